This design comes from an exercise in tuning for small area, a short achievable clock period and few clock cycles on the open sky130 flow, not from production work. At most, simulation tests tie the RTL to the original design; equivalence was not proved. The runs stand in the order in which they began. Some may have run side by side, so a run need not build on the results above it, and the first need not be the original design. Not every run is shown, and edits may drop behaviour that the tests do not exercise. The RTL of runs 2 to 4 was laid out without a check of its function. Power figures rest on the tool's default switching activity, not on a simulated workload.

==> flow/design.v <==
`timescale 1ns / 1ps
module ALU(
    input [31:0] A,
    input [31:0] B,
    input [2:0] ALU_control,
    output reg [31:0] ALU_result,
    output reg Zero
    );
always@(*)
begin
		case(ALU_control)
		4'b000:
			ALU_result = A+B;
		4'b001:
			ALU_result = A-B;
		4'b010:
			ALU_result = A&B;
		4'b011:
			ALU_result = A|B;
		4'b100:
			ALU_result = A<<B;
		4'b101:
			ALU_result = A>>B;
		default:
			ALU_result = 32'b0;
		endcase
if(ALU_result==0)
begin
	Zero = 1'b1;
end
else
begin
	Zero = 1'b0;
end
end
endmodule
`timescale 1ns / 1ps
module ALU_control(
    input [5:0] Funct,
	 input ALU_op,
    output reg[2:0] ALU_control
    );
wire [6:0] ALU_control_in;
assign ALU_control_in = {ALU_op,Funct};
always@(ALU_control_in)
casex(ALU_control_in)
7'b0100000: ALU_control = 3'b000;
7'b0100010: ALU_control = 3'b001;
7'b0100100: ALU_control = 3'b010;
7'b0100101: ALU_control = 3'b011;
7'b0000000: ALU_control = 3'b100;
7'b0000010: ALU_control = 3'b101;
default: ALU_control = 3'b000;
endcase
endmodule
`timescale 1ns / 1ps
module ControlUnit(
    input [5:0] Opcode,
	 input [5:0] Funct,
    output reg ALU_op,
	 output reg ALU_src,
    output reg Reg_write,
    output reg Writeback_src
    );
wire Funct_MSB;
assign Funct_MSB = Funct[5];
always@(*)
begin 
	case(Opcode)
		6'b000000:
		begin
			ALU_op = 1'b0;
			Reg_write = 1'b1;
			if(Funct_MSB == 1'b1)
			begin
			ALU_src = 1'b0;
			end
			else
			begin
			ALU_src = 1'b1;
			end
			Writeback_src = 1'b0;
		end
		6'b111111:
		begin
			ALU_op = 1'b1;
			Reg_write = 1'b1;
			ALU_src= 1'b0;
			Writeback_src = 1'b1;
		end
		default: begin
			ALU_op = 1'b1;
			Reg_write = 1'b0;
			ALU_src= 1'b0;
			Writeback_src = 1'b0;
		end
	endcase
end
endmodule
`timescale 1ns / 1ps
module RegisterFile(
    input [4:0] ReadRegNum1,
    input [4:0] ReadRegNum2,
    input [4:0] WriteRegNum,
    input [31:0] WriteData,
    output [31:0] ReadData1,
    output [31:0] ReadData2,
    input RegWrite,
    input clk,
    input Reset
    );
reg [31:0] reg_mem [31:0];
assign ReadData1 = reg_mem[ReadRegNum1];
assign ReadData2 = reg_mem[ReadRegNum2];
always@(posedge clk, negedge Reset)
begin
	if(Reset == 0)begin
		reg_mem[0]= 0;
		reg_mem[1]= 20;
		reg_mem[2]= 40;
		reg_mem[3]= 10;
		reg_mem[4]= 10;
		reg_mem[5]= 15;
		reg_mem[6]= 50;
		reg_mem[7]= 5;
		reg_mem[8]= 20;
		reg_mem[9]= 30;
		reg_mem[10]= 0;
		reg_mem[11]= 30;
		reg_mem[12]= 10;
		reg_mem[13]= 15;
	end
	else if(RegWrite == 1)begin
		reg_mem[WriteRegNum] = WriteData;
	end
end
endmodule
`timescale 1ns / 1ps
module InstructionFetch(
		input clk,
		input Reset,
		output reg [31:0] PC
		);
always@(posedge clk, negedge Reset)
begin
if(Reset==0)
PC<=0;
else
PC<=PC+4;
end
endmodule
`timescale 1ns / 1ps
module Datapath(
	input clk,
	input Reg_write,ALU_op,ALU_src,Writeback_src,Reset,
	output [5:0] Opcode,
	output [5:0] Funct,
	output [31:0] PC,
	input [31:0] InstructionCode,
	output [4:0] RegWriteNum,
	output [31:0] RegWriteData
	);
wire [31:0] Instr;
wire [4:0] WriteRegNum;
wire [31:0] WriteData;
wire [4:0] ReadRegNum1;
wire [31:0] ReadData1;
wire [4:0] ReadRegNum2;
wire [31:0] RegReadData2;
wire [31:0] Imm, ReadData2;
wire [31:0] Shamt;
wire [2:0] ALU_control;
wire [31:0] ALU_result;
wire Zero;
InstructionFetch IF(.clk(clk),.Reset(Reset), .PC(PC));
assign Instr = InstructionCode;
assign WriteRegNum = Instr[25:21];
assign ReadRegNum1 = Instr[20:16];
assign ReadRegNum2 = Instr[15:11];
RegisterFile Rfile(
	.ReadRegNum1(ReadRegNum1),
	.ReadRegNum2(ReadRegNum2),
	.WriteRegNum(WriteRegNum),
	.WriteData(WriteData),
	.ReadData1(ReadData1),
	.ReadData2(ReadData2),
	.RegWrite(Reg_write),
	.clk(clk),
	.Reset(Reset)
	);
assign Imm = {{11{Instr[21]}}, Instr[21:0]};
assign Shamt = {{27{Instr[10]}}, Instr[10:6]};
ALU_control ALU_control_unit(.Funct(Instr[5:0]), .ALU_op(ALU_op), .ALU_control(ALU_control));
assign RegReadData2 = (ALU_src == 1'b0)? ReadData2 : Shamt;
ALU ALU_unit(.A(ReadData1), .B(RegReadData2), .ALU_control(ALU_control), .ALU_result(ALU_result), .Zero(Zero));
assign WriteData = (Writeback_src==1'b0)? ALU_result : Imm;
assign Opcode = Instr[31:26];
assign Funct = Instr[5:0];
assign RegWriteNum = WriteRegNum;
assign RegWriteData = WriteData;
endmodule
`timescale 1ns / 1ps
module RISC_processor(
    input clk,
    input Reset,
    output [31:0] PC,
    input [31:0] InstructionCode,
    output RegWriteEn,
    output [4:0] RegWriteNum,
    output [31:0] RegWriteData
    );
	 wire Reg_write,ALU_op,ALU_src,Writeback_src;
	 wire [5:0] Opcode;
	 wire [5:0] Funct;
	 Datapath DU
	 (
		.clk(clk),
		.Reg_write(Reg_write),
		.ALU_op(ALU_op),
		.ALU_src(ALU_src),
		.Writeback_src(Writeback_src),
		.Reset(Reset),
		.Opcode(Opcode),
		.Funct(Funct),
		.PC(PC),
		.InstructionCode(InstructionCode),
		.RegWriteNum(RegWriteNum),
		.RegWriteData(RegWriteData)
		);
	 assign RegWriteEn = Reg_write;
	 ControlUnit CU
	 (
		.Opcode(Opcode),
		.Funct(Funct),
		.ALU_op(ALU_op),
		.ALU_src(ALU_src),
		.Reg_write(Reg_write),
		.Writeback_src(Writeback_src)
	 );
endmodule
==> flow/run.sh <==
#!/bin/bash
# synth_recipe.tcl (not shown) runs the flow's synth.tcl, then flattens the netlist and writes it again
# the make line also repeats each setting of config.mk as NAME=value (left out here)
make -C /OpenROAD-flow-scripts/flow DESIGN_CONFIG=/design/flow/config.mk WORK_HOME=/design/flow/orfs CLKGATE_MAP_FILE= SYNTH_SCRIPT=/design/flow/synth_recipe.tcl finish
==> flow/config.mk <==
export PLATFORM = sky130hd
export DESIGN_NAME = RISC_processor
export DESIGN_NICKNAME = RISC_processor
export VERILOG_FILES = /design/flow/design.v
export SDC_FILE = /design/flow/constraint.sdc
export NUM_CORES = 4
export LEC_CHECK = 0
export ABC_CLOCK_PERIOD_IN_PS = 10000
export CAP_MARGIN = 20
export CORE_MARGIN = 2
export CORE_UTILIZATION = 40
export SLEW_MARGIN = 20
==> flow/constraint.sdc <==
create_clock -name core_clock -period 14.0 [get_ports {clk}]
set_input_delay 2.8000 -clock core_clock [delete_from_list [all_inputs] [get_ports {clk}]]
set_output_delay 2.8000 -clock core_clock [all_outputs]
set_load 0.01 [all_outputs]
==> results by group, run 1 <==
STA
  • Worst Skew: 54.8 ps
  • Clock period minus worst slack: 13,840 ps
  • Fmax: just over 70 MHz
  • RSZ-0062 raised after global routing: no
  • Tightest Pin Transition: 1320 ps
  • Slew headroom: 0.122
  • Final period utilization: 0.988
  • Fin. max-slew vios: 0
  • Final Hold Vio Count: 0
  • Final setup fails: 0
  • Final worst slack: 161 ps

Drt
  • Starting DRC count in detailed routing: 11.4k
  • Drt wl/cell: between 40 and 50 microns
  • 1st-pass router iterations: 18
  • Final WL: about 350 mm
  • Vias post-DR: 59.9k
  • DRC: 0
  • Post-route ant nets: 0
  • Drt via density: 7.42

Floorplan
  • Initial core utilization: 0.403
  • Die area: 148,000 sq um
  • Horiz. Die Dim: 385 microns
  • Core area: roughly 140,000 sq um
  • Die Y: 385 microns
  • Core Rows: 139
  • # IOs: 104

Yosys
  • Post-Syn Area: 57,900 sq um
  • Synth Register Bits: approximately 1.1k
  • Avg Inst Size Synth: 9.76 sq um
  • Synthesis warning total: 6
  • Fraction of registers with async set/reset: 0.454
  • Library cells used by synthesis: 106
  • Cell count after synthesis: a little under 6k
  • EDFF count, synth: 576
  • Seq/Total Area, Yosys: 0.506
  • Ys flop type: edfxtp_1

CTS
  • H-tree Lvls: 3
  • Clk slew on worst S/H paths: 60 ps
  • CTS Root Cell: clkbuf_16
  • CTS buffer count: between 100 and 150
  • Clk sinks: 1,054
  • Max clock buf depth: 3
  • Hold buffers post-CTS: 0
  • CTS tree: yes
  • Clk Latency, worst-skew pair: between 700 and 800 ps

Pwr
  • Max VDD drop: 0.0998 mV
  • Pwr per Cell Area: approximately 130 nW/um^2
  • P_leak: 26.4 nW

Critical path
  • Crit Path Category: in2out
  • Cell mode on critical path: buf_4
  • Crit path max-delay cell type: or4_1
  • Worst setup startpoint: InstructionCode[11]
  • CP Max Fanout: 32
  • Worst endpoint required time: 11,200 ps
  • Arr. time, crit path: 11,040 ps
  • Slowest Stage Delay on Critical Path: 710 ps
  • Crit end category: primary output
  • Crit path launch type: input port
  • Worst reg2reg path startpoint: DU.Rfile.reg_mem[13][6]$_DFFE_PN0P_

Final layout
  • Post-route insts no fill: 8,072
  • Util after Layout: 0.465
  • Most frequent cells in the layout: nand3_1, edfxtp_1, nand2_1
  • Area grow syn2layout: 15.4%
  • Net count, final: 6,112
  • Most common cell after layout, fill and taps aside: nand3_1
  • Fill cell count: roughly 14k
  • Share of cells above drive strength 1: 0.142

Global routing
  • First-pass GRT wire length: 475 mm
  • Vias in the first global route: 55.6k
  • Total grt overflow: 0
  • Largest net degree at the start of global routing: 149
  • Initial antenna violation count: 40
  • Tot GR Track Use: 0.467

Flow run
  • Max_cap viols: 0

Place
  • GP Congestion: ~1.1
  • Placed cells: 7,829
  • Pre-CTS WS: -42.3 ps
  • Dpl hpwl: between 200 and 250 mm
  • Number of port buffers: 101

Worst hold path
  • Worst Hold Class: reg2reg
  • Worst hold start: DU.IF.PC[31]$_DFF_PN0_

Outcome
  • Outcome: no timing/DRC/antenna violations
worst max-delay path: cells and delay by family:
kind            cells  cell delay (ps)
simple gates       11             2750
xor+xnor            2              350
compound gates      9             2200
buf+inv             8             2480
fa+ha+maj           1              360
cells by family after synthesis:
family	Yosys count	synth area share
buffers and inverters	596	0.0458
and+or+nand+nor	2667	0.238
DFF	1054	0.506
adders and majority gates	48	0.00998
xor gates and xnor gates	80	0.0124
AOI/OAI and AO/OA	1300	0.154
muxes	192	0.0340
other	1	0.0000647
state kept, by name, indices dropped and copies added, names as in the netlist:
register,count
DU.IF.PC,30
DU.Rfile.reg_mem,1024
layout make-up:
cell class	instances	area [sq um]	share of cell area
sequential	1054	29300	0.438
multi-input combinational	4289	26500	0.397
timing repair buffer	541	4620	0.0692
clock buffer	156	3180	0.0476
tap	1903	2380	0.0356
clock inverter	58	617	0.00923
inverter	43	163	0.00243
antenna	28	70.1	0.00105
timing repair:
item / CTS / global route
setup endpoints to repair: 1 / 7
setup buffers: 0 / 0
resized for setup: 1 / 5
where the power goes:
group	switching, mW	internal (mW)	total (mW)
Combinational	1.54	0.591	2.14
Clock	1.38	1.78	3.15
Sequential	0.0710	3.57	3.64
cells in the mapped netlist (all sizes together), types with 22 or more instances:
cell,count,area (sq um)
inv,42,158
mux2,37,417
a22oi,235,1770
dfrtp,445,11100
nand3b,23,176
buf,178,1080
a21oi,120,608
a221oi,38,339
o32a,28,280
nand4,285,1780
nand3,910,4570
nand2,520,1950
clkbuf,375,1410
nand2b,22,138
a2111oi,86,785
xor2,27,236
mux2i,155,1550
or3,24,155
o21ai,454,2270
nor3,57,295
nor2,270,1020
nor4,57,363
ha,35,438
a22o,37,324
or4,37,282
o31ai,37,288
xnor2,53,483
and3,350,2190
a31oi,38,244
dfstp,33,867
edfxtp,576,17300
metrics by stage:
stage / hold WS [ps] / total power [mW] / area [sq um] / TNS [ps]
2_1_floorplan: 448 / 4.64 / 57900 / 0
3_3_place_gp: 463 / 5.72 / 62800 / -191
3_5_place_dp: 470 / 5.71 / 62900 / -42.3
4_1_cts: 486 / 8.80 / 66700 / 0
5_1_grt: 510 / 9.09 / 66800 / 0
6_report: 482 / 8.94 / 66800 / 0
path summary, 6_finish.rpt:
kind | to | slack [ps] | cells past startpoint
worst max-delay path | RegWriteData[31] | 160 | 31
worst max register to register | DU.Rfile.reg_mem[30][28]$_DFFE_PP_ | 6480 | 28
min in group asynchronous | DU.Rfile.reg_mem[6][31]$_DFFE_PN0P_ | 2050 | 1
worst min-delay path | DU.IF.PC[31]$_DFF_PN0_ | 480 | 1
worst min register to register | DU.IF.PC[31]$_DFF_PN0_ | 480 | 1
max in group asynchronous | DU.Rfile.reg_mem[10][5]$_DFFE_PN0P_ | 8760 | 4
routing by layer:
layer  up-vias  track usage  share of wire
met3      1760        0.199           0.16
met1     29100        0.565           0.34
li1      23000            -              -
met2      5929        0.656           0.40
met5         -      0.00812         0.0012
met4        24        0.354          0.094
Testbench counts, summed over its fixed seeds: cycles 64,000.
==> run 2: changes to the inputs <==
==> flow/design.v (replaced) <==
module RISC_processor(
    input clk,
    input Reset,
    output [31:0] PC,
    input [31:0] InstructionCode,
    output RegWriteEn,
    output [4:0] RegWriteNum,
    output [31:0] RegWriteData
    );
reg [29:0] pc_q;
always @(posedge clk or negedge Reset)
    if (!Reset) pc_q <= 30'd0;
    else        pc_q <= pc_q + 30'd1;
assign PC = {pc_q, 2'b00};
reg        d_v;
reg [31:0] ir;
always @(posedge clk or negedge Reset)
    if (!Reset) d_v <= 1'b0;
    else        d_v <= 1'b1;
always @(posedge clk)
    ir <= InstructionCode;
reg        w_we;
reg [4:0]  w_rd;
reg [31:0] w_data;
wire [1023:0] rf_flat;
genvar gi;
generate
for (gi = 0; gi < 32; gi = gi + 1) begin : R
    reg [31:0] q;
    wire wen = w_we && (w_rd == gi);
    if (gi < 14) begin : RST
        localparam [31:0] INIT =
            gi == 1  ? 32'd20 : gi == 2  ? 32'd40 : gi == 3  ? 32'd10 :
            gi == 4  ? 32'd10 : gi == 5  ? 32'd15 : gi == 6  ? 32'd50 :
            gi == 7  ? 32'd5  : gi == 8  ? 32'd20 : gi == 9  ? 32'd30 :
            gi == 11 ? 32'd30 : gi == 12 ? 32'd10 : gi == 13 ? 32'd15 : 32'd0;
        always @(posedge clk or negedge Reset)
            if (!Reset)   q <= INIT;
            else if (wen) q <= w_data;
    end else begin : NORST
        always @(posedge clk)
            if (wen) q <= w_data;
    end
    assign rf_flat[gi*32 +: 32] = q;
end
endgenerate
wire [5:0] op  = ir[31:26];
wire [4:0] rd  = ir[25:21];
wire [4:0] rs1 = ir[20:16];
wire [4:0] rs2 = ir[15:11];
wire [4:0] sh  = ir[10:6];
wire [5:0] fn  = ir[5:0];
wire is_r  = (op == 6'b000000);
wire is_li = (op == 6'b111111);
wire d_we  = d_v && (is_r || is_li);
wire f_sub = (fn == 6'b100010);
wire f_and = (fn == 6'b100100);
wire f_or  = (fn == 6'b100101);
wire f_sll = (fn == 6'b000000);
wire f_srl = (fn == 6'b000010);
wire [31:0] rf_a = rf_flat[rs1*32 +: 32];
wire [31:0] rf_b = rf_flat[rs2*32 +: 32];
wire [31:0] rd_a = (w_we && w_rd == rs1) ? w_data : rf_a;
wire [31:0] rd_b = (w_we && w_rd == rs2) ? w_data : rf_b;
wire [31:0] imm   = {{10{ir[21]}}, ir[21:0]};
wire [31:0] shamt = {{27{sh[4]}}, sh};
reg        e_we;
reg [4:0]  e_rd;
reg [31:0] e_a, e_b;
reg        e_fa, e_fb;      
reg        e_sub, e_and, e_or, e_sll, e_srl, e_add;
reg [4:0]  e_sh;
always @(posedge clk or negedge Reset)
    if (!Reset) e_we <= 1'b0;
    else        e_we <= d_we;
always @(posedge clk) begin
    e_rd  <= rd;
    e_sh  <= sh;
    e_sub <= is_r && f_sub;
    e_and <= is_r && f_and;
    e_or  <= is_r && f_or;
    e_sll <= is_r && f_sll;
    e_srl <= is_r && f_srl;
    e_add <= !(is_r && (f_and || f_or || f_sll || f_srl));
    e_fa  <= e_we && is_r && (e_rd == rs1);
    e_fb  <= e_we && is_r && fn[5] && (e_rd == rs2);
    e_a   <= is_li ? 32'd0 : rd_a;
    e_b   <= is_li ? imm : !fn[5] ? shamt : (f_sub ? ~rd_b : rd_b);
end
wire [31:0] a = e_fa ? w_data : e_a;
wire [31:0] b = e_fb ? (e_sub ? ~w_data : w_data) : e_b;
wire [31:0] sum = a + b + {31'd0, e_sub};
wire [31:0] shl = e_sh[4] ? 32'd0 : a << e_sh[3:0];
wire [31:0] shr = e_sh[4] ? 32'd0 : a >> e_sh[3:0];
wire [31:0] res = ({32{e_add}} & sum)
                | ({32{e_and}} & (a & b))
                | ({32{e_or }} & (a | b))
                | ({32{e_sll}} & shl)
                | ({32{e_srl}} & shr);
always @(posedge clk or negedge Reset)
    if (!Reset) w_we <= 1'b0;
    else        w_we <= e_we;
always @(posedge clk) begin
    w_rd   <= e_rd;
    w_data <= res;
end
assign RegWriteEn   = w_we;
assign RegWriteNum  = w_rd;
assign RegWriteData = w_data;
endmodule
==> run 2 against run 1 <==
Still clean. Worst hold slack worse by 150 ps. Clock skew down 20 ps. Clock-buffer cell count up 35. Setup slack better by 8900 ps. Final area up 5.8%. Wire length down 45%. Die area up 8.7%. Critical endpoint is now RegWriteData[29].
==> results by group, run 2 <==
Yosys
  • Ys flop type: edfxtp_1
  • Cell count after synthesis: between 4k and 5k
  • Area share of the leading cell type in the synthesized netlist: 0.274
  • Seq/Total Area, Yosys: 0.514
  • Library cells used by synthesis: 65
  • Avg Inst Size Synth: 15.5 sq um
  • Area contributors post-synth: edfxtp_1, mux4_2, dfrtp_1
  • List of most frequent post-synthesis cells: mux4_2, edfxtp_1, mux2_2
  • Area leader, netlist: edfxtp_1
  • Most numerous cell in the Yosys netlist: mux4_2
  • Synthesis warning total: 1
  • Synth Register Bits: between 1k and 1.5k
  • Post-Syn Area: between 60,000 and 70,000 sq um
  • Fraction of registers with async set/reset: 0.398
  • EDFF count, synth: between 500 and 600

STA
  • Sum of negative setup slack: 0 ps
  • Clock period minus worst slack: 4970 ps
  • RSZ-0062 raised after global routing: no
  • Tightest Pin Transition: between 1000 and 1500 ps
  • Final setup fails: 0
  • Fin. max-slew vios: 0
  • Final period utilization: 0.355
  • Worst Skew: 34.6 ps
  • Fin Hold WS: 331 ps
  • Final Hold Vio Count: 0
  • Fmax: roughly 200 MHz
  • Slew headroom: 0.233

Critical path
  • Crit path max-delay cell type: clkdlybuf4s50_1
  • WP depth: 2
  • Crit end category: primary output
  • Slowest Stage Delay on Critical Path: 650 ps
  • Crit path max-delay family: buffers and inverters
  • CP Max Fanout: 37
  • Critical path cell sequence: buf_4 -> clkdlybuf4s50_1
  • Arr. time, crit path: 2170 ps
  • CP Buf/Inv Count: 2
  • Worst r2r path cells: 12
  • Crit path launch type: flip-flop
  • Crit Path Category: reg2out
  • Worst endpoint required time: around 11,000 ps

Drt
  • DRC: 0
  • Vias post-DR: around 39k
  • Final WL: 194 mm
  • Drt wl/cell: roughly 31 microns
  • 1st-pass router iterations: 7
  • Drt via density: 6.26
  • Post-route ant nets: 0
  • Starting DRC count in detailed routing: 4,602

Floorplan
  • Die area: 161,000 sq um
  • Horiz. Die Dim: 401 microns
  • Initial core utilization: 0.403
  • Die Y: 401 microns
  • Core area: 156,000 sq um
  • Core Rows: ~150
  • # IOs: 104

Place
  • Dpl hpwl: 113 mm
  • Number of port buffers: just over 100
  • Placed cell area: around 66,000 sq um
  • GP Congestion: just under 1

Worst hold path
  • Hold depth: 0
  • Worst Hold Class: reg2reg

Outcome
  • Outcome: no timing/DRC/antenna violations

Global routing
  • Total grt overflow: 0
  • Tot GR Track Use: 0.242
  • Initial antenna violation count: 7
  • Vias in the first global route: 39.0k
  • Largest net degree at the start of global routing: between 100 and 150
  • First-pass GRT wire length: 283 mm

CTS
  • CTS tree: yes
  • Clk Latency, worst-skew pair: 780 ps
  • CTS buffer count: 135
  • Post_cts resized: 0
  • Hold buffers post-CTS: 0
  • Max clock buf depth: 3
  • Clk sinks: 1,208
  • H-tree Lvls: 4
  • Postcts setup bufs: 0
  • Clk slew on worst S/H paths: 60 ps
  • CTS Root Cell: clkbuf_16

Final layout
  • Share of cells above drive strength 1: 0.372
  • Most common cell after layout, fill and taps aside: mux4_2
  • Net count, final: 4,156
  • Area grow syn2layout: 12.2%
  • Fill cell count: 13.7k
  • Max reg flops: 1,024
  • Post-route cell area: 70,700 sq um
  • Most frequent cells in the layout: mux4_2, edfxtp_1, mux2_2

Pwr
  • Pwr per Cell Area: roughly 130 nW/um^2
  • Power, Total: 8.92 mW
  • P_leak: 27.3 nW
  • Max VDD drop: approximately 0.12 mV

Flow run
  • Max_cap viols: 0
-- run 2: per-layer routing --
layer | share of wire | wire [microns] | vias up | GRT usage
li1 | - | - | 16100 | -
met1 | 0.44 | 84900 | 20900 | 0.356
met2 | 0.45 | 87700 | 1776 | 0.364
met3 | 0.085 | 16600 | 285 | 0.0484
met4 | 0.026 | 5100 | 0 | 0.0677
met5 | 0 | 0 | - | 0
-- run 2: area by class of cell --
class	instances	area [sq um]	share of cell area
clock buffers	191	3810	0.0539
repair buffers	216	1950	0.0276
well taps	2058	2570	0.0364
diodes	1	2.50	0.0000354
multi-input cells	2383	29000	0.409
flip-flops and latches	1208	32400	0.459
clock inverters	58	581	0.00821
inverters	111	417	0.00589
-- run 2: logic make-up (layout without fill, tap and decap cells) --
logic type | after synthesis | after routing | share of synthesized area
multiplexers | 1323 | 1323 | 0.354
flip-flops | 1208 | 1208 | 0.514
other | 2 | 4 | 0.000119
adder cells (fa/ha/maj) | 67 | 67 | 0.0135
AND/OR/NAND/NOR | 488 | 488 | 0.0331
XOR/XNOR | 103 | 103 | 0.0143
buffers and inverters | 484 | 576 | 0.0310
AO/OA/AOI/OAI | 399 | 399 | 0.0404
-- run 2: stage by stage --
stage | utilization | std cells | setup WS, ps
after floorplan | - | 4075 | 10170
after detailed placement | 0.424 | 5976 | 8730
after global placement | 0.424 | 5976 | 8720
after CTS | 0.452 | 6225 | 8980
final | 0.452 | 6226 | 9030
after global routing | 0.452 | 6225 | 8780
-- run 2: worst paths after layout --
check / start / endpoint / slack [ps]
setup / recovery: w_data[29]$_DFF_P_ / RegWriteData[29] / 9030
hold / removal: ir[24]$_DFF_P_ / e_rd[3]$_DFF_P_ / 330
setup reg to reg: e_fa$_DFF_P_ / w_data[30]$_DFF_P_ / 9040
hold reg to reg: ir[24]$_DFF_P_ / e_rd[3]$_DFF_P_ / 330
max in group asynchronous: Reset / R[13].q[19]$_DFFE_PN0P_ / 9670
min in group asynchronous: Reset / R[6].q[6]$_DFFE_PN0P_ / 2030
-- run 2: report_power, final --
part           switching (mW)  internal (mW)
Combinational           0.822          0.473
Clock                    1.50           2.08
Sequential             0.0915           3.96
==> run 3: changes to the inputs <==
==> flow/design.v (replaced) <==
module RISC_processor(
    input clk,
    input Reset,
    output [31:0] PC,
    input [31:0] InstructionCode,
    output RegWriteEn,
    output [4:0] RegWriteNum,
    output [31:0] RegWriteData
    );
reg [29:0] pc_q;
always @(posedge clk or negedge Reset)
    if (!Reset) pc_q <= 30'd0;
    else        pc_q <= pc_q + 30'd1;
assign PC = {pc_q, 2'b00};
reg [25:0] ir;
reg        p_we;                         
reg        p_li, p_rs2, p_sh, p_sub, p_and, p_or, p_sll, p_srl, p_add;
wire [5:0] i_op = InstructionCode[31:26];
wire [5:0] i_fn = InstructionCode[5:0];
wire       i_r  = (i_op == 6'b000000);
wire       i_sl = i_r && (i_fn == 6'b000000);
wire       i_sr = i_r && (i_fn == 6'b000010);
wire       i_an = i_r && (i_fn == 6'b100100);
wire       i_or = i_r && (i_fn == 6'b100101);
always @(posedge clk or negedge Reset)
    if (!Reset) p_we <= 1'b0;
    else        p_we <= i_r || (i_op == 6'b111111);
reg [3:0] r1h, r2h;
reg [7:0] r1l, r2l;
wire [4:0] i_rs1 = InstructionCode[20:16];
wire [4:0] i_rs2 = InstructionCode[15:11];
integer m;
always @(posedge clk) begin
    for (m = 0; m < 4; m = m + 1) begin
        r1h[m] <= (i_op != 6'b111111) && (i_rs1[4:3] == m);
        r2h[m] <= i_r && i_fn[5] && (i_rs2[4:3] == m);
    end
    for (m = 0; m < 8; m = m + 1) begin
        r1l[m] <= (i_rs1[2:0] == m);
        r2l[m] <= (i_rs2[2:0] == m);
    end
end
always @(posedge clk) begin
    ir    <= InstructionCode[25:0];
    p_li  <= (i_op == 6'b111111);
    p_rs2 <= i_r && i_fn[5];
    p_sh  <= i_r && !i_fn[5];
    p_sub <= i_r && (i_fn == 6'b100010);
    p_and <= i_an;
    p_or  <= i_or;
    p_sll <= i_sl && !InstructionCode[10];
    p_srl <= i_sr && !InstructionCode[10];
    p_add <= !(i_sl || i_sr || i_an || i_or);
end
wire [4:0] rd  = ir[25:21];
wire [4:0] rs1 = ir[20:16];
wire [4:0] rs2 = ir[15:11];
wire [4:0] sh  = ir[10:6];
wire       we  = p_we;
wire [31:0] imm   = {{10{ir[21]}}, ir[21:0]};
wire [31:0] shamt = {{27{sh[4]}}, sh};
localparam [14*32-1:0] INITS = {
    32'd15, 32'd10, 32'd30, 32'd0, 32'd30, 32'd20, 32'd5,
    32'd50, 32'd15, 32'd10, 32'd10, 32'd40, 32'd20, 32'd0};
wire [31:0]   res;
wire [1023:0] rf_q;
wire [31:0]   wsel;
reg  [13:0]   dflt;
genvar gi, gb;
generate
for (gi = 0; gi < 32; gi = gi + 1) begin : R
    reg  [31:0] q;
    wire [31:0] d;
    assign wsel[gi] = we && (rd == gi);
    wire nsel = !wsel[gi];
    for (gb = 0; gb < 32; gb = gb + 1) begin : B
        rf_hold u(.q(q[gb]), .w(res[gb]), .en(wsel[gi]), .nen(nsel), .d(d[gb]));
    end
    always @(posedge clk)
        q <= d;
    assign rf_q[gi*32 +: 32] = q;
end
endgenerate
always @(posedge clk or negedge Reset)
    if (!Reset) dflt <= 14'h3fff;
    else        dflt <= dflt & ~wsel[13:0];
wire [31:0] s1, s2;       
wire [13:0] c1, c2;       
generate
for (gi = 0; gi < 32; gi = gi + 1) begin : S
    wire h1 = r1h[gi >> 3] && r1l[gi & 7];
    wire h2 = r2h[gi >> 3] && r2l[gi & 7];
    if (gi < 14) begin : D
        assign s1[gi] = h1 && !dflt[gi];
        assign s2[gi] = h2 && !dflt[gi];
        assign c1[gi] = h1 && dflt[gi];
        assign c2[gi] = h2 && dflt[gi];
    end else begin : N
        assign s1[gi] = h1;
        assign s2[gi] = h2;
    end
end
endgenerate
wire [31:0] rf_a, rf_b;
generate
for (gb = 0; gb < 32; gb = gb + 1) begin : P
    wire [31:0] col;
    wire [13:0] cm;
    for (gi = 0; gi < 32; gi = gi + 1) begin : C
        assign col[gi] = rf_q[gi*32 + gb];
        if (gi < 14) begin : I
            assign cm[gi] = INITS[gi*32 + gb];
        end
    end
    rf_rdbit ua(.s(s1), .d(col), .c(|(c1 & cm)), .y(rf_a[gb]));
    rf_rdbit ub(.s(s2), .d(col), .c(|(c2 & cm)), .y(rf_b[gb]));
end
endgenerate
wire [31:0] a = rf_a;
wire [31:0] b = rf_b | (p_li ? imm : 32'd0) | (p_sh ? shamt : 32'd0);
wire [31:0] sum;
alu_add32 add(.a(p_sub ? ~a : a), .b(b), .s(sum));
wire [31:0] shl = a << sh[3:0];
wire [31:0] shr = a >> sh[3:0];
assign res = ({32{p_add && !p_sub}} & sum)
           | ({32{p_sub}} & ~sum)
           | ({32{p_and}} & (a & b))
           | ({32{p_or }} & (a | b))
           | ({32{p_sll}} & shl)
           | ({32{p_srl}} & shr);
reg        w_we;
reg [4:0]  w_rd;
reg [31:0] w_data;
always @(posedge clk or negedge Reset)
    if (!Reset) w_we <= 1'b0;
    else        w_we <= we;
always @(posedge clk) begin
    w_rd   <= rd;
    w_data <= res;
end
assign RegWriteEn   = w_we;
assign RegWriteNum  = w_rd;
assign RegWriteData = w_data;
endmodule
module rf_hold(input q, input w, input en, input nen, output d);
assign d = (q & nen) | (w & en);
endmodule
module rf_aoi222(input a1, input b1, input a2, input b2, input a3, input b3, output y);
assign y = ~((a1 & b1) | (a2 & b2) | (a3 & b3));
endmodule
module rf_aoi221(input a1, input b1, input a2, input b2, input c, output y);
assign y = ~((a1 & b1) | (a2 & b2) | c);
endmodule
module rf_rdbit(input [31:0] s, input [31:0] d, input c, output y);
wire [10:0] g;
genvar j;
generate
for (j = 0; j < 10; j = j + 1) begin : G
    rf_aoi222 u(.a1(s[3*j]), .b1(d[3*j]), .a2(s[3*j+1]), .b2(d[3*j+1]),
                .a3(s[3*j+2]), .b3(d[3*j+2]), .y(g[j]));
end
endgenerate
rf_aoi221 u10(.a1(s[30]), .b1(d[30]), .a2(s[31]), .b2(d[31]), .c(c), .y(g[10]));
assign y = ~&g;
endmodule
module alu_pg(input a, input b, output p, output g);
assign p = a ^ b;
assign g = a & b;
endmodule
module alu_ao(input g1, input t1, input g0, output g);
assign g = g1 | (t1 & g0);
endmodule
module alu_aa(input t1, input t0, output t);
assign t = t1 & t0;
endmodule
module alu_xor(input a, input b, output y);
assign y = a ^ b;
endmodule
module alu_add32(input [31:0] a, input [31:0] b, output [31:0] s);
wire [31:0] p, g0;
wire [31:0] gl [0:5];
wire [31:0] tl [0:5];
genvar l, i;
generate
for (i = 0; i < 32; i = i + 1) begin : PG
    alu_pg u(.a(a[i]), .b(b[i]), .p(p[i]), .g(g0[i]));
end
assign gl[0] = g0;
assign tl[0] = p;
for (l = 0; l < 5; l = l + 1) begin : L
    for (i = 0; i < 32; i = i + 1) begin : B
        if (i & (1 << l)) begin : C
            alu_ao ug(.g1(gl[l][i]), .t1(tl[l][i]), .g0(gl[l][((i >> l) << l) - 1]), .g(gl[l+1][i]));
            if ((i >> (l + 1)) != 0) begin : T
                alu_aa ut(.t1(tl[l][i]), .t0(tl[l][((i >> l) << l) - 1]), .t(tl[l+1][i]));
            end else begin : NT
                assign tl[l+1][i] = 1'b0;
            end
        end else begin : P
            assign gl[l+1][i] = gl[l][i];
            assign tl[l+1][i] = tl[l][i];
        end
    end
end
assign s[0] = p[0];
for (i = 1; i < 32; i = i + 1) begin : S
    alu_xor x(.a(p[i]), .b(gl[5][i-1]), .y(s[i]));
end
endgenerate
endmodule
==> flow/flow/run.sh (new file) <==
#!/bin/bash
# Layout: the standard flow (standard.sh) with its unchanged synthesis and
# the design's SDC. The setup repair steps are asked to keep a larger slack
# margin, so that they work on paths well below the design's clock period,
# and to repair only the worst paths (not every endpoint's negative slack).
set -euo pipefail
bash standard.sh SETUP_SLACK_MARGIN=10 TNS_END_PERCENT=0 finish > flow_make.log 2>&1
==> flow/standard.sh (new file) <==
#!/bin/bash
# synth_recipe.tcl (not shown) runs the flow's synth.tcl, then flattens the netlist and writes it again
# the make line also repeats each setting of config.mk as NAME=value (left out here)
make -C /OpenROAD-flow-scripts/flow DESIGN_CONFIG=/design/flow/config.mk WORK_HOME=/design/flow/orfs CLKGATE_MAP_FILE= SYNTH_SCRIPT=/design/flow/synth_recipe.tcl "${@:-finish}"
--- a/flow/config.mk
+++ b/flow/config.mk
@@ -5,8 +5,9 @@
 export SDC_FILE = /design/flow/constraint.sdc
 export NUM_CORES = 4
 export LEC_CHECK = 0
-export ABC_CLOCK_PERIOD_IN_PS = 10000
+export ABC_CLOCK_PERIOD_IN_PS = 4000
 export CAP_MARGIN = 20
 export CORE_MARGIN = 2
 export CORE_UTILIZATION = 40
 export SLEW_MARGIN = 20
+export SYNTH_HIERARCHICAL = 1
removed: flow/run.sh
==> run 3 against run 2 <==
Clock skew is 11 ps higher. Register-to-register slack worse by 950 ps. Final cell count is 4.9% higher. Sequential cell count is 43 lower. Critical path depth is 20 higher. Core utilization is 3.2 points higher. Via count is 27% higher. Sequential share of layout area is 6.4 points lower. First-iteration DRC count is 140% higher. Wire length is 26% higher. Clock power is 4% lower. Largest cell class is now multi-input gates. Largest power group unchanged.
==> results by group, run 3 <==
Pwr
  • Pwr per Cell Area: 131 nW/um^2
  • P_leak: ~23 nW
  • Max VDD drop: 0.0976 mV

Drt
  • Drt wl/cell: 37.5 microns
  • Vias post-DR: 49.6k
  • 1st-pass router iterations: 14
  • Drt via density: roughly 7.6
  • Post-route ant nets: 0
  • DRC: 0
  • Final WL: 245 mm
  • Starting DRC count in detailed routing: 11.1k

Critical path
  • CP Max Fanout: 35
  • Slowest Stage Delay on Critical Path: 620 ps
  • Crit end category: flip-flop
  • Critical path cell sequence: nor2_4 -> buf_6 -> a222oi_1 -> nand4_1 -> or3_4 -> a21oi_4 -> nand2_1 -> ha_1 -> and2_4 -> and2_1 -> a21o_4 -> buf_4 -> a21o_1 -> a21o_1 -> xor2_1 -> nor2_1 -> a21oi_1 -> a31oi_1 -> o311ai_0 -> a211o_1 -> buf_12 -> a22o_1
  • Worst r2r path cells: 22
  • Crit path max-delay cell type: dfstp_2
  • Arr. time, crit path: 6530 ps
  • Crit path launch type: flip-flop
  • Worst endpoint required time: 14,620 ps
  • Cell mode on critical path: a21o_1
  • Crit Path Category: reg2reg

Floorplan
  • Initial core utilization: 0.402
  • Core area: between 100,000 and 150,000 sq um
  • Die area: around 130,000 sq um
  • # IOs: 104
  • Core Rows: 129
  • Horiz. Die Dim: 357 microns
  • Die Y: about 360 microns

Global routing
  • Largest net degree at the start of global routing: 61
  • Total grt overflow: 0
  • First-pass GRT wire length: 342 mm
  • Vias in the first global route: between 40k and 50k
  • Initial antenna violation count: 20
  • Tot GR Track Use: 0.367

Yosys
  • Synth Register Bits: ~1.2k
  • Area share of the leading cell type in the synthesized netlist: 0.450
  • Most numerous cell in the Yosys netlist: dfxtp_1
  • Avg Inst Size Synth: approximately 11 sq um
  • Area contributors post-synth: dfxtp_1, a22o_1, a222oi_1
  • Synthesis warning total: 8
  • List of most frequent post-synthesis cells: dfxtp_1, a22o_1, a222oi_1
  • Ys flop type: dfxtp_1
  • EDFF count, synth: 0
  • Seq/Total Area, Yosys: 0.474
  • Post-Syn Area: 49,800 sq um
  • Fraction of registers with async set/reset: 0.0395
  • Cell count after synthesis: 4,395
  • Area leader, netlist: dfxtp_1
  • Library cells used by synthesis: 77

Final layout
  • Share of cells above drive strength 1: 0.154
  • Post-route insts no fill: 6,528
  • Area grow syn2layout: 20.3%
  • Max reg flops: roughly 1.0k
  • Most frequent cells in the layout: dfxtp_1, a22o_1, a222oi_1
  • Most common cell after layout, fill and taps aside: dfxtp_1
  • Net count, final: 4,850

Place
  • Number of port buffers: 101
  • Dpl hpwl: 142 mm
  • Placed cells: 6,241
  • GP Congestion: 1.02

CTS
  • Hold buffers post-CTS: 0
  • H-tree Lvls: 3
  • CTS tree: yes
  • Clk sinks: ~1.2k
  • CTS Root Cell: clkbuf_16
  • Max clock buf depth: 3
  • Clk slew on worst S/H paths: roughly 60 ps
  • Clk Latency, worst-skew pair: 770 ps
  • CTS buffer count: 118

STA
  • Final setup fails: 0
  • Tightest Pin Transition: 1230 ps
  • Final period utilization: 0.422
  • Fmax: about 170 MHz
  • Worst Skew: 45.2 ps
  • Slew headroom: 0.174
  • Fin. max-slew vios: 0
  • Fin Hold WS: 388 ps
  • Clock period minus worst slack: between 5000 and 6000 ps
  • Final Hold Vio Count: 0
  • RSZ-0062 raised after global routing: yes
  • Sum of negative setup slack: 0 ps

Worst hold path
  • Worst Hold Class: reg2reg
  • Hold depth: 0

Outcome
  • Outcome: no timing/DRC/antenna violations

Flow run
  • Max_cap viols: 0
## run 3: changes by cell type in the layout (fill, tap and decap cells not counted), sizes merged, moves of 90 or more
cell,before,now
a22o,0,1034
dfxtp,151,1119
mux4,677,19
a222oi,18,644
edfxtp,576,0
mux2,466,31
dfrtp,448,32
nand4,13,135
mux2i,180,72
and2,4,102
buf,116,206
## run 3: report_power, final
part	leakage (nW)	total, mW	switching, mW	internal, mW
sequential	9.65	3.54	0.101	3.44
clock	2.07	3.43	1.42	2.02
combinational	11.3	0.891	0.587	0.305
total	23.0	7.86	2.11	5.76
## run 3: cell type report
class	instances	area [sq um]
Clock buffer	169	3520
Sequential cell	1165	23600
Tap cell	1637	2050
Inverter	45	169
Clock inverter	45	657
Antenna cell	14	35.0
Timing Repair Buffer	307	2970
Fill cell	11300	63800
Multi-Input combinational cell	3146	26900
## run 3: routing by layer
| metal | global-route usage | share of wire | vias to the layer above | wire length (microns) |
|---|---|---|---|---|
| met4 | 0.249 | 0.078 | 10 | 19200 |
| met3 | 0.151 | 0.16 | 891 | 38400 |
| met2 | 0.500 | 0.39 | 4246 | 96100 |
| met1 | 0.469 | 0.37 | 24300 | 91100 |
| li1 | - | - | 20100 | - |
| met5 | 0 | 0.00027 | - | 65 |
## run 3: worst paths after layout
| check | from | end | slack, ps |
|---|---|---|---|
| worst min-delay path | ir[25]$_DFF_P_ | w_rd[4]$_DFF_P_ | 390 |
| worst max register to register | dflt[5]$_DFF_PN1_ | R[31].q[29]$_DFF_P_ | 8090 |
| worst min register to register | ir[25]$_DFF_P_ | w_rd[4]$_DFF_P_ | 390 |
| worst max-delay path | dflt[5]$_DFF_PN1_ | R[31].q[29]$_DFF_P_ | 8090 |
| max in group asynchronous | Reset | pc_q[5]$_DFF_PN0_ | 11330 |
| min in group asynchronous | Reset | pc_q[26]$_DFF_PN0_ | 2190 |
## run 3: worst max-delay path, delay by kind of cell, from the launching register on
family	cells	cell delay (ps)
buf+inv	3	600
fa+ha+maj	1	440
compound gates	10	2100
flops	1	620
simple gates	7	1750
xor+xnor	1	170
## run 3: logic make-up after synthesis
kind of cell,after synthesis,synth area share
DFF,1165,0.474
other,1,0.0000754
AOI/OAI and AO/OA,2059,0.375
buffers and inverters,150,0.0142
muxes,122,0.0301
xor gates and xnor gates,90,0.0158
and+or+nand+nor,775,0.0826
adders and majority gates,33,0.00830
## run 3: Yosys stat by module, one instance, submodules excluded
module,copies in the design,cells inside,cell area [sq um],flip-flops and latches
RISC_processor,1,2227,30400,1165
alu_aa,45,1,6.26,0
alu_add32,1,1,7.51,0
alu_ao,75,1,7.51,0
alu_pg,32,1,12.5,0
alu_xor,31,1,8.76,0
rf_aoi221,64,1,15.0,0
rf_aoi222,640,1,10.0,0
rf_hold,1024,1,8.76,0
rf_rdbit,64,4,23.8,0
## run 3: through the flow
step	power [mW]	util	worst slack [ps]	cell area, sq um
floorplan	4.00	-	8960	50200
global placement	4.37	0.438	7610	54200
detailed placement	4.38	0.439	7700	54300
CTS	7.79	0.482	8460	59600
global route	8.03	0.484	8120	59900
finish	7.86	0.484	8090	59900
## run 3: what timing repair did
item,in CTS,in global routing
pin swaps,75,33
cloned,13,1
setup endpoints to repair,1130,1130
endpoints found under the hold margin,0,0
resized for setup,155,43
buffers inserted,39,6
==> run 4: changes to the inputs <==
==> flow/design.v (replaced) <==
module RISC_processor(
    input clk,
    input Reset,
    output [31:0] PC,
    input [31:0] InstructionCode,
    output RegWriteEn,
    output [4:0] RegWriteNum,
    output [31:0] RegWriteData
    );
reg [29:0] pc_q;
always @(posedge clk or negedge Reset)
    if (!Reset) pc_q <= 30'd0;
    else        pc_q <= pc_q + 30'd1;
assign PC = {pc_q, 2'b00};
wire [31:0] ins = InstructionCode;
wire [5:0] op  = ins[31:26];
wire [4:0] rd  = ins[25:21];
wire [4:0] rs1 = ins[20:16];
wire [4:0] rs2 = ins[15:11];
wire [4:0] sh  = ins[10:6];
wire [5:0] fn  = ins[5:0];
wire is_r  = (op == 6'b000000);
wire is_li = (op == 6'b111111);
wire f_sll = is_r && (fn == 6'b000000);
wire f_srl = is_r && (fn == 6'b000010);
wire f_and = is_r && (fn == 6'b100100);
wire f_or  = is_r && (fn == 6'b100101);
wire f_sub = is_r && (fn == 6'b100010);
wire use_rs2 = is_r && fn[5];
wire [31:0] imm   = {{10{ins[21]}}, ins[21:0]};
wire [31:0] shamt = {{27{sh[4]}}, sh};
reg        e_we;                         
reg [4:0]  e_rd;
reg [31:0] e_a, e_b;
reg        e_fa, e_fb;                   
reg        e_add, e_sub, e_and, e_or, e_sll, e_srl;
reg [3:0]  e_sh;
reg        w_we;
reg [4:0]  w_rd;
reg [31:0] w_data;
localparam [14*32-1:0] INITS = {
    32'd15, 32'd10, 32'd30, 32'd0, 32'd30, 32'd20, 32'd5,
    32'd50, 32'd15, 32'd10, 32'd10, 32'd40, 32'd20, 32'd0};
wire [31:0]   res;
wire [1023:0] rf_q;
wire [31:0]   wsel;
reg  [13:0]   dflt;
genvar gi, gb;
generate
for (gi = 0; gi < 32; gi = gi + 1) begin : R
    reg  [31:0] q;
    wire [31:0] d;
    assign wsel[gi] = e_we && (e_rd == gi);
    wire nsel = !wsel[gi];
    for (gb = 0; gb < 32; gb = gb + 1) begin : B
        rf_hold u(.q(q[gb]), .w(res[gb]), .en(wsel[gi]), .nen(nsel), .d(d[gb]));
    end
    always @(posedge clk)
        q <= d;
    assign rf_q[gi*32 +: 32] = q;
end
endgenerate
always @(posedge clk or negedge Reset)
    if (!Reset) dflt <= 14'h3fff;
    else        dflt <= dflt & ~wsel[13:0];
wire [31:0] s1, s2;       
wire [13:0] c1, c2;       
generate
for (gi = 0; gi < 32; gi = gi + 1) begin : S
    wire h1 = !is_li   && (rs1 == gi);
    wire h2 = use_rs2  && (rs2 == gi);
    if (gi < 14) begin : D
        assign s1[gi] = h1 && !dflt[gi];
        assign s2[gi] = h2 && !dflt[gi];
        assign c1[gi] = h1 && dflt[gi];
        assign c2[gi] = h2 && dflt[gi];
    end else begin : N
        assign s1[gi] = h1;
        assign s2[gi] = h2;
    end
end
endgenerate
wire [31:0] rf_a, rf_b;
generate
for (gb = 0; gb < 32; gb = gb + 1) begin : P
    wire [31:0] col;
    wire [13:0] cm;
    for (gi = 0; gi < 32; gi = gi + 1) begin : C
        assign col[gi] = rf_q[gi*32 + gb];
        if (gi < 14) begin : I
            assign cm[gi] = INITS[gi*32 + gb];
        end
    end
    rf_rdbit ua(.s(s1), .d(col), .c(|(c1 & cm)), .y(rf_a[gb]));
    rf_rdbit ub(.s(s2), .d(col), .c(|(c2 & cm)), .y(rf_b[gb]));
end
endgenerate
always @(posedge clk or negedge Reset)
    if (!Reset) e_we <= 1'b0;
    else        e_we <= is_r || is_li;
always @(posedge clk) begin
    e_rd  <= rd;
    e_sh  <= sh[3:0];
    e_a   <= rf_a;
    e_b   <= rf_b | (is_li ? imm : 32'd0) | ((is_r && !fn[5]) ? shamt : 32'd0);
    e_fa  <= e_we && !is_li && (e_rd == rs1);
    e_fb  <= e_we && use_rs2 && (e_rd == rs2);
    e_sub <= f_sub;
    e_and <= f_and;
    e_or  <= f_or;
    e_sll <= f_sll && !sh[4];
    e_srl <= f_srl && !sh[4];
    e_add <= !(f_sll || f_srl || f_and || f_or);
end
wire [31:0] a = e_fa ? w_data : e_a;
wire [31:0] b = e_fb ? w_data : e_b;
wire [31:0] sum;
alu_add32 add(.a(a), .b(e_sub ? ~b : b), .ci(e_sub), .s(sum));
wire [31:0] shl = a << e_sh;
wire [31:0] shr = a >> e_sh;
assign res = ({32{e_add}} & sum)
           | ({32{e_and}} & (a & b))
           | ({32{e_or }} & (a | b))
           | ({32{e_sll}} & shl)
           | ({32{e_srl}} & shr);
always @(posedge clk or negedge Reset)
    if (!Reset) w_we <= 1'b0;
    else        w_we <= e_we;
always @(posedge clk) begin
    w_rd   <= e_rd;
    w_data <= res;
end
assign RegWriteEn   = w_we;
assign RegWriteNum  = w_rd;
assign RegWriteData = w_data;
endmodule
module rf_hold(input q, input w, input en, input nen, output d);
assign d = (q & nen) | (w & en);
endmodule
module rf_aoi222(input a1, input b1, input a2, input b2, input a3, input b3, output y);
assign y = ~((a1 & b1) | (a2 & b2) | (a3 & b3));
endmodule
module rf_aoi221(input a1, input b1, input a2, input b2, input c, output y);
assign y = ~((a1 & b1) | (a2 & b2) | c);
endmodule
module rf_rdbit(input [31:0] s, input [31:0] d, input c, output y);
wire [10:0] g;
genvar j;
generate
for (j = 0; j < 10; j = j + 1) begin : G
    rf_aoi222 u(.a1(s[3*j]), .b1(d[3*j]), .a2(s[3*j+1]), .b2(d[3*j+1]),
                .a3(s[3*j+2]), .b3(d[3*j+2]), .y(g[j]));
end
endgenerate
rf_aoi221 u10(.a1(s[30]), .b1(d[30]), .a2(s[31]), .b2(d[31]), .c(c), .y(g[10]));
assign y = ~&g;
endmodule
module alu_add32(input [31:0] a, input [31:0] b, input ci, output [31:0] s);
wire [31:0] p = a ^ b;
reg  [31:0] g, t;
reg  [31:0] gn, tn;
integer l, i;
always @* begin
    g = a & b;
    t = p;
    g[0] = g[0] | (p[0] & ci);
    for (l = 0; l < 5; l = l + 1) begin
        gn = g;
        tn = t;
        for (i = 0; i < 32; i = i + 1)
            if (i[l]) begin
                gn[i] = g[i] | (t[i] & g[((i >> l) << l) - 1]);
                tn[i] = t[i] & t[((i >> l) << l) - 1];
            end
        g = gn;
        t = tn;
    end
end
assign s = p ^ {g[30:0], ci};
endmodule
==> run 4 against run 3 <==
Sequential power rose by 4%. Critical path type is now in2reg. Critical endpoint is now e_a[25]$_DFF_P_. Register-to-register slack improved by 1000 ps. Via count rose by 8.4%. Wire length up 12%. Highest routed layer unchanged. Sequential cell count grew 23.
==> results by group, run 4 <==
Outcome
  • Outcome: no timing/DRC/antenna violations

Critical path
  • Slowest Stage Delay on Critical Path: ~550 ps
  • Critical path cell sequence: clkdlybuf4s50_1 -> buf_12 -> nand2b_4 -> buf_4 -> nor2_4 -> buf_12 -> a222oi_1 -> nand4_1 -> or3_1
  • WP depth: 9
  • Arr. time, crit path: 5630 ps
  • CP Max Fanout: 17
  • Worst endpoint required time: ~15,000 ps
  • CP Buf/Inv Count: 4
  • Crit path max-delay family: simple AND/OR/NAND/NOR gates
  • Crit path max-delay cell type: nand4_1
  • Worst r2r path cells: 12
  • Cell mode on critical path: buf_12
  • Crit Path Category: in2reg
  • Crit end category: flip-flop
  • Crit path launch type: input port

CTS
  • Max clock buf depth: 3
  • Clk sinks: 1,188
  • Hold buffers post-CTS: 0
  • CTS tree: yes
  • CTS buffer count: 130
  • Clk Latency, worst-skew pair: 790 ps
  • Clk slew on worst S/H paths: roughly 60 ps
  • CTS Root Cell: clkbuf_16
  • H-tree Lvls: 4

Pwr
  • Max VDD drop: between 0.1 and 0.15 mV
  • Pwr per Cell Area: 126 nW/um^2
  • P_leak: 24.5 nW

Yosys
  • Fraction of registers with async set/reset: 0.0387
  • Area contributors post-synth: dfxtp_1, a22o_1, a222oi_1
  • EDFF count, synth: 0
  • Seq/Total Area, Yosys: 0.462
  • List of most frequent post-synthesis cells: dfxtp_1, a22o_1, a222oi_1
  • Area share of the leading cell type in the synthesized netlist: 0.439
  • Post-Syn Area: 52,000 sq um
  • Most numerous cell in the Yosys netlist: dfxtp_1
  • Cell count after synthesis: roughly 4.6k
  • Synth Register Bits: about 1.2k
  • Ys flop type: dfxtp_1
  • Library cells used by synthesis: 82
  • Area leader, netlist: dfxtp_1
  • Synthesis warning total: 8
  • Avg Inst Size Synth: 11.3 sq um

Global routing
  • Initial antenna violation count: 25
  • Tot GR Track Use: 0.395
  • Vias in the first global route: ~49k
  • First-pass GRT wire length: 380 mm
  • Largest net degree at the start of global routing: 70
  • Total grt overflow: 0

STA
  • Fin Hold WS: 455 ps
  • Tightest Pin Transition: roughly 1200 ps
  • Final period utilization: 0.355
  • Clock period minus worst slack: 4970 ps
  • Final setup fails: 0
  • Final worst slack: 9030 ps
  • Final Hold Vio Count: 0
  • Sum of negative setup slack: 0 ps
  • Fin. max-slew vios: 0
  • Slew headroom: 0.217
  • Worst Skew: 44.4 ps
  • RSZ-0062 raised after global routing: yes
  • Fmax: 201 MHz

Place
  • GP Congestion: 0.999
  • Pre-CTS WS: 6890 ps
  • Number of port buffers: approximately 100
  • Dpl hpwl: 157 mm

Drt
  • Post-route ant nets: 0
  • 1st-pass router iterations: 13
  • Vias post-DR: 53.7k
  • DRC: 0
  • Final WL: 275 mm
  • Starting DRC count in detailed routing: 11.6k
  • Drt via density: 7.71
  • Drt wl/cell: between 30 and 40 microns

Final layout
  • Share of cells above drive strength 1: 0.186
  • Max reg flops: approximately 1.0k
  • Most common cell after layout, fill and taps aside: dfxtp_1
  • Most frequent cells in the layout: dfxtp_1, a22o_1, a222oi_1
  • Area grow syn2layout: 24.0%
  • Net count, final: 5,188

Floorplan
  • Core area: 129,000 sq um
  • Horiz. Die Dim: 365 microns
  • # IOs: roughly 100
  • Initial core utilization: 0.402
  • Die area: 133,000 sq um
  • Core Rows: around 130
  • Die Y: 365 microns

Worst hold path
  • Hold depth: 0
  • Worst Hold Class: reg2reg

Flow run
  • Max_cap viols: 0
==> run 4: cell count changes in the layout (fill, tap and decap cells not counted), sizes merged, moves of 21 or more <==
cell    delta
a221oi    +22
nand2     +52
inv       +22
xor2      -27
xnor2     +30
mux2      +56
dfxtp     +23
a21o      -44
and2      -73
buf      +129
nor3      +32
clkbuf    +28
mux4      +21
==> run 4: cell type report <==
type	count	area (sq um)
Inverter	64	240
Fill cell	11500	64800
Clock inverter	33	375
Timing Repair Buffer	441	4950
Multi-Input combinational cell	3293	28800
Tap cell	1742	2180
Clock buffer	195	3910
Sequential cell	1188	24100
Antenna cell	16	40.0
==> run 4: timing repair <==
action | in CTS | in global routing
gates resized for setup | 311 | 29
gates cloned | 22 | 3
buffers inserted | 88 | 29
pin swaps | 101 | 46
endpoints found under the setup margin | 1139 | 1141
==> run 4: routing by layer <==
metal | global-route usage | wire length [microns] | share of wire
met5 | 0.0145 | 178 | 0.00065
met3 | 0.146 | 44600 | 0.16
met2 | 0.536 | 107000 | 0.39
met4 | 0.286 | 23900 | 0.087
met1 | 0.508 | 99300 | 0.36
==> run 4: worst reg2reg max path: cells and delay by family (launching register included) <==
family / cells / cell delay, ps
AO/OA/AOI/OAI: 5 / 1890
adder cells (fa/ha/maj): 2 / 930
AND/OR/NAND/NOR: 1 / 690
flip-flops: 1 / 430
multiplexers: 1 / 360
buffers and inverters: 2 / 270
XOR/XNOR: 1 / 160
==> run 4: kinds of logic after synthesis <==
group | count (synthesis) | synth area share
AOI/OAI and AO/OA | 2085 | 0.365
and+or+nand+nor | 814 | 0.0803
DFF | 1188 | 0.462
buffers and inverters | 180 | 0.0153
xor gates and xnor gates | 93 | 0.0157
muxes | 208 | 0.0517
other | 1 | 0.0000721
adders and majority gates | 36 | 0.00952
==> run 4: final timing paths <==
check	startpoint	to	slack, ps
min reg2reg	e_rd[4]$_DFF_P_	w_rd[4]$_DFF_P_	460
min	e_rd[4]$_DFF_P_	w_rd[4]$_DFF_P_	460
min in group asynchronous	Reset	pc_q[4]$_DFF_PN0_	2200
max in group asynchronous	Reset	w_we$_DFF_PN0_	11240
max	InstructionCode[16]	e_a[25]$_DFF_P_	9030
max reg2reg	e_fb$_DFF_P_	R[17].q[4]$_DFF_P_	9120
==> run 4: Yosys stat by module (local to each module, per instance) <==
| module | cells inside | copies in the design |
|---|---|---|
| alu_add32 | 182 | 1 |
| rf_rdbit | 4 | 64 |
| rf_aoi222 | 1 | 640 |
| RISC_processor | 2439 | 1 |
| rf_aoi221 | 1 | 64 |
| rf_hold | 1 | 1024 |
==> run 4: per-stage QoR <==
stage               utilization  instances  power (mW)  instance area, sq um
detailed placement        0.443       6585        4.57                 57300
finish                    0.499       6972        8.11                 64500
CTS                       0.495       6923        8.05                 64000
global placement          0.443       6585        4.56                 57300
floorplan                     -       4658        4.13                 52700
global route              0.499       6962        8.28                 64500
==> run 4: report_power, final <==
| part | leakage (nW) | switching, mW | internal, mW |
|---|---|---|---|
| sequential | 9.84 | 0.177 | 3.51 |
| combinational | 12.5 | 0.606 | 0.327 |
| clock | 2.12 | 1.48 | 2.01 |
| total | 24.5 | 2.26 | 5.85 |
==> run 5: changes to the inputs <==
--- a/flow/design.v
+++ b/flow/design.v
@@ -31,9 +31,9 @@
 wire [31:0] shamt = {{27{sh[4]}}, sh};
 reg        e_we;                         
 reg [4:0]  e_rd;
-reg [31:0] e_a, e_b;
+reg [31:0] e_an, e_bn;                   
 reg        e_fa, e_fb;                   
-reg        e_add, e_sub, e_and, e_or, e_sll, e_srl;
+reg        e_add, e_sub, e_and, e_or, e_sll, e_srl, e_li;
 reg [3:0]  e_sh;
 reg        w_we;
 reg [4:0]  w_rd;
@@ -67,7 +67,7 @@
 wire [13:0] c1, c2;       
 generate
 for (gi = 0; gi < 32; gi = gi + 1) begin : S
-    wire h1 = !is_li   && (rs1 == gi);
+    wire h1 = (rs1 == gi);
     wire h2 = use_rs2  && (rs2 == gi);
     if (gi < 14) begin : D
         assign s1[gi] = h1 && !dflt[gi];
@@ -80,7 +80,8 @@
     end
 end
 endgenerate
-wire [31:0] rf_a, rf_b;
+wire [31:0] bconst = (is_li ? imm : 32'd0) | ((is_r && !fn[5]) ? shamt : 32'd0);
+wire [31:0] rf_an, rf_bn;
 generate
 for (gb = 0; gb < 32; gb = gb + 1) begin : P
     wire [31:0] col;
@@ -91,8 +92,8 @@
             assign cm[gi] = INITS[gi*32 + gb];
         end
     end
-    rf_rdbit ua(.s(s1), .d(col), .c(|(c1 & cm)), .y(rf_a[gb]));
-    rf_rdbit ub(.s(s2), .d(col), .c(|(c2 & cm)), .y(rf_b[gb]));
+    rf_rdbit ua(.s(s1), .d(col), .cn(!(|(c1 & cm))), .yn(rf_an[gb]));
+    rf_rdbit ub(.s(s2), .d(col), .cn(!((|(c2 & cm)) | bconst[gb])), .yn(rf_bn[gb]));
 end
 endgenerate
 always @(posedge clk or negedge Reset)
@@ -101,8 +102,8 @@
 always @(posedge clk) begin
     e_rd  <= rd;
     e_sh  <= sh[3:0];
-    e_a   <= rf_a;
-    e_b   <= rf_b | (is_li ? imm : 32'd0) | ((is_r && !fn[5]) ? shamt : 32'd0);
+    e_an  <= rf_an;
+    e_bn  <= rf_bn;
     e_fa  <= e_we && !is_li && (e_rd == rs1);
     e_fb  <= e_we && use_rs2 && (e_rd == rs2);
     e_sub <= f_sub;
@@ -110,19 +111,32 @@
     e_or  <= f_or;
     e_sll <= f_sll && !sh[4];
     e_srl <= f_srl && !sh[4];
-    e_add <= !(f_sll || f_srl || f_and || f_or);
-end
-wire [31:0] a = e_fa ? w_data : e_a;
-wire [31:0] b = e_fb ? w_data : e_b;
+    e_li  <= is_li;
+    e_add <= !(f_sll || f_srl || f_and || f_or || is_li);
+end
+wire [31:0] a = e_fa ? w_data : ~e_an;
+wire [31:0] b = e_fb ? w_data : ~e_bn;
 wire [31:0] sum;
-alu_add32 add(.a(a), .b(e_sub ? ~b : b), .ci(e_sub), .s(sum));
-wire [31:0] shl = a << e_sh;
-wire [31:0] shr = a >> e_sh;
-assign res = ({32{e_add}} & sum)
-           | ({32{e_and}} & (a & b))
-           | ({32{e_or }} & (a | b))
-           | ({32{e_sll}} & shl)
-           | ({32{e_srl}} & shr);
+alu_add32 add(.a(e_sub ? ~a : a), .b(b), .s(sum));
+function [31:0] rev32(input [31:0] x);
+    integer r;
+    for (r = 0; r < 32; r = r + 1) rev32[r] = x[31 - r];
+endfunction
+wire [31:0] shx = (e_sll ? rev32(a) : a) >> e_sh;
+wire [31:0] shl = rev32(shx);
+wire [31:0] shr = shx;
+wire [31:0] rest = ({32{e_and}} & (a & b))
+                 | ({32{e_or }} & (a | b))
+                 | ({32{e_sll}} & shl)
+                 | ({32{e_srl}} & shr)
+                 | ({32{e_li }} & b);
+wire e_pos = e_add && !e_sub;
+genvar gr;
+generate
+for (gr = 0; gr < 32; gr = gr + 1) begin : RS
+    alu_res u(.sum(sum[gr]), .pos(e_pos), .neg(e_sub), .rest(rest[gr]), .y(res[gr]));
+end
+endgenerate
 always @(posedge clk or negedge Reset)
     if (!Reset) w_we <= 1'b0;
     else        w_we <= e_we;
@@ -140,10 +154,10 @@
 module rf_aoi222(input a1, input b1, input a2, input b2, input a3, input b3, output y);
 assign y = ~((a1 & b1) | (a2 & b2) | (a3 & b3));
 endmodule
-module rf_aoi221(input a1, input b1, input a2, input b2, input c, output y);
-assign y = ~((a1 & b1) | (a2 & b2) | c);
-endmodule
-module rf_rdbit(input [31:0] s, input [31:0] d, input c, output y);
+module rf_aoi22(input a1, input b1, input a2, input b2, output y);
+assign y = ~((a1 & b1) | (a2 & b2));
+endmodule
+module rf_rdbit(input [31:0] s, input [31:0] d, input cn, output yn);
 wire [10:0] g;
 genvar j;
 generate
@@ -152,29 +166,54 @@
                 .a3(s[3*j+2]), .b3(d[3*j+2]), .y(g[j]));
 end
 endgenerate
-rf_aoi221 u10(.a1(s[30]), .b1(d[30]), .a2(s[31]), .b2(d[31]), .c(c), .y(g[10]));
-assign y = ~&g;
-endmodule
-module alu_add32(input [31:0] a, input [31:0] b, input ci, output [31:0] s);
-wire [31:0] p = a ^ b;
-reg  [31:0] g, t;
-reg  [31:0] gn, tn;
-integer l, i;
-always @* begin
-    g = a & b;
-    t = p;
-    g[0] = g[0] | (p[0] & ci);
-    for (l = 0; l < 5; l = l + 1) begin
-        gn = g;
-        tn = t;
-        for (i = 0; i < 32; i = i + 1)
-            if (i[l]) begin
-                gn[i] = g[i] | (t[i] & g[((i >> l) << l) - 1]);
-                tn[i] = t[i] & t[((i >> l) << l) - 1];
+rf_aoi22 u10(.a1(s[30]), .b1(d[30]), .a2(s[31]), .b2(d[31]), .y(g[10]));
+assign yn = (&g) & cn;
+endmodule
+module alu_res(input sum, input pos, input neg, input rest, output y);
+assign y = (sum & pos) | (!sum & neg) | rest;
+endmodule
+module alu_pg(input a, input b, output p, output g);
+assign p = a ^ b;
+assign g = a & b;
+endmodule
+module alu_ao(input g1, input t1, input g0, output g);
+assign g = g1 | (t1 & g0);
+endmodule
+module alu_aa(input t1, input t0, output t);
+assign t = t1 & t0;
+endmodule
+module alu_xor(input a, input b, output y);
+assign y = a ^ b;
+endmodule
+module alu_add32(input [31:0] a, input [31:0] b, output [31:0] s);
+wire [31:0] p, g0;
+wire [31:0] gl [0:5];
+wire [31:0] tl [0:5];
+genvar l, i;
+generate
+for (i = 0; i < 32; i = i + 1) begin : PG
+    alu_pg u(.a(a[i]), .b(b[i]), .p(p[i]), .g(g0[i]));
+end
+assign gl[0] = g0;
+assign tl[0] = p;
+for (l = 0; l < 5; l = l + 1) begin : L
+    for (i = 0; i < 32; i = i + 1) begin : B
+        if (i & (1 << l)) begin : C
+            alu_ao ug(.g1(gl[l][i]), .t1(tl[l][i]), .g0(gl[l][((i >> l) << l) - 1]), .g(gl[l+1][i]));
+            if ((i >> (l + 1)) != 0) begin : T
+                alu_aa ut(.t1(tl[l][i]), .t0(tl[l][((i >> l) << l) - 1]), .t(tl[l+1][i]));
+            end else begin : NT
+                assign tl[l+1][i] = 1'b0;
             end
-        g = gn;
-        t = tn;
-    end
-end
-assign s = p ^ {g[30:0], ci};
-endmodule
+        end else begin : P
+            assign gl[l+1][i] = gl[l][i];
+            assign tl[l+1][i] = tl[l][i];
+        end
+    end
+end
+assign s[0] = p[0];
+for (i = 1; i < 32; i = i + 1) begin : S
+    alu_xor x(.a(p[i]), .b(gl[5][i-1]), .y(s[i]));
+end
+endgenerate
+endmodule
==> flow/flow/run.sh (replaced) <==
#!/bin/bash
# Layout: the standard flow (standard.sh) with its unchanged synthesis and
# the design's SDC. The setup repair steps are asked to keep a larger slack
# margin, so that they work on paths well below the design's clock period.
# Ports are buffered (as the standard flow does) with buf_4 cells.
set -euo pipefail
bash standard.sh SETUP_SLACK_MARGIN=10 TNS_END_PERCENT=0 \
  "BUFFER_PORTS_ARGS=-buffer_cell sky130_fd_sc_hd__buf_4" finish > flow_make.log 2>&1
==> run 5 against run 4 <==
Sequential share of layout area grew 0.58 points. Non-clock buffer count shrank 52. Area after synthesis shrank 0.42%. Sequential cell count grew 1. Clock power grew 5%. Still clean on timing, DRC and antenna. Largest cell class unchanged. Critical path type unchanged.
==> results by group, run 5 <==
Pwr
  • Comb pwr share: 0.064
  • Power, Total: 7.73 mW
  • Pwr per Cell Area: 122 nW/um^2
  • Clock group share of total power: 0.473
  • Max VDD drop: 0.137 mV
  • Switch share: 0.249
  • Cell internal pwr: 5.80 mW
  • Sequential Power Share: 0.463
  • P_leak: 24.3 nW
  • NetSw: 1.93 mW

Final layout
  • Max reg flops: approximately 1.0k
  • Fill cell count: 11.6k
  • Post-route cell area: 63,600 sq um
  • Net count, final: 5,101
  • Most common cell after layout, fill and taps aside: dfxtp_1
  • Area grow syn2layout: 22.7%
  • Most frequent cells in the layout: dfxtp_1, a22o_1, a222oi_1
  • Post-route insts no fill: between 6k and 7k
  • Share of cells above drive strength 1: 0.202
  • Util after Layout: 0.493

STA
  • Fmax: 217 MHz
  • RSZ-0062 raised after global routing: yes
  • Final worst slack: 9390 ps
  • Final setup fails: 0
  • Fin Hold WS: between 400 and 500 ps
  • Fin. max-slew vios: 0
  • Sum of negative setup slack: 0 ps
  • Worst Skew: around 46 ps
  • Clock period minus worst slack: 4610 ps
  • Slew headroom: 0.265
  • Final period utilization: 0.329
  • Tightest Pin Transition: 1100 ps
  • Final Hold Vio Count: 0

CTS
  • Hold buffers post-CTS: 0
  • CTS buffer count: 132
  • Clk sinks: 1,189
  • H-tree Lvls: 4
  • Clk slew on worst S/H paths: 60 ps
  • CTS tree: yes
  • CTS Root Cell: clkbuf_16
  • Clk Latency, worst-skew pair: approximately 800 ps
  • Max clock buf depth: 3

Floorplan
  • Die area: 132,000 sq um
  • Core area: around 130,000 sq um
  • Die Y: 364 microns
  • Core Rows: 132
  • Initial core utilization: 0.402
  • # IOs: 104
  • Horiz. Die Dim: between 300 and 400 microns

Drt
  • Post-route ant nets: 0
  • Drt wl/cell: 38.2 microns
  • DRC: 0
  • Final WL: 263 mm
  • Starting DRC count in detailed routing: 11.5k
  • Vias post-DR: 51.8k
  • 1st-pass router iterations: 14
  • Drt via density: 7.52

Place
  • Pre-CTS WS: 7900 ps
  • Placed cells: 6,487
  • Number of port buffers: ~100
  • Dpl hpwl: approximately 150 mm
  • Placed cell area: 56,300 sq um
  • GP Congestion: approximately 0.99

Global routing
  • First-pass GRT wire length: about 370 mm
  • Largest net degree at the start of global routing: 66
  • Vias in the first global route: 48.1k
  • Initial antenna violation count: 6
  • Tot GR Track Use: 0.382
  • Total grt overflow: 0

Yosys
  • Area share of the leading cell type in the synthesized netlist: 0.442
  • Avg Inst Size Synth: 11.4 sq um
  • Area contributors post-synth: dfxtp_1, a22o_1, a222oi_1
  • EDFF count, synth: 0
  • Cell count after synthesis: ~4.6k
  • List of most frequent post-synthesis cells: dfxtp_1, a22o_1, a222oi_1
  • Synth Register Bits: 1,189
  • Seq/Total Area, Yosys: 0.464
  • Library cells used by synthesis: 75
  • Post-Syn Area: just over 50,000 sq um
  • Synthesis warning total: 8
  • Most numerous cell in the Yosys netlist: dfxtp_1
  • Ys flop type: dfxtp_1
  • Area leader, netlist: dfxtp_1
  • Fraction of registers with async set/reset: 0.0387

Critical path
  • Worst endpoint required time: between 10,000 and 15,000 ps
  • Crit path launch type: input port
  • Crit end category: flip-flop
  • Arr. time, crit path: 5230 ps
  • CP Max Fanout: 12
  • Crit Path Category: in2reg

Outcome
  • Outcome: no timing/DRC/antenna violations

Worst hold path
  • Worst Hold Class: reg2reg

Flow run
  • Max_cap viols: 0
-- run 5: cells by family (layout without fill, tap and decap cells) --
group,count (synthesis),after routing,synth area share
AO/OA/AOI/OAI,2070,2070,0.360
XOR/XNOR,101,101,0.0171
adder cells (fa/ha/maj),33,33,0.00797
buffers and inverters,204,741,0.0165
flip-flops,1189,1189,0.464
multiplexers,205,205,0.0512
other,2,36,0.000145
AND/OR/NAND/NOR,747,770,0.0827
-- run 5: per-module statistics from Yosys, one instance, submodules excluded --
module,cells,times used,flip-flops and latches
RISC_processor,2319,1,1189
alu_aa,1,45,0
alu_add32,1,1,0
alu_ao,1,75,0
alu_pg,1,32,0
alu_res,2,32,0
alu_xor,1,31,0
rf_aoi22,1,64,0
rf_aoi222,1,640,0
rf_hold,1,1024,0
rf_rdbit,4,64,0
-- run 5: layer usage --
metal	share of wire	GRT usage	up-vias
li1	-	-	20900
met4	0.082	0.265	6
met2	0.40	0.539	4484
met1	0.36	0.483	25400
met5	0.0017	0.00182	-
met3	0.15	0.139	1037
-- run 5: worst max-delay path, cell delays in order --
cell and delay [ps]:
buf_6 170, or2_4 230, buf_4 150, nor3_4 50
buf_12 160, a222oi_1 510, nand4_1 580, nor3_4 580
-- run 5: what timing repair did --
item,CTS,global route
setup endpoints to repair,1182,982
endpoints found under the hold margin,0,0
pin swaps,92,8
gates cloned,34,0
setup buffers,109,10
gates resized for setup,225,13
-- run 5: final cells by class --
cell class                 instances  area, sq um  share of cell area
antenna                            8         20.0            0.000315
clock buffer                     186         3810              0.0599
clock inverter                    51          663              0.0104
inverter                         115          444             0.00699
multi-input combinational       3207        28300               0.446
sequential                      1189        24100               0.379
tap                             1742         2180              0.0343
timing repair buffer             389         4040              0.0636
-- run 5: power groups by stage --
| stage | combinational (mW) | clock (mW) | sequential (mW) |
|---|---|---|---|
| detailed placement | 0.440 | 0 | 3.64 |
| finish | 0.497 | 3.66 | 3.58 |
| floorplan | 0.259 | 0 | 3.61 |
| global placement | 0.439 | 0 | 3.64 |
| global route | 0.507 | 3.80 | 3.58 |
| CTS | 0.472 | 3.65 | 3.57 |
-- run 5: worst paths after layout --
check                                    start             endpoint  slack (ps)  cells past startpoint
max in group asynchronous                Reset       w_we$_DFF_PN0_       11440                      1
hold reg to reg                e_rd[4]$_DFF_P_      w_rd[4]$_DFF_P_         440                      0
setup reg to reg                  e_fa$_DFF_P_  R[12].q[28]$_DFF_P_        9660                     17
min in group asynchronous                Reset   pc_q[10]$_DFF_PN0_        2090                      1
setup / recovery           InstructionCode[19]     e_an[20]$_DFF_P_        9390                      8
hold / removal                 e_rd[4]$_DFF_P_      w_rd[4]$_DFF_P_         440                      0
Testbench counts for the RTL of run 5, summed over its fixed seeds: cycles 64,064.
==> run 6: changes to the inputs <==
--- a/flow/config.mk
+++ b/flow/config.mk
@@ -7,7 +7,11 @@
 export LEC_CHECK = 0
 export ABC_CLOCK_PERIOD_IN_PS = 4000
 export CAP_MARGIN = 20
+export CELL_PAD_IN_SITES_DETAIL_PLACEMENT = 1
+export CELL_PAD_IN_SITES_GLOBAL_PLACEMENT = 1
 export CORE_MARGIN = 2
-export CORE_UTILIZATION = 40
+export CORE_UTILIZATION = 35
+export CTS_BUF_LIST = sky130_fd_sc_hd__clkbuf_4 sky130_fd_sc_hd__clkbuf_8
+export PLACE_DENSITY = 0.45
 export SLEW_MARGIN = 20
 export SYNTH_HIERARCHICAL = 1
==> run 6 against run 5 <==
Largest power group is now sequential cells. Critical path type unchanged. Still clean. Sequential share of layout area up 0.43 points. Wire length increased by 18%. Highest routed layer unchanged. Worst hold slack better by 41 ps. Core utilization fell by 6.6 points. Sequential cell count unchanged.
==> results by group, run 6 <==
Worst hold path
  • Hold depth: 1
  • Hold Path Sink: pc_q[29]$_DFF_PN0_
  • Worst Hold Class: reg2reg
  • Worst hold start: pc_q[29]$_DFF_PN0_

STA
  • Sum of negative setup slack: 0 ps
  • Final setup fails: 0
  • RSZ-0062 raised after global routing: yes
  • Final period utilization: 0.333
  • Slew headroom: 0.173
  • Fmax: 214 MHz
  • Fin. max-slew vios: 0
  • Worst Skew: between 80 and 90 ps
  • Clock period minus worst slack: 4660 ps
  • Tightest Pin Transition: 1230 ps
  • Final Hold Vio Count: 0
  • Fin Hold WS: 477 ps

Critical path
  • R2R Path End: R[15].q[17]$_DFF_P_
  • Arr. time, crit path: 5500 ps
  • Worst r2r path cells: 13
  • Crit path launch type: input port
  • Worst endpoint required time: 14,830 ps
  • Worst reg2reg path startpoint: e_fb$_DFF_P_
  • CP Max Fanout: 32
  • Worst setup startpoint: InstructionCode[12]
  • Crit Path Category: in2reg
  • R2R setup slack: about 9500 ps
  • Crit end category: flip-flop

Place
  • GP Congestion: around 1
  • Number of port buffers: between 100 and 150
  • Dpl hpwl: 190 mm
  • Placed cells: between 6k and 7k

Outcome
  • Outcome: no timing/DRC/antenna violations

Yosys
  • Seq/Total Area, Yosys: 0.464
  • Fraction of registers with async set/reset: 0.0387
  • Most numerous cell in the Yosys netlist: dfxtp_1
  • Synthesis warning total: 8
  • Library cells used by synthesis: 75
  • Area share of the leading cell type in the synthesized netlist: 0.442
  • Ys flop type: dfxtp_1
  • Synth Register Bits: 1,189
  • Area leader, netlist: dfxtp_1
  • Cell count after synthesis: 4,551
  • Avg Inst Size Synth: approximately 11 sq um
  • Post-Syn Area: 51,800 sq um
  • List of most frequent post-synthesis cells: dfxtp_1, a22o_1, a222oi_1
  • EDFF count, synth: 0
  • Area contributors post-synth: dfxtp_1, a22o_1, a222oi_1

Final layout
  • Most common cell after layout, fill and taps aside: dfxtp_1
  • Util after Layout: 0.427
  • Area grow syn2layout: 21.3%
  • Max reg flops: 1,024
  • Share of cells above drive strength 1: 0.223
  • Post-route insts no fill: 7,142
  • Most frequent cells in the layout: dfxtp_1, a22o_1, a222oi_1
  • Net count, final: 5,108

Pwr
  • Power, Total: 7.67 mW
  • Max VDD drop: 0.0820 mV
  • Pwr per Cell Area: 122 nW/um^2
  • P_leak: around 24 nW

Global routing
  • Tot GR Track Use: 0.393
  • Met3 usage: 0.101
  • Largest net degree at the start of global routing: 52
  • Initial antenna violation count: 15
  • GRT Max-Usage Layer: met2
  • Vias in the first global route: about 50k
  • M1 GR Usage: 0.528
  • Total grt overflow: 0
  • Routing usage on met2: 0.570
  • First-pass GRT wire length: 421 mm

Drt
  • Vias post-DR: 52.0k
  • 1st-pass router iterations: 11
  • DRC: 0
  • Starting DRC count in detailed routing: 9,637
  • Post-route ant nets: 0
  • Drt wl/cell: 43.4 microns
  • Final WL: 310 mm
  • Drt via density: 7.28

CTS
  • Clk Latency, worst-skew pair: around 950 ps
  • Clk slew on worst S/H paths: 60 ps
  • CTS Root Cell: clkbuf_8
  • Max clock buf depth: 3
  • Clk sinks: 1,189
  • CTS buffer count: 210
  • H-tree Lvls: 4
  • Hold buffers post-CTS: 0
  • CTS tree: yes

Floorplan
  • Die area: 151,000 sq um
  • # IOs: between 100 and 150
  • Core Rows: around 140
  • Horiz. Die Dim: 389 microns
  • Die Y: between 300 and 400 microns
  • Core area: 147,000 sq um
  • Initial core utilization: 0.352

Flow run
  • Max_cap viols: 0
[run 6: worst max path at each step]
| stage | cells past startpoint | slack (ps) | to |
|---|---|---|---|
| 5_1_grt | 10 | 9410 | e_bn[23]$_DFF_P_ |
| 2_1_floorplan | 7 | 8910 | e_bn[21]$_DFF_P_ |
| 3_5_place_dp | 9 | 7810 | e_bn[23]$_DFF_P_ |
| 6_report | 10 | 9340 | e_bn[23]$_DFF_P_ |
| 4_1_cts | 11 | 9510 | e_bn[31]$_DFF_P_ |
| 3_3_place_gp | 9 | 7790 | e_bn[23]$_DFF_P_ |
[run 6: kinds of logic (layout without fill, tap and decap cells)]
family | after synthesis | count (layout) | share of synthesized area
DFF | 1189 | 1189 | 0.464
muxes | 205 | 205 | 0.0512
other | 2 | 34 | 0.000145
buffers and inverters | 204 | 830 | 0.0165
and+or+nand+nor | 747 | 747 | 0.0827
adders and majority gates | 33 | 33 | 0.00797
xor gates and xnor gates | 101 | 101 | 0.0171
AOI/OAI and AO/OA | 2070 | 2073 | 0.360
[run 6: timing repair]
item | 4_1_cts | 5_1_grt
resized for setup | 178 | 54
setup endpoints to repair | 1188 | 1123
cloned | 4 | 4
setup buffers | 38 | 7
pin swaps | 24 | 21
[run 6: metrics by stage]
stage / area, sq um / setup WS (ps)
2_1_floorplan: 52300 / 8910
6_report: 62800 / 9340
4_1_cts: 62500 / 9510
3_3_place_gp: 56800 / 7790
5_1_grt: 62800 / 9410
3_5_place_dp: 56800 / 7810
[run 6: layout make-up]
class	count	area, sq um
repair buffers	338	3110
clock buffers	338	4250
multi-input cells	3187	28200
clock inverters	39	327
diodes	6	15.0
inverters	115	437
fillers	15700	84500
flip-flops and latches	1189	24100
well taps	1930	2410
[run 6: critical path: stages]
cell      delay (ps)
buf_4            190
or2_4            160
nor2_1            50
nand2_4          120
buf_4            140
nor3_4            40
buf_12           210
a222oi_1         420
nand4_1          900
nor3_2           390
[run 6: Yosys stat by module (local to each module, per instance), a selection]
module / cells inside / cell area [sq um] / copies in the design / flip-flops and latches
rf_aoi22: 1 / 12.5 / 64 / 0
rf_aoi222: 1 / 10.0 / 640 / 0
rf_hold: 1 / 8.76 / 1024 / 0
RISC_processor: 2319 / 31800 / 1 / 1189
rf_rdbit: 4 / 28.8 / 64 / 0
alu_ao: 1 / 7.51 / 75 / 0
[run 6: where the power goes]
| group | switching [mW] | internal, mW | leakage, nW |
|---|---|---|---|
| Clock | 1.60 | 1.95 | 2.44 |
| Combinational | 0.356 | 0.177 | 11.8 |
| Sequential | 0.106 | 3.48 | 9.84 |
| Total | 2.06 | 5.60 | 24.0 |
[run 6: layer usage]
layer / up-vias / share of wire
met5: - / 0.00017
met4: 10 / 0.064
met3: 708 / 0.11
met2: 3394 / 0.41
met1: 27000 / 0.41
li1: 20900 / -
==> run 7: changes to the inputs <==
--- a/flow/config.mk
+++ b/flow/config.mk
@@ -11,7 +11,9 @@
 export CELL_PAD_IN_SITES_GLOBAL_PLACEMENT = 1
 export CORE_MARGIN = 2
 export CORE_UTILIZATION = 35
-export CTS_BUF_LIST = sky130_fd_sc_hd__clkbuf_4 sky130_fd_sc_hd__clkbuf_8
+export CTS_BUF_LIST = sky130_fd_sc_hd__clkbuf_16
+export CTS_CLUSTER_DIAMETER = 60
+export CTS_CLUSTER_SIZE = 20
 export PLACE_DENSITY = 0.45
 export SLEW_MARGIN = 20
 export SYNTH_HIERARCHICAL = 1
==> run 7 against run 6 <==
Clock power is 3% lower. Global-route usage fell by 0.45 points. Non-clock buffer count fell by 9. Die area is the same. Setup slack worse by 160 ps. Critical endpoint is now e_an[8]$_DFF_P_. First-iteration DRC count fell by 5.3%.
==> results by group, run 7 <==
Yosys
  • List of most frequent post-synthesis cells: dfxtp_1, a22o_1, a222oi_1
  • Most numerous cell in the Yosys netlist: dfxtp_1
  • Synthesis warning total: 8
  • Fraction of registers with async set/reset: 0.0387
  • Library cells used by synthesis: 75
  • Area leader, netlist: dfxtp_1
  • EDFF count, synth: 0
  • Cell count after synthesis: between 4k and 5k
  • Seq/Total Area, Yosys: 0.464
  • Avg Inst Size Synth: 11.4 sq um
  • Post-Syn Area: slightly above 50,000 sq um
  • Area contributors post-synth: dfxtp_1, a22o_1, a222oi_1
  • Ys flop type: dfxtp_1
  • Synth Register Bits: roughly 1.2k
  • Area share of the leading cell type in the synthesized netlist: 0.442

Critical path
  • Crit Path Category: in2reg
  • Slowest Stage Delay on Critical Path: 820 ps
  • CP Max Fanout: 32
  • Crit end category: flip-flop
  • Arr. time, crit path: 5440 ps
  • Worst endpoint required time: 14,610 ps
  • Crit path launch type: input port
  • Critical path cell sequence: buf_4 -> nand2b_4 -> nor2_4 -> buf_6 -> a222oi_1 -> nand4_1 -> nor3_4
  • CP Buf/Inv Count: 2
  • Crit path max-delay family: simple AND/OR/NAND/NOR gates
  • Crit path max-delay cell type: nand4_1

STA
  • Worst Skew: 80.3 ps
  • Final setup fails: 0
  • Final period utilization: 0.344
  • Clock period minus worst slack: 4820 ps
  • Sum of negative setup slack: 0 ps
  • Fin Hold WS: 477 ps
  • Slew headroom: 0.202
  • Final Hold Vio Count: 0
  • Tightest Pin Transition: ~1200 ps
  • Fin. max-slew vios: 0
  • RSZ-0062 raised after global routing: yes
  • Fmax: 207 MHz

Floorplan
  • Core Rows: ~140
  • # IOs: 104
  • Die area: between 150,000 and 200,000 sq um
  • Die Y: 389 microns
  • Core area: between 100,000 and 150,000 sq um
  • Horiz. Die Dim: 389 microns
  • Initial core utilization: 0.352

Place
  • GP Congestion: 0.975
  • Placed cell area: 56,800 sq um
  • Number of port buffers: 101
  • Dpl hpwl: 190 mm

CTS
  • Clk Latency, worst-skew pair: approximately 800 ps
  • CTS tree: yes
  • CTS Root Cell: clkbuf_16
  • H-tree Lvls: 3
  • CTS buffer count: between 100 and 150
  • Max clock buf depth: 3
  • Clk slew on worst S/H paths: 70 ps
  • Clk sinks: 1,189

Drt
  • Post-route ant nets: 0
  • Vias post-DR: between 50k and 60k
  • DRC: 0
  • Starting DRC count in detailed routing: 9,126
  • 1st-pass router iterations: 12
  • Drt wl/cell: 43.6 microns
  • Final WL: 305 mm
  • Drt via density: 7.35

Global routing
  • Vias in the first global route: 49.1k
  • Tot GR Track Use: 0.388
  • Initial antenna violation count: 18
  • First-pass GRT wire length: 416 mm
  • Largest net degree at the start of global routing: 52
  • Total grt overflow: 0

Outcome
  • Outcome: no timing/DRC/antenna violations

Final layout
  • Post-route cell area: around 62,000 sq um
  • Max reg flops: between 1k and 1.5k
  • Most common cell after layout, fill and taps aside: dfxtp_1
  • Net count, final: 5,004
  • Util after Layout: 0.422
  • Area grow syn2layout: 20.0%
  • Share of cells above drive strength 1: 0.191
  • Most frequent cells in the layout: dfxtp_1, a22o_1, a222oi_1

Worst hold path
  • Worst Hold Class: reg2reg

Pwr
  • Power, Total: 7.55 mW
  • P_leak: 23.5 nW
  • Max VDD drop: 0.113 mV
  • Pwr per Cell Area: 121 nW/um^2

Flow run
  • Max_cap viols: 0
-- run 7: cell counts after synthesis --
Identical to the previous run, type by type.
-- run 7: cell families (layout without fill, tap and decap cells) --
kind of cell,count (synthesis),after routing,synth area share
compound gates,2070,2070,0.360
simple gates,747,747,0.0827
flops,1189,1189,0.464
mux,205,205,0.0512
other cells,2,39,0.000145
fa+ha+maj,33,33,0.00797
xor+xnor,101,101,0.0171
buf+inv,204,670,0.0165
-- run 7: power breakdown --
part	total (mW)	internal [mW]	switching [mW]	leakage, nW
Clock	3.45	1.74	1.71	2.03
Combinational	0.522	0.172	0.349	11.7
Sequential	3.58	3.47	0.105	9.84
-- run 7: final timing paths --
kind | endpoint | slack, ps | start | cells past startpoint
setup / recovery | e_an[8]$_DFF_P_ | 9180 | InstructionCode[18] | 7
hold / removal | pc_q[29]$_DFF_PN0_ | 480 | pc_q[29]$_DFF_PN0_ | 1
setup reg to reg | R[18].q[11]$_DFF_P_ | 9380 | e_sll$_DFF_P_ | 10
hold reg to reg | pc_q[29]$_DFF_PN0_ | 480 | pc_q[29]$_DFF_PN0_ | 1
max in group asynchronous | w_we$_DFF_PN0_ | 11300 | Reset | 1
min in group asynchronous | pc_q[23]$_DFF_PN0_ | 2070 | Reset | 1
-- run 7: timing repair --
action,4_1_cts,5_1_grt
pin swaps,26,28
cloned,3,1
setup buffers,31,6
endpoints found under the hold margin,0,0
hold buffers,0,0
setup endpoints to repair,1187,1183
resized for setup,129,62
-- run 7: Yosys stat by module, one instance, submodules excluded --
| module | area, sq um | flops+latches | times used |
|---|---|---|---|
| RISC_processor | 31800 | 1189 | 1 |
| alu_aa | 6.26 | 0 | 45 |
| alu_add32 | 7.51 | 0 | 1 |
| alu_ao | 7.51 | 0 | 75 |
| alu_pg | 12.5 | 0 | 32 |
| alu_res | 15.0 | 0 | 32 |
| alu_xor | 8.76 | 0 | 31 |
| rf_aoi22 | 12.5 | 0 | 64 |
| rf_aoi222 | 10.0 | 0 | 640 |
| rf_hold | 8.76 | 0 | 1024 |
| rf_rdbit | 28.8 | 0 | 64 |
-- run 7: per-layer routing --
metal	track usage	vias to the layer above	wire (microns)
met1	0.522	26800	126000
met4	0.210	16	18800
met2	0.566	3199	127000
met5	0	-	107
met3	0.0992	672	33100
li1	-	20700	-
-- run 7: metrics by stage --
stage	std cells	worst slack [ps]
floorplan	4577	8910
global placement	6706	7790
detailed placement	6706	7810
CTS	6966	9280
global route	6974	9230
finish	6984	9180
-- run 7: final cells by class --
type	instances	area [sq um]
Fill cell	15600	85100
Multi-Input combinational cell	3184	28000
Inverter	115	437
Timing Repair Buffer	329	3030
Clock buffer	118	2950
Clock inverter	108	1210
Sequential cell	1189	24100
Tap cell	1930	2410
Antenna cell	11	27.5
==> run 8: changes to the inputs <==
--- a/flow/design.v
+++ b/flow/design.v
@@ -12,7 +12,14 @@
     if (!Reset) pc_q <= 30'd0;
     else        pc_q <= pc_q + 30'd1;
 assign PC = {pc_q, 2'b00};
-wire [31:0] ins = InstructionCode;
+reg        d_v;                          
+reg [31:0] ir;
+always @(posedge clk or negedge Reset)
+    if (!Reset) d_v <= 1'b0;
+    else        d_v <= 1'b1;
+always @(posedge clk)
+    ir <= InstructionCode;
+wire [31:0] ins = ir;
 wire [5:0] op  = ins[31:26];
 wire [4:0] rd  = ins[25:21];
 wire [4:0] rs1 = ins[20:16];
@@ -38,6 +45,7 @@
 reg        w_we;
 reg [4:0]  w_rd;
 reg [31:0] w_data;
+reg [31:0] f_data;                       
 localparam [14*32-1:0] INITS = {
     32'd15, 32'd10, 32'd30, 32'd0, 32'd30, 32'd20, 32'd5,
     32'd50, 32'd15, 32'd10, 32'd10, 32'd40, 32'd20, 32'd0};
@@ -98,7 +106,7 @@
 endgenerate
 always @(posedge clk or negedge Reset)
     if (!Reset) e_we <= 1'b0;
-    else        e_we <= is_r || is_li;
+    else        e_we <= d_v && (is_r || is_li);
 always @(posedge clk) begin
     e_rd  <= rd;
     e_sh  <= sh[3:0];
@@ -114,8 +122,8 @@
     e_li  <= is_li;
     e_add <= !(f_sll || f_srl || f_and || f_or || is_li);
 end
-wire [31:0] a = e_fa ? w_data : ~e_an;
-wire [31:0] b = e_fb ? w_data : ~e_bn;
+wire [31:0] a = e_fa ? f_data : ~e_an;
+wire [31:0] b = e_fb ? f_data : ~e_bn;
 wire [31:0] sum;
 alu_add32 add(.a(e_sub ? ~a : a), .b(b), .s(sum));
 function [31:0] rev32(input [31:0] x);
@@ -143,6 +151,7 @@
 always @(posedge clk) begin
     w_rd   <= e_rd;
     w_data <= res;
+    f_data <= res;
 end
 assign RegWriteEn   = w_we;
 assign RegWriteNum  = w_rd;
--- a/flow/config.mk
+++ b/flow/config.mk
@@ -11,9 +11,6 @@
 export CELL_PAD_IN_SITES_GLOBAL_PLACEMENT = 1
 export CORE_MARGIN = 2
 export CORE_UTILIZATION = 35
-export CTS_BUF_LIST = sky130_fd_sc_hd__clkbuf_16
-export CTS_CLUSTER_DIAMETER = 60
-export CTS_CLUSTER_SIZE = 20
 export PLACE_DENSITY = 0.45
 export SLEW_MARGIN = 20
 export SYNTH_HIERARCHICAL = 1
==> run 8 against run 7 <==
Final cell count increased by 0.63%. Fmax increased by 13%. Area after synthesis increased by 0.86%. Clock power increased by 13%. Highest routed layer unchanged. Wire length increased by 0.99%. Sequential power increased by 1%. Clock-buffer cell count increased by 105.
==> results by group, run 8 <==
Outcome
  • Outcome: no timing/DRC/antenna violations

Pwr
  • Comb pwr share: 0.060
  • Pwr per Cell Area: 127 nW/um^2
  • Sequential Power Share: 0.453
  • Clock group share of total power: 0.487
  • Switch share: 0.254
  • Max VDD drop: 0.120 mV
  • NetSw: 2.03 mW
  • Cell internal pwr: 5.96 mW
  • P_leak: 24.1 nW

Drt
  • 1st-pass router iterations: 13
  • Post-route ant nets: 0
  • DRC: 0
  • Drt wl/cell: between 40 and 50 microns
  • Vias post-DR: 52.0k
  • Drt via density: between 7 and 8
  • Starting DRC count in detailed routing: 8,822
  • Final WL: 308 mm

Final layout
  • Net count, final: 5,041
  • Most common cell after layout, fill and taps aside: dfxtp_1
  • Fill cell count: 15.7k
  • Combined area of the multi-input logic cells: 27,900 sq um
  • Util after Layout: 0.426
  • Most frequent cells in the layout: dfxtp_1, a22o_1, a222oi_1
  • Area grow syn2layout: 20.8%
  • Share of cells above drive strength 1: 0.189
  • Max reg flops: 1,024
  • Seq. cell area: between 20,000 and 25,000 sq um

Critical path
  • R2R setup slack: 9740 ps
  • Worst setup startpoint: ir[11]$_DFF_P_
  • Cell mode on critical path: nor3_2
  • Slowest Stage Delay on Critical Path: 860 ps
  • Arr. time, crit path: 4890 ps
  • Crit path max-delay cell type: dfxtp_1
  • Worst reg2reg path startpoint: ir[11]$_DFF_P_
  • Worst endpoint required time: 14,640 ps
  • Critical path cell sequence: nand2b_1 -> or4_1 -> nor3_2 -> buf_4 -> a222oi_1 -> nand4_1 -> nor3_2
  • Crit path launch type: flip-flop
  • Worst r2r path cells: 7
  • Crit path to: e_bn[3]$_DFF_P_
  • Crit end category: flip-flop
  • CP Max Fanout: 32
  • Crit Path Category: reg2reg
  • R2R Path End: e_bn[3]$_DFF_P_

Yosys
  • Area contributors post-synth: dfxtp_1, a22o_1, a222oi_1
  • Ys flop type: dfxtp_1
  • Mux cell area share after synthesis: 0.0464
  • Area share of the leading cell type in the synthesized netlist: 0.450
  • Compound-gate portion of the synthesized area: 0.358
  • Library cells used by synthesis: 84
  • Area leader, netlist: dfxtp_1
  • XOR/XNOR Fraction of Synth Area: 0.0169
  • Adder-Cell Fraction of Synth Area: 0.00790
  • Avg Inst Size Synth: between 10 and 15 sq um
  • Fraction of registers with async set/reset: 0.0385
  • Synth Area in Simple Gates: 0.0804
  • Largest family of logic cells by synthesized area: compound AO/OA/AOI/OAI gates
  • Synth Register Bits: 1,222
  • EDFF count, synth: 0
  • Synthesis warning total: 8
  • Cell count after synthesis: about 4.6k
  • Most numerous cell in the Yosys netlist: dfxtp_1
  • Seq/Total Area, Yosys: 0.473
  • Post-Syn Area: 52,200 sq um
  • List of most frequent post-synthesis cells: dfxtp_1, a22o_1, a222oi_1

Place
  • Number of port buffers: 101
  • Dpl hpwl: 177 mm
  • GP Congestion: 0.930

Floorplan
  • Core area: about 150,000 sq um
  • Horiz. Die Dim: 390 microns
  • Core Rows: ~140
  • # IOs: approximately 100
  • Die Y: 390 microns
  • Initial core utilization: 0.353
  • Die area: 152,000 sq um

Global routing
  • Largest net degree at the start of global routing: 66
  • Tot GR Track Use: 0.373
  • Vias in the first global route: 49.8k
  • Total grt overflow: 0
  • First-pass GRT wire length: 404 mm
  • Initial antenna violation count: 20

STA
  • Final Hold Vio Count: 0
  • Sum of negative setup slack: 0 ps
  • Slew headroom: 0.189
  • RSZ-0062 raised after global routing: yes
  • Tightest Pin Transition: 1210 ps
  • Worst Skew: 29.4 ps
  • Fmax: 235 MHz
  • Clock period minus worst slack: 4260 ps
  • Fin. max-slew vios: 0
  • Final period utilization: 0.304
  • Final setup fails: 0

CTS
  • Max clock buf depth: 3
  • Clk Latency, worst-skew pair: 790 ps
  • Clk sinks: 1,222
  • CTS buffer count: 142
  • Clk slew on worst S/H paths: 60 ps
  • CTS Root Cell: clkbuf_16
  • Hold buffers post-CTS: 0
  • H-tree Lvls: 4
  • CTS tree: yes

Flow run
  • Max_cap viols: 0

Worst hold path
  • Worst Hold Class: reg2reg
## run 8: cell count changes in the layout (fill, tap and decap cells not counted), moves of 19 or more
cell / before / now
a211o_4: 4 / 30
inv_8: 20 / 1
clkbuf_16: 119 / 150
inv_6: 30 / 4
nor3_4: 27 / 2
buf_4: 259 / 281
clkbuf_1: 0 / 37
mux2_2: 49 / 29
clkbuf_8: 3 / 37
buf_6: 36 / 17
nor3_2: 61 / 90
## run 8: worst min path at each step
stage | startpoint | endpoint | slack (ps) | depth (start not counted)
finish | ir[24]$_DFF_P_ | e_rd[3]$_DFF_P_ | 320 | 0
global route | ir[22]$_DFF_P_ | e_rd[1]$_DFF_P_ | 340 | 0
CTS | ir[24]$_DFF_P_ | e_rd[3]$_DFF_P_ | 330 | 0
detailed placement | ir[24]$_DFF_P_ | e_rd[3]$_DFF_P_ | 310 | 0
global placement | ir[24]$_DFF_P_ | e_rd[3]$_DFF_P_ | 310 | 0
floorplan | ir[22]$_DFF_P_ | e_rd[1]$_DFF_P_ | 310 | 0
## run 8: area by class of cell
| cell class | instances | share of cell area |
|---|---|---|
| well taps | 1930 | 0.0383 |
| inverters | 117 | 0.00743 |
| clock buffers | 223 | 0.0693 |
| flip-flops and latches | 1222 | 0.393 |
| clock inverters | 39 | 0.00729 |
| repair inverters | 1 | 0.000178 |
| diodes | 6 | 0.000238 |
| repair buffers | 314 | 0.0417 |
| multi-input cells | 3176 | 0.443 |
## run 8: Yosys stat by module (local to each module, per instance), a selection
module,times used,flip-flops and latches,cells inside,area (sq um)
alu_ao,75,0,1,7.51
alu_add32,1,0,1,7.51
alu_aa,45,0,1,6.26
RISC_processor,1,1222,2332,32200
rf_aoi222,640,0,1,10.0
alu_pg,32,0,1,12.5
## run 8: repair_timing
item | CTS | global route
setup endpoints to repair | 1145 | 1034
buffers inserted | 14 | 31
resized for setup | 95 | 72
cloned | 0 | 16
hold endpoints to repair | 0 | 0
pin swaps | 1 | 21
## run 8: power by group through the flow
stage	Clock (mW)	Combinational, mW	Sequential (mW)
after global placement	0	0.400	3.69
after global routing	4.07	0.488	3.62
final	3.90	0.480	3.62
after floorplan	0	0.219	3.66
after CTS	3.92	0.416	3.62
after detailed placement	0	0.402	3.69
## run 8: worst max-delay path, delay by kind of cell, from the launching register on
family | cells | cell delay [ps]
AOI/OAI and AO/OA | 1 | 440
buffers and inverters | 1 | 370
DFF | 1 | 860
and+or+nand+nor | 5 | 2380
## run 8: layer usage
layer  GRT usage  share of wire  vias to the layer above
met5           0        0.00033                        -
met3      0.0952           0.11                      816
met1       0.484           0.40                    27000
met2       0.571           0.43                     3327
li1            -              -                    20800
met4       0.190          0.060                       16
## run 8: through the flow
stage / cell area, sq um / setup WS (ps) / power (mW) / cells / hold slack, ps
2_1_floorplan: 52400 / 9950 / 3.88 / 4591 / 310
6_report: 63100 / 9740 / 8.00 / 7028 / 324
5_1_grt: 63100 / 9760 / 8.18 / 7022 / 337
3_3_place_gp: 56900 / 8930 / 4.09 / 6699 / 311
4_1_cts: 62200 / 9780 / 7.95 / 6975 / 326
3_5_place_dp: 56900 / 8920 / 4.10 / 6699 / 313
## run 8: kinds of logic after synthesis
family                     count (synthesis)
other                                      2
and+or+nand+nor                          720
muxes                                    189
xor gates and xnor gates                 101
buffers and inverters                    207
adders and majority gates                 33
AOI/OAI and AO/OA                       2090
DFF                                     1222
Testbench counts for the RTL of run 8, summed over its fixed seeds: cycles 64,096.
==> run 9: changes to the inputs <==
--- a/flow/design.v
+++ b/flow/design.v
@@ -39,7 +39,7 @@
 reg        e_we;                         
 reg [4:0]  e_rd;
 reg [31:0] e_an, e_bn;                   
-reg        e_fa, e_fb;                   
+reg [3:0]  e_fa, e_fb;                   
 reg        e_add, e_sub, e_and, e_or, e_sll, e_srl, e_li;
 reg [3:0]  e_sh;
 reg        w_we;
@@ -112,8 +112,8 @@
     e_sh  <= sh[3:0];
     e_an  <= rf_an;
     e_bn  <= rf_bn;
-    e_fa  <= e_we && !is_li && (e_rd == rs1);
-    e_fb  <= e_we && use_rs2 && (e_rd == rs2);
+    e_fa  <= {4{e_we && !is_li && (e_rd == rs1)}};
+    e_fb  <= {4{e_we && use_rs2 && (e_rd == rs2)}};
     e_sub <= f_sub;
     e_and <= f_and;
     e_or  <= f_or;
@@ -122,8 +122,10 @@
     e_li  <= is_li;
     e_add <= !(f_sll || f_srl || f_and || f_or || is_li);
 end
-wire [31:0] a = e_fa ? f_data : ~e_an;
-wire [31:0] b = e_fb ? f_data : ~e_bn;
+wire [31:0] fa = {{8{e_fa[3]}}, {8{e_fa[2]}}, {8{e_fa[1]}}, {8{e_fa[0]}}};
+wire [31:0] fb = {{8{e_fb[3]}}, {8{e_fb[2]}}, {8{e_fb[1]}}, {8{e_fb[0]}}};
+wire [31:0] a = (fa & f_data) | (~fa & ~e_an);
+wire [31:0] b = (fb & f_data) | (~fb & ~e_bn);
 wire [31:0] sum;
 alu_add32 add(.a(e_sub ? ~a : a), .b(b), .s(sum));
 function [31:0] rev32(input [31:0] x);
==> flow/flow/run.sh (replaced) <==
#!/bin/bash
# Layout: the standard flow (standard.sh) with its unchanged synthesis and
# the design's SDC. The setup repair steps are asked to keep a larger slack
# margin, so that they work on paths well below the design's clock period,
# and to repair every endpoint within it. Ports are buffered (as the standard
# flow does) with buf_4 cells.
set -euo pipefail
bash standard.sh SETUP_SLACK_MARGIN=9.7 TNS_END_PERCENT=100 \
  "BUFFER_PORTS_ARGS=-buffer_cell sky130_fd_sc_hd__buf_4" finish > flow_make.log 2>&1
--- a/flow/config.mk
+++ b/flow/config.mk
@@ -11,6 +11,9 @@
 export CELL_PAD_IN_SITES_GLOBAL_PLACEMENT = 1
 export CORE_MARGIN = 2
 export CORE_UTILIZATION = 35
+export CTS_BUF_LIST = sky130_fd_sc_hd__clkbuf_16
+export CTS_CLUSTER_DIAMETER = 60
+export CTS_CLUSTER_SIZE = 20
 export PLACE_DENSITY = 0.45
 export SLEW_MARGIN = 20
 export SYNTH_HIERARCHICAL = 1
==> run 9 against run 8 <==
Via count fell by 2.5%. Sequential power about the same. Die area fell by 0.47%. Area after synthesis fell by 0.47%. Clock-buffer cell count decreased by 89. Sequential cell count is the same. Total power fell by 3.1%. Global-route usage up 0.84 points. Final area shrank 2.2%. Synthesized cell count is 0.42% lower. Worst hold slack improved by 7.1 ps. Critical endpoint is now e_an[15]$_DFF_P_. Highest routed layer unchanged.
==> results by group, run 9 <==
Drt
  • Starting DRC count in detailed routing: 8,283
  • Vias post-DR: 50.6k
  • DRC: 0
  • 1st-pass router iterations: 12
  • Drt wl/cell: 43.0 microns
  • Post-route ant nets: 0
  • Final WL: 300 mm
  • Drt via density: about 7.3

Global routing
  • Vias in the first global route: 48.6k
  • Total grt overflow: 0
  • Tot GR Track Use: 0.381
  • Initial antenna violation count: 28
  • Largest net degree at the start of global routing: 51
  • First-pass GRT wire length: 408 mm

Critical path
  • CP Max Fanout: 32
  • Crit end category: flip-flop
  • Worst r2r path cells: 7
  • Worst endpoint required time: 14,600 ps
  • R2R Path End: e_an[15]$_DFF_P_
  • R2R setup slack: 9550 ps
  • Arr. time, crit path: 5050 ps
  • Worst reg2reg path startpoint: ir[20]$_DFF_P_
  • Crit Path Category: reg2reg
  • Crit path launch type: flip-flop

CTS
  • CTS tree: yes
  • Hold buffers post-CTS: 0
  • CTS buffer count: 130
  • H-tree Lvls: 4
  • Max clock buf depth: 3
  • Clk slew on worst S/H paths: 70 ps
  • Clk Latency, worst-skew pair: approximately 800 ps
  • CTS Root Cell: clkbuf_16
  • Clk sinks: 1,222

Worst hold path
  • Hold depth: 0
  • Worst hold start: ir[24]$_DFF_P_
  • Worst Hold Class: reg2reg
  • Hold Path Sink: e_rd[3]$_DFF_P_

STA
  • Tightest Pin Transition: 1150 ps
  • Final setup fails: 0
  • Final Hold Vio Count: 0
  • Slew headroom: 0.231
  • RSZ-0062 raised after global routing: no
  • Final period utilization: 0.318
  • Clock period minus worst slack: 4450 ps
  • Final worst slack: 9550 ps
  • Fmax: 225 MHz
  • Sum of negative setup slack: 0 ps
  • Fin. max-slew vios: 0
  • Fin Hold WS: approximately 330 ps
  • Worst Skew: between 40 and 50 ps

Yosys
  • Seq/Total Area, Yosys: 0.475
  • Area leader, netlist: dfxtp_1
  • Most numerous cell in the Yosys netlist: dfxtp_1
  • Cell count after synthesis: 4,545
  • EDFF count, synth: 0
  • Avg Inst Size Synth: approximately 11 sq um
  • Area contributors post-synth: dfxtp_1, a22o_1, a222oi_1
  • Post-Syn Area: approximately 52,000 sq um
  • Library cells used by synthesis: 71
  • List of most frequent post-synthesis cells: dfxtp_1, a22o_1, a222oi_1
  • Fraction of registers with async set/reset: 0.0385
  • Area share of the leading cell type in the synthesized netlist: 0.452
  • Synthesis warning total: 8
  • Ys flop type: dfxtp_1
  • Synth Register Bits: 1,222

Pwr
  • Pwr per Cell Area: 126 nW/um^2
  • Clock group share of total power: 0.479
  • Switch share: 0.267
  • Comb pwr share: 0.056
  • Power, Total: 7.75 mW
  • NetSw: about 2.1 mW
  • Sequential Power Share: 0.465
  • Max VDD drop: 0.119 mV
  • P_leak: 23.7 nW
  • Cell internal pwr: 5.69 mW

Final layout
  • Most common cell after layout, fill and taps aside: dfxtp_1
  • Max reg flops: slightly above 1k
  • Share of cells above drive strength 1: 0.179
  • Net count, final: roughly 5k
  • Most frequent cells in the layout: dfxtp_1, a22o_1, a222oi_1
  • Post-route insts no fill: 6,974
  • Util after Layout: 0.418
  • Fill cell count: ~16k
  • Post-route cell area: 61,700 sq um
  • Area grow syn2layout: 18.7%

Floorplan
  • Core Rows: 141
  • # IOs: 104
  • Core area: 148,000 sq um
  • Initial core utilization: 0.352
  • Horiz. Die Dim: approximately 390 microns
  • Die area: between 150,000 and 200,000 sq um
  • Die Y: 389 microns

Place
  • Pre-CTS WS: 8290 ps
  • GP Congestion: a little under 1
  • Number of port buffers: 101
  • Dpl hpwl: 188 mm
  • Placed cell area: 56,900 sq um
  • Placed cells: 6,719

Flow run
  • Max_cap viols: 0

Outcome
  • Outcome: no timing/DRC/antenna violations
==> run 9: changes by cell type after synthesis, sizes merged, moves of 9 or more <==
cell | previous run | this run
a211oi | 12 | 2
buf | 38 | 29
mux2 | 39 | 51
mux2i | 113 | 100
nand2b | 28 | 19
nor2 | 107 | 97
o21ai | 56 | 92
==> run 9: worst max path at each step <==
| stage | start | endpoint | slack, ps | cells after the start |
|---|---|---|---|---|
| after floorplan | e_fa[0]$_DFF_P_ | R[12].q[19]$_DFF_P_ | 9730 | 17 |
| after global placement | e_fa[0]$_DFF_P_ | R[23].q[27]$_DFF_P_ | 8350 | 16 |
| after detailed placement | e_fa[0]$_DFF_P_ | R[13].q[24]$_DFF_P_ | 8290 | 15 |
| after CTS | e_fa[0]$_DFF_P_ | R[13].q[27]$_DFF_P_ | 9620 | 15 |
| after global routing | ir[20]$_DFF_P_ | e_an[13]$_DFF_P_ | 9710 | 7 |
| final | ir[20]$_DFF_P_ | e_an[15]$_DFF_P_ | 9550 | 7 |
==> run 9: kinds of logic (layout without fill, tap and decap cells) <==
family / count (synthesis) / count (layout) / synth area share
AOI/OAI and AO/OA: 2106 / 2106 / 0.361
and+or+nand+nor: 704 / 704 / 0.0782
other: 2 / 37 / 0.000144
adders and majority gates: 33 / 33 / 0.00794
DFF: 1222 / 1222 / 0.475
xor gates and xnor gates: 101 / 101 / 0.0170
buffers and inverters: 194 / 658 / 0.0157
muxes: 183 / 183 / 0.0444
==> run 9: layer usage <==
layer | part of all wire | up-vias | track usage
li1 | - | 20600 | -
met1 | 0.41 | 26500 | 0.504
met2 | 0.43 | 2905 | 0.572
met3 | 0.099 | 620 | 0.0905
met4 | 0.060 | 10 | 0.207
met5 | 0.00019 | - | 0
==> run 9: critical path: stages, from the launching register on <==
cell and delay [ps]:
dfxtp_1 720, nand2b_1 510, or2_2 360, nor3_2 60, buf_4 310, a222oi_1 430, nand4_1 830, nor3_2 970
==> run 9: power by group through the flow <==
stage                     clock network [mW]  registers [mW]  logic, mW
after floorplan                            0            3.65      0.205
after global placement                     0            3.68      0.416
after detailed placement                   0            3.68      0.417
after CTS                               3.75            3.60      0.421
after global routing                    3.90            3.61      0.447
final                                   3.71            3.61      0.435
==> run 9: area by class of cell <==
type	count	area (sq um)	area share
well taps	1930	2410	0.0391
clock inverters	105	1130	0.0183
clock buffers	134	3350	0.0543
flip-flops and latches	1222	24700	0.401
diodes	8	20.0	0.000324
multi-input cells	3156	27200	0.441
repair buffers	306	2420	0.0392
inverters	113	440	0.00713
==> run 9: what timing repair did <==
item,CTS,global route
setup buffers,1,6
endpoints found under the setup margin,995,509
gates resized for setup,41,31
pin swaps,0,2
gates cloned,1,0
==> run 9: Yosys stat by module (local to each module, per instance) <==
module | copies in the design | cells
alu_aa | 45 | 1
RISC_processor | 1 | 2313
alu_add32 | 1 | 1
rf_hold | 1024 | 1
alu_pg | 32 | 1
alu_ao | 75 | 1
alu_res | 32 | 2
rf_aoi22 | 64 | 1
rf_aoi222 | 640 | 1
rf_rdbit | 64 | 4
alu_xor | 31 | 1
Testbench counts for the RTL of run 9, summed over its fixed seeds: cycles 64,096.
==> run 10: changes to the inputs <==
--- a/flow/design.v
+++ b/flow/design.v
@@ -39,13 +39,11 @@
 reg        e_we;                         
 reg [4:0]  e_rd;
 reg [31:0] e_an, e_bn;                   
-reg [3:0]  e_fa, e_fb;                   
 reg        e_add, e_sub, e_and, e_or, e_sll, e_srl, e_li;
 reg [3:0]  e_sh;
 reg        w_we;
 reg [4:0]  w_rd;
 reg [31:0] w_data;
-reg [31:0] f_data;                       
 localparam [14*32-1:0] INITS = {
     32'd15, 32'd10, 32'd30, 32'd0, 32'd30, 32'd20, 32'd5,
     32'd50, 32'd15, 32'd10, 32'd10, 32'd40, 32'd20, 32'd0};
@@ -110,10 +108,8 @@
 always @(posedge clk) begin
     e_rd  <= rd;
     e_sh  <= sh[3:0];
-    e_an  <= rf_an;
-    e_bn  <= rf_bn;
-    e_fa  <= {4{e_we && !is_li && (e_rd == rs1)}};
-    e_fb  <= {4{e_we && use_rs2 && (e_rd == rs2)}};
+    e_an  <= (e_we && (e_rd == rs1)) ? ~res : rf_an;
+    e_bn  <= (e_we && use_rs2 && (e_rd == rs2)) ? ~res : rf_bn;
     e_sub <= f_sub;
     e_and <= f_and;
     e_or  <= f_or;
@@ -122,10 +118,8 @@
     e_li  <= is_li;
     e_add <= !(f_sll || f_srl || f_and || f_or || is_li);
 end
-wire [31:0] fa = {{8{e_fa[3]}}, {8{e_fa[2]}}, {8{e_fa[1]}}, {8{e_fa[0]}}};
-wire [31:0] fb = {{8{e_fb[3]}}, {8{e_fb[2]}}, {8{e_fb[1]}}, {8{e_fb[0]}}};
-wire [31:0] a = (fa & f_data) | (~fa & ~e_an);
-wire [31:0] b = (fb & f_data) | (~fb & ~e_bn);
+wire [31:0] a = ~e_an;
+wire [31:0] b = ~e_bn;
 wire [31:0] sum;
 alu_add32 add(.a(e_sub ? ~a : a), .b(b), .s(sum));
 function [31:0] rev32(input [31:0] x);
@@ -153,7 +147,6 @@
 always @(posedge clk) begin
     w_rd   <= e_rd;
     w_data <= res;
-    f_data <= res;
 end
 assign RegWriteEn   = w_we;
 assign RegWriteNum  = w_rd;
==> flow/flow/run.sh (replaced) <==
#!/bin/bash
# Layout: the standard flow (standard.sh) with its unchanged synthesis and
# the design's SDC. The setup repair steps are asked to keep a larger slack
# margin, so that they work on paths well below the design's clock period.
# Ports are buffered (as the standard flow does) with buf_4 cells.
set -euo pipefail
bash standard.sh SETUP_SLACK_MARGIN=10 TNS_END_PERCENT=0 \
  "BUFFER_PORTS_ARGS=-buffer_cell sky130_fd_sc_hd__buf_4" finish > flow_make.log 2>&1
--- a/flow/config.mk
+++ b/flow/config.mk
@@ -11,9 +11,6 @@
 export CELL_PAD_IN_SITES_GLOBAL_PLACEMENT = 1
 export CORE_MARGIN = 2
 export CORE_UTILIZATION = 35
-export CTS_BUF_LIST = sky130_fd_sc_hd__clkbuf_16
-export CTS_CLUSTER_DIAMETER = 60
-export CTS_CLUSTER_SIZE = 20
 export PLACE_DENSITY = 0.45
 export SLEW_MARGIN = 20
 export SYNTH_HIERARCHICAL = 1
==> run 10 against run 9 <==
Still clean on timing, DRC and antenna. Sequential power about the same. Register-to-register slack improved by 200 ps. Clock skew decreased by 5.9 ps. Final area decreased by 0.72%. Global-route usage increased by 0.40 points. Clock power increased by 5.4%. Clock-buffer cell count increased by 82. Largest cell class unchanged. Highest routed layer unchanged.
==> results by group, run 10 <==
Drt
  • Vias post-DR: approximately 50k
  • Drt wl/cell: 43.7 microns
  • Drt via density: 7.35
  • DRC: 0
  • Final WL: between 300 and 400 mm
  • Starting DRC count in detailed routing: just under 9k
  • Post-route ant nets: 0
  • 1st-pass router iterations: 11

Critical path
  • Crit end category: flip-flop
  • CP Max Fanout: 20
  • Crit path max-delay cell type: nor2_4
  • WP depth: 11
  • Critical path cell sequence: buf_4 -> inv_1 -> nor2_1 -> nand2_1 -> nor2_4 -> buf_4 -> a222oi_1 -> nand4_1 -> nor3_2 -> nand2_1 -> o21ai_1
  • Arr. time, crit path: about 4700 ps
  • Worst setup startpoint: ir[19]$_DFF_P_
  • Worst r2r path cells: 11
  • Crit Path Category: reg2reg
  • Slowest Stage Delay on Critical Path: 670 ps
  • Crit path launch type: flip-flop
  • R2R setup slack: 9750 ps
  • Crit path max-delay family: simple AND/OR/NAND/NOR gates
  • R2R Path End: e_an[1]$_DFF_P_
  • Worst endpoint required time: between 10,000 and 15,000 ps
  • Crit path to: e_an[1]$_DFF_P_
  • Worst reg2reg path startpoint: ir[19]$_DFF_P_
  • CP Buf/Inv Count: 3

CTS
  • Clk sinks: 1,220
  • CTS tree: yes
  • Max clock buf depth: 3
  • Clk Latency, worst-skew pair: between 700 and 800 ps
  • Clk slew on worst S/H paths: 60 ps
  • CTS Root Cell: clkbuf_16
  • CTS buffer count: 143
  • H-tree Lvls: 4

Final layout
  • Post-route cell area: 61,300 sq um
  • Max reg flops: about 1k
  • Most frequent cells in the layout: dfxtp_1, a22o_1, a222oi_1
  • Most common cell after layout, fill and taps aside: dfxtp_1
  • Net count, final: 4,964
  • Post-route insts no fill: 6,931
  • Share of cells above drive strength 1: 0.171
  • Area grow syn2layout: 19.0%
  • Util after Layout: 0.420

Pwr
  • Power, Total: around 8 mW
  • Switch share: 0.251
  • Comb pwr share: 0.051
  • P_leak: approximately 24 nW
  • Clock group share of total power: 0.494
  • NetSw: 1.99 mW
  • Sequential Power Share: 0.455
  • Max VDD drop: roughly 0.12 mV
  • Pwr per Cell Area: 129 nW/um^2
  • Cell internal pwr: 5.93 mW

Yosys
  • Cell count after synthesis: 4,543
  • List of most frequent post-synthesis cells: dfxtp_1, a22o_1, a222oi_1
  • Area contributors post-synth: dfxtp_1, a22o_1, a222oi_1
  • Synth Register Bits: 1,220
  • Ys flop type: dfxtp_1
  • Area leader, netlist: dfxtp_1
  • Area share of the leading cell type in the synthesized netlist: 0.456
  • Avg Inst Size Synth: 11.3 sq um
  • Library cells used by synthesis: 79
  • Largest family of logic cells by synthesized area: compound AO/OA/AOI/OAI gates
  • Seq/Total Area, Yosys: 0.479
  • XOR/XNOR Fraction of Synth Area: 0.0173
  • EDFF count, synth: 0
  • Synthesis warning total: 8
  • Post-Syn Area: 51,500 sq um
  • Adder-Cell Fraction of Synth Area: 0.00802
  • Mux cell area share after synthesis: 0.0281
  • Fraction of registers with async set/reset: 0.0385
  • Synth Area in Simple Gates: 0.0840
  • Compound-gate portion of the synthesized area: 0.366
  • Most numerous cell in the Yosys netlist: dfxtp_1

STA
  • Fmax: 235 MHz
  • Worst Skew: 40.9 ps
  • Clock period minus worst slack: 4250 ps
  • Final worst slack: 9750 ps
  • Slew headroom: 0.238
  • Final setup fails: 0
  • Sum of negative setup slack: 0 ps
  • RSZ-0062 raised after global routing: yes
  • Final period utilization: 0.303
  • Fin. max-slew vios: 0
  • Fin Hold WS: 326 ps
  • Final Hold Vio Count: 0
  • Tightest Pin Transition: around 1100 ps

Floorplan
  • Core Rows: 140
  • Die area: approximately 150,000 sq um
  • Horiz. Die Dim: 388 microns
  • Core area: between 100,000 and 150,000 sq um
  • # IOs: 104
  • Die Y: 388 microns
  • Initial core utilization: 0.353

Global routing
  • Largest net degree at the start of global routing: 66
  • Total grt overflow: 0
  • Initial antenna violation count: 19
  • First-pass GRT wire length: 412 mm
  • Tot GR Track Use: 0.385
  • Vias in the first global route: between 40k and 50k

Flow run
  • Max_cap viols: 0

Worst hold path
  • Worst Hold Class: reg2reg
  • Worst hold start: ir[22]$_DFF_P_

Place
  • Pre-CTS WS: 9330 ps
  • Placed cells: 6,665
  • Placed cell area: ~56,000 sq um
  • Number of port buffers: between 100 and 150
  • Dpl hpwl: 180 mm
  • GP Congestion: 0.926

Outcome
  • Outcome: no timing/DRC/antenna violations
## run 10: changes by cell type in the layout (fill, tap and decap cells not counted), sizes merged, moves of 8 or more
cell / delta
clkinv: -20
mux2: -30
a31oi: -8
inv: -39
xor2: -22
o221ai: +23
a221oi: -8
clkbuf: +82
o211ai: -8
a211oi: +8
xnor2: +23
buf: -24
mux2i: -47
nand2: +50
## run 10: worst register-to-register path, delay by kind of cell, from the launching register on
family	cells	cell delay (ps)
AO/OA/AOI/OAI	2	530
AND/OR/NAND/NOR	6	2060
flip-flops	1	320
buffers and inverters	3	1070
## run 10: final cells by class
type	count	area [sq um]
Clock inverter	38	508
Sequential cell	1220	24700
Clock buffer	216	4320
Inverter	110	417
Multi-Input combinational cell	3141	26800
Timing Repair Buffer	281	2140
Antenna cell	8	20.0
Tap cell	1917	2400
Fill cell	15700	84600
## run 10: cells by family (layout without fill, tap and decap cells)
| logic type | Yosys count | count (layout) |
|---|---|---|
| simple gates | 756 | 756 |
| flops | 1220 | 1220 |
| fa+ha+maj | 33 | 33 |
| compound gates | 2116 | 2117 |
| mux | 104 | 104 |
| xor+xnor | 102 | 102 |
| buf+inv | 210 | 645 |
| other cells | 2 | 37 |
## run 10: layer usage
metal | part of all wire | routed length, microns | vias to the layer above | track usage
met5 | 0.00015 | 46 | - | 0
met4 | 0.054 | 16200 | 8 | 0.178
met3 | 0.11 | 31900 | 723 | 0.0967
met2 | 0.42 | 127000 | 3169 | 0.568
met1 | 0.42 | 128000 | 26600 | 0.526
li1 | - | - | 20500 | -
## run 10: worst min path at each step
stage / end / slack, ps / cells after the start
after global placement: e_rd[4]$_DFF_P_ / 310 / 0
after floorplan: e_rd[1]$_DFF_P_ / 310 / 0
after global routing: e_rd[1]$_DFF_P_ / 340 / 0
after CTS: e_rd[1]$_DFF_P_ / 340 / 0
after detailed placement: e_rd[3]$_DFF_P_ / 320 / 0
final: e_rd[1]$_DFF_P_ / 330 / 0
## run 10: what timing repair did
action	in CTS	in global routing
pin swaps	3	2
hold buffers	0	0
gates resized for setup	11	30
endpoints found under the setup margin	953	818
buffers inserted	3	0
gates cloned	0	1
## run 10: Yosys stat by module (local to each module, per instance)
module          cells inside  flip-flops and latches  cell area, sq um
alu_res                    2                       0              15.0
rf_aoi22                   1                       0              12.5
alu_xor                    1                       0              8.76
alu_ao                     1                       0              7.51
rf_rdbit                   4                       0              28.8
RISC_processor          2311                    1220             31500
rf_hold                    1                       0              8.76
rf_aoi222                  1                       0              10.0
alu_add32                  1                       0              7.51
alu_aa                     1                       0              6.26
alu_pg                     1                       0              12.5
## run 10: power by group through the flow
| stage | combinational (mW) | clock (mW) | sequential, mW |
|---|---|---|---|
| 6_report | 0.404 | 3.91 | 3.60 |
| 5_1_grt | 0.413 | 4.08 | 3.61 |
| 4_1_cts | 0.386 | 3.94 | 3.60 |
| 3_5_place_dp | 0.382 | 0 | 3.67 |
| 3_3_place_gp | 0.380 | 0 | 3.67 |
| 2_1_floorplan | 0.208 | 0 | 3.64 |
Testbench counts for the RTL of run 10, summed over its fixed seeds: cycles 64,096.
==> run 11: changes to the inputs <==
--- a/flow/config.mk
+++ b/flow/config.mk
@@ -11,6 +11,9 @@
 export CELL_PAD_IN_SITES_GLOBAL_PLACEMENT = 1
 export CORE_MARGIN = 2
 export CORE_UTILIZATION = 35
+export CTS_BUF_LIST = sky130_fd_sc_hd__clkbuf_16
+export CTS_CLUSTER_DIAMETER = 60
+export CTS_CLUSTER_SIZE = 20
 export PLACE_DENSITY = 0.45
 export SLEW_MARGIN = 20
 export SYNTH_HIERARCHICAL = 1
==> run 11 against run 10 <==
First-iteration DRC count is 5.5% lower. Register-to-register slack hardly changed. Critical path depth down 3. Clock skew is 5.8 ps higher. Wire length is 0.44% lower. Clock-buffer cell count is 86 lower. Still clean.
==> results by group, run 11 <==
Outcome
  • Outcome: no timing/DRC/antenna violations

CTS
  • CTS Root Cell: clkbuf_16
  • CTS tree: yes
  • Max clock buf depth: 3
  • Clk Latency, worst-skew pair: roughly 800 ps
  • H-tree Lvls: 4
  • Clk slew on worst S/H paths: 70 ps
  • Hold buffers post-CTS: 0
  • CTS buffer count: 130
  • Clk sinks: 1,220

Yosys
  • Seq/Total Area, Yosys: 0.479
  • EDFF count, synth: 0
  • Synth Register Bits: about 1.2k
  • Avg Inst Size Synth: 11.3 sq um
  • Library cells used by synthesis: 79
  • Fraction of registers with async set/reset: 0.0385
  • Area share of the leading cell type in the synthesized netlist: 0.456
  • Cell count after synthesis: between 4k and 5k
  • Area leader, netlist: dfxtp_1
  • Ys flop type: dfxtp_1
  • List of most frequent post-synthesis cells: dfxtp_1, a22o_1, a222oi_1
  • Area contributors post-synth: dfxtp_1, a22o_1, a222oi_1
  • Synthesis warning total: 8
  • Most numerous cell in the Yosys netlist: dfxtp_1
  • Post-Syn Area: ~50,000 sq um

Global routing
  • Initial antenna violation count: 17
  • Routing usage on met2: 0.570
  • GRT Max-Usage Layer: met2
  • Tot GR Track Use: 0.385
  • Vias in the first global route: 49.3k
  • First-pass GRT wire length: 412 mm
  • Largest net degree at the start of global routing: 66
  • M1 GR Usage: 0.520
  • Met3 usage: 0.100
  • Total grt overflow: 0

Pwr
  • Comb pwr share: 0.052
  • Cell internal pwr: between 5 and 6 mW
  • Switch share: 0.268
  • Pwr per Cell Area: approximately 130 nW/um^2
  • Sequential Power Share: 0.468
  • NetSw: ~2 mW
  • Max VDD drop: 0.0929 mV
  • Power, Total: 7.70 mW
  • P_leak: around 24 nW
  • Clock group share of total power: 0.480

STA
  • Worst Skew: 46.7 ps
  • Fmax: 235 MHz
  • Clock period minus worst slack: around 4300 ps
  • Final period utilization: 0.304
  • Slew headroom: 0.220
  • RSZ-0062 raised after global routing: yes
  • Final setup fails: 0
  • Final Hold Vio Count: 0
  • Tightest Pin Transition: 1160 ps
  • Fin. max-slew vios: 0
  • Sum of negative setup slack: 0 ps

Place
  • Number of port buffers: 101
  • Placed cell area: 56,200 sq um
  • Placed cells: 6,665
  • Dpl hpwl: 180 mm
  • GP Congestion: 0.926

Final layout
  • Seq. cell area: 24,700 sq um
  • Most frequent cells in the layout: dfxtp_1, a22o_1, a222oi_1
  • Post-route cell area: 61,200 sq um
  • Most common cell after layout, fill and taps aside: dfxtp_1
  • Combined area of the multi-input logic cells: 26,800 sq um
  • Post-route insts no fill: 6,938
  • Util after Layout: 0.419
  • Net count, final: 4,982
  • Fill cell count: 15.7k
  • Antenna diode count: 0
  • Max reg flops: 1,024
  • Area grow syn2layout: 18.7%
  • Share of cells above drive strength 1: 0.176

Drt
  • Vias post-DR: 51.1k
  • Starting DRC count in detailed routing: 8,216
  • Drt wl/cell: 43.5 microns
  • DRC: 0
  • Drt via density: 7.36
  • Final WL: 302 mm
  • Post-route ant nets: 0
  • 1st-pass router iterations: 11

Floorplan
  • Initial core utilization: 0.353
  • Horiz. Die Dim: between 300 and 400 microns
  • # IOs: 104
  • Core area: roughly 150,000 sq um
  • Die Y: 388 microns
  • Core Rows: 140
  • Die area: 150,000 sq um

Critical path
  • CP Max Fanout: 47
  • Worst endpoint required time: 14,580 ps
  • Crit end category: flip-flop
  • Crit Path Category: reg2reg
  • Arr. time, crit path: 4840 ps
  • Crit path launch type: flip-flop

Flow run
  • Max_cap viols: 0

Worst hold path
  • Worst Hold Class: reg2reg
-- run 11: cell counts after synthesis --
No cell type changed its count.
-- run 11: cells by family (layout without fill, tap and decap cells) --
kind of cell / after synthesis / in the layout / synth area share
buffers and inverters: 210 / 661 / 0.0171
xor gates and xnor gates: 102 / 102 / 0.0173
AOI/OAI and AO/OA: 2116 / 2116 / 0.366
and+or+nand+nor: 756 / 756 / 0.0840
muxes: 104 / 104 / 0.0281
DFF: 1220 / 1220 / 0.479
other: 2 / 29 / 0.000146
adders and majority gates: 33 / 33 / 0.00802
-- run 11: per-module statistics from Yosys, one instance, submodules excluded --
module | cells | area, sq um | flops+latches | copies in the design
alu_add32 | 1 | 7.51 | 0 | 1
alu_res | 2 | 15.0 | 0 | 32
rf_aoi222 | 1 | 10.0 | 0 | 640
alu_xor | 1 | 8.76 | 0 | 31
alu_aa | 1 | 6.26 | 0 | 45
alu_pg | 1 | 12.5 | 0 | 32
rf_hold | 1 | 8.76 | 0 | 1024
alu_ao | 1 | 7.51 | 0 | 75
rf_rdbit | 4 | 28.8 | 0 | 64
rf_aoi22 | 1 | 12.5 | 0 | 64
RISC_processor | 2311 | 31500 | 1220 | 1
-- run 11: path summary, 6_finish.rpt --
kind | slack, ps | cells past startpoint | start | endpoint
setup reg to reg | 9740 | 8 | e_sh[0]$_DFF_P_ | e_an[31]$_DFF_P_
hold / removal | 330 | 0 | ir[22]$_DFF_P_ | e_rd[1]$_DFF_P_
max in group asynchronous | 11360 | 1 | Reset | w_we$_DFF_PN0_
hold reg to reg | 330 | 0 | ir[22]$_DFF_P_ | e_rd[1]$_DFF_P_
setup / recovery | 9740 | 8 | e_sh[0]$_DFF_P_ | e_an[31]$_DFF_P_
min in group asynchronous | 2060 | 1 | Reset | pc_q[16]$_DFF_PN0_
-- run 11: area by class of cell --
| type | instances | share of cell area |
|---|---|---|
| Inverter | 110 | 0.00681 |
| Clock buffer | 130 | 0.0532 |
| Timing Repair Buffer | 313 | 0.0392 |
| Sequential cell | 1220 | 0.404 |
| Tap cell | 1917 | 0.0392 |
| Multi-Input combinational cell | 3140 | 0.438 |
| Clock inverter | 108 | 0.0200 |
-- run 11: timing repair --
| item | CTS | global route |
|---|---|---|
| setup endpoints to repair | 901 | 804 |
| gates resized for setup | 21 | 24 |
| cloned | 0 | 0 |
| pin swaps | 3 | 4 |
| buffers inserted | 21 | 13 |
-- run 11: stage by stage --
step | hold slack [ps] | setup WS, ps
global placement | 315 | 9370
finish | 327 | 9740
detailed placement | 315 | 9330
global route | 341 | 9780
floorplan | 310 | 10020
CTS | 333 | 9760
-- run 11: per-layer routing --
metal / up-vias / share of wire
li1: 20500 / -
met1: 26700 / 0.42
met2: 3174 / 0.42
met3: 699 / 0.11
met4: 12 / 0.053
met5: - / 0.00024
-- run 11: power by group through the flow --
stage	Sequential, mW	Combinational, mW	Clock [mW]
5_1_grt	3.60	0.411	3.87
6_report	3.60	0.401	3.70
3_5_place_dp	3.67	0.382	0
4_1_cts	3.60	0.386	3.74
2_1_floorplan	3.64	0.208	0
3_3_place_gp	3.67	0.380	0
-- run 11: critical path, cell delays in order (launching register included) --
cell and delay (ps):
dfxtp_4 620, buf_6 490, mux2_2 430, mux4_2 530, a22oi_1 210, o311ai_1 290, o221ai_1 530, a211o_4 570
o21ai_0 320

what the ideal ports hide:
How much do the figures lean on ideal ports? The routed layouts below were timed once more, with nothing changed but the port constraints. Step 1: set_driving_cell puts a clkbuf_16 on clk and a buf_2 on each other input, an assumption about the parent block. Step 2 adds t to the input delays and takes it off the output delays; t is the mean of the earliest and latest rising clock arrival at the registers after step 1. Input paths then give back, and output paths get back, about the clock's delay inside the block. Three values: ideal, step 1, step 2; two values: the first two.
run	t, ns	slack for setup (ns)	slew at the worst register clock pin (ns)
run 1	0.818	0.161 / 0.056 / 0.056	0.07 / 0.07
run 2	0.846	9.028 / 8.949 / 8.844	0.07 / 0.07
run 3	0.827	8.089 / 8.089 / 7.865	0.07 / 0.07
run 4	0.841	9.027 / 9.074 / 8.233	0.07 / 0.07
run 5	0.852	9.390 / 9.398 / 8.546	0.07 / 0.07
run 6	0.989	9.336 / 9.375 / 8.386	0.09 / 0.09
run 7	0.842	9.178 / 9.231 / 8.390	0.08 / 0.08
run 8	0.853	9.743 / 9.720 / 9.743	0.07 / 0.07
run 9	0.859	9.555 / 9.555 / 9.555	0.08 / 0.08
run 10	0.865	9.751 / 9.705 / 9.751	0.07 / 0.07
run 11	0.869	9.737 / 9.729 / 9.737	0.08 / 0.08
After both steps setup and hold are still met in every run listed. For run 6, which loses most, drivers alone change the setup slack by +0.039 ns; drivers and shift together by -0.950 ns. Setup slack includes reset recovery checks.
